This design comes from an exercise in tuning for a short achievable clock period and few clock cycles on the open sky130 flow, not from production work.
RTL that was checked went through simulation tests only; none was proved equivalent to the original.
Order is by start time. A run may have started before the one above it ended, and the first run may already hold edits.
Some runs may be left out. An edit can pass the tests and still lose a function that they never use.
Function not checked in run 1: the RTL went through the layout flow alone.
Power is estimated from default activity; no workload was simulated.

==> design/flow/design.v <==
`default_nettype none
module alu32(
    input [31:0] srcA, srcB,
    input [2:0] alu_control,
    output reg [31:0] alu_out,
    output reg alu_zero,
    output reg alu_less
);
  always @(*) begin  
    case (alu_control)
      3'b000: alu_out = srcA + srcB;  
      3'b001: alu_out = srcA - srcB;  
      3'b010: alu_out = srcA & srcB;  
      3'b011: alu_out = srcA >> srcB[4:0];  
      3'b100: begin  
        alu_out = {(srcA[31:24] + srcB[31:24]),
             (srcA[23:16] + srcB[23:16]),
             (srcA[15:8]  + srcB[15:8]),
             (srcA[7:0]   + srcB[7:0])};
      end
      3'b101: begin  
        alu_out = {((srcA[31:24] + srcB[31:24]) >> 1),
             ((srcA[23:16] + srcB[23:16]) >> 1),
             ((srcA[15:8]  + srcB[15:8])  >> 1),
             ((srcA[7:0]   + srcB[7:0])   >> 1)};
      end
      3'b110: alu_out = 32'b0;  
      default: alu_out = 32'b0;
    endcase
    alu_zero = (alu_out == 32'b0);
    alu_less = ($signed(srcA) < $signed(srcB));
  end
endmodule
module control_unit(
    input  [6:0] opcode,
    input  [2:0] funct3,
    input  [6:0] funct7,
    output reg       BranchBeq,
    output reg       BranchJal,
    output reg       BranchJalr,
    output reg       RegWrite,
    output reg       MemToReg,
    output reg       MemWrite,
    output reg [2:0] ALUControl,
    output reg       ALUSrc,
    output reg [2:0] immControl,
    output reg      BranchBLT
    );
localparam R_TYPE   = 7'b0110011;
localparam addi_instr   = 7'b0010011;
localparam lw_instr   = 7'b0000011;
localparam sw_instr   = 7'b0100011;
localparam beq_blt_instr   = 7'b1100011;  
localparam JAL      = 7'b1101111;
localparam JALR     = 7'b1100111;
localparam ADD_V    = 7'b0001011;
  always @(*) begin
    BranchBeq   = 0;
    BranchJal   = 0;
    BranchJalr  = 0;
    RegWrite    = 0;
    MemToReg    = 0;
    MemWrite    = 0;
    ALUControl  = 3'b000;
    ALUSrc      = 0;
    immControl  = 3'b000;
    BranchBLT   = 0;
    case (opcode)
      R_TYPE: begin
        RegWrite = 1;
        ALUSrc   = 0;
        if (funct3 == 3'b000) begin
          if (funct7 == 7'b0100000)
            ALUControl = 3'b001;  
          else
            ALUControl = 3'b000;  
        end
        else if (funct3 == 3'b111) begin
          ALUControl = 3'b010;  
        end
        else if (funct3 == 3'b101) begin
          ALUControl = 3'b011;  
        end
      end
      addi_instr: begin
        RegWrite = 1;
        ALUSrc   = 1;
        ALUControl = 3'b000;
        immControl = 3'b001;
      end
      lw_instr: begin
        RegWrite = 1;
        ALUSrc   = 1;
        MemToReg = 1;
        ALUControl = 3'b000;
        immControl = 3'b001;
      end
      sw_instr: begin
        MemWrite = 1;
        ALUSrc   = 1;
        ALUControl = 3'b000;
        immControl = 3'b010; 
      end
      beq_blt_instr: begin
        if (funct3 == 3'b000) begin  
          BranchBeq = 1;
          ALUControl = 3'b001; 
        end
        else if (funct3 == 3'b100) begin  
          BranchBLT = 1;
          ALUControl = 3'b110;  
        end
        immControl = 3'b011;
      end
      JAL: begin
        RegWrite  = 1;
        BranchJal = 1;
        ALUSrc = 1;
        immControl = 3'b101;
      end
      JALR: begin
        RegWrite  = 1;
        BranchJalr = 1;
        ALUSrc = 1;
        immControl = 3'b001;
      end
      ADD_V: begin
        RegWrite = 1;
        ALUSrc   = 0;
        if (funct3 == 3'b000) begin
          ALUControl = 3'b100;
        end
        else if (funct3 == 3'b001) begin
          ALUControl = 3'b101;
        end
      end
      default: begin
        RegWrite   = 0;
        MemToReg   = 0;
        MemWrite   = 0;
        BranchBeq  = 0;
        BranchJal  = 0;
        BranchJalr = 0;
        ALUSrc     = 0;
        ALUControl = 3'b000;
        immControl = 3'b000;
        BranchBLT  = 0;
      end
    endcase
  end
endmodule
module imm_decode(
    input  [31:0] instr,
    input  [2:0]  immControl,
    output reg [31:0] imm_out);
  always @(*) begin
    case (immControl)
      3'b000: imm_out = 0;  
      3'b001: imm_out =  {{20{instr[31]}}, instr[31:20]};  
      3'b010: imm_out = {{20{instr[31]}}, instr[31:25], instr[11:7]};  
      3'b011: imm_out = {{19{instr[31]}}, instr[31], instr[7], instr[30:25], instr[11:8], 1'b0};  
      3'b100: imm_out = {instr[31:12], 12'b0};  
      3'b101: imm_out = {{11{instr[31]}}, instr[31], instr[19:12], instr[20], instr[30:21], 1'b0};  
      default: imm_out = 32'b0;
    endcase
  end
endmodule
module reg_file(
  input clk,
  input regWrite,
  input [4:0] rs1, rs2, addressWrite,
  input [31:0] wd,
  output reg [31:0] rd1, rd2);
  reg [31:0] regs [31:0];
  always @(posedge clk) begin
    if (regWrite && (addressWrite != 0))
      regs[addressWrite] <= wd;
  end
  always @(*) begin
    rd1 = (rs1 == 0) ? 32'b0 : regs[rs1];
    rd2 = (rs2 == 0) ? 32'b0 : regs[rs2];
  end
endmodule
module mux2_1(
  input  [31:0] a, 
  input  [31:0] b, 
  input  select,
  output [31:0] y
);
  assign y = (select == 0) ? a : b;
endmodule
module pc_reg(
    input        clk,
    input        reset,
    input [31:0] out,
    output reg [31:0] pc
);
  always @(posedge clk) begin
    if (reset)
      pc <= 32'b0;
    else
      pc <= out;
  end
endmodule
module add_operation(
    input  [31:0] a,
    input  [31:0] b,
    output [31:0] y
);
    assign y = a + b;
endmodule
module and2(input a, b, output y);
    assign y = a & b;
endmodule
module or2(input a, b, output y);
    assign y = a | b;
endmodule
module or3(input a, b, c, output y);
    assign y = a | b | c;
endmodule
module processor( input         clk, reset,
                  output [31:0] PC,
                  input  [31:0] instruction,
                  output        WE,
                  output [31:0] address_to_mem,
                  output [31:0] data_to_mem,
                  input  [31:0] data_from_mem
);
wire [6:0]  opcode = instruction[6:0];
wire [2:0]  funct3 = instruction[14:12];
wire [6:0]  funct7 = instruction[31:25];
wire [4:0]  a1    = instruction[19:15];
wire [4:0]  a2    = instruction[24:20];
wire [4:0]  a3     = instruction[11:7];
wire RegWrite, MemToReg, MemWrite, ALUSrc, BranchJal, BranchJalr, BranchBeq, BranchJalrx, branchBLT;
wire [2:0] ALUControl, immControl;
wire alu_zero, alu_less;
wire [31:0] ALUOut;
control_unit cu_res (opcode, funct3, funct7, BranchBeq, BranchJal, BranchJalr, RegWrite, MemToReg, MemWrite, ALUControl, ALUSrc, immControl, branchBLT);
wire [31:0] imm_out;
imm_decode dec_res (instruction, immControl, imm_out);
wire [31:0] rd1, rd2, writeData;
reg_file reg_res (clk, RegWrite, a1, a2, a3, writeData, rd1, rd2);
wire [31:0] SrcA = rd1;
wire [31:0] SrcB;
mux2_1 alu_operand_mux (rd2, imm_out, ALUSrc, SrcB);
alu32 alu_res (SrcA, SrcB, ALUControl, ALUOut, alu_zero, alu_less);
assign WE             = MemWrite;
assign address_to_mem = ALUOut; 
assign data_to_mem    = rd2;
wire [31:0] PCplus4;
wire [31:0] jalr_target;
wire [31:0] regWriteData;
mux2_1 regWriteMux1 (ALUOut, PCplus4, BranchJalrx, jalr_target);
mux2_1 regWriteMux2 (jalr_target, data_from_mem, MemToReg, writeData);
wire [31:0] branchAdderOutput;
wire[31:0] branchTargetOutput;
add_operation branchAdder (imm_out, PC, branchAdderOutput);
mux2_1 branchTarget_mux (branchAdderOutput, ALUOut, BranchJalr, branchTargetOutput);
add_operation pcPlus4Adder (PC, 32'd4, PCplus4);
wire BranchOutcome;
wire[31:0] Pc_n;
mux2_1 leftestMux (PCplus4, branchTargetOutput, BranchOutcome, Pc_n);
pc_reg pc_register (clk, reset, Pc_n, PC);
or2 branchOrJalr (BranchJal, BranchJalr, BranchJalrx);
wire branchBeqAndZeroResult;
wire branchBLTandLessResult;
and2 branchAndZero (BranchBeq, alu_zero, branchBeqAndZeroResult);
and2 branchBltAndLess (branchBLT, alu_less, branchBLTandLessResult);
or3 branchOutcomeOrJal (branchBeqAndZeroResult, BranchJalrx, branchBLTandLessResult, BranchOutcome);
endmodule
`default_nettype wire
==> design/flow/run.sh <==
#!/bin/bash
# synth_recipe.tcl (not shown) runs the flow's synth.tcl, then flattens the netlist and writes it again
# the make line also repeats each setting of config.mk as NAME=value (left out here)
make -C /OpenROAD-flow-scripts/flow DESIGN_CONFIG=/design/flow/config.mk WORK_HOME=/design/flow/orfs CLKGATE_MAP_FILE= SYNTH_SCRIPT=/design/flow/synth_recipe.tcl finish
==> design/flow/config.mk <==
export PLATFORM = sky130hd
export DESIGN_NAME = processor
export DESIGN_NICKNAME = processor
export VERILOG_FILES = /design/flow/design.v
export SDC_FILE = /design/flow/constraint.sdc
export NUM_CORES = 4
export LEC_CHECK = 0
export CAP_MARGIN = 20
export CORE_MARGIN = 2
export CORE_UTILIZATION = 40
export SLEW_MARGIN = 20
==> design/flow/constraint.sdc <==
create_clock -name core_clock -period 11.0 [get_ports {clk}]
set_input_delay 2.2000 -clock core_clock [delete_from_list [all_inputs] [get_ports {clk}]]
set_output_delay 2.2000 -clock core_clock [all_outputs]
set_load 0.01 [all_outputs]
==> summary.txt, run 1 <==
Clock Path Buffers=3; Post-Syn Area=roughly 0.059 mm²; WL final=225000 µm; Arrival @ worst endpoint=8.51 ns; beginning of the critical path=instruction[20]; Worst-Skew Late Latency=0.75 ns; P&R area growth vs syn=15.9%; TNS Setup=0 ns; max_cap viols=0; Max VDD drop=~0.13 mV; Initial Utilization=0.403; io pins=163; FILL cells=12600; setup violators final=0; vias per std cell=~6.7; CP max FO=24; vias in the first global route=41500; number of flip-flops in the largest register=1024; nets=4607; Finished Cell Area=around 0.068 mm²; Vias=43200; Worst Hold Slack=0.598 ns; Pins Over Slew Limit=0; RSZ-0062 raised after global routing=false; worst hold start=pc_register.pc[1]; area leader, netlist=edfxtp_1; n_diodes=0; reg2reg path depth=29; share of cells above drive strength 1=0.253; antenna-violating nets left=0; CP Class=in2out; largest net degree at the start of global routing=61; Fmax=0.0934 GHz; core footprint=0.146 mm²; period utilization=0.974; Min Clock Period, post-route=10.71 ns; total track usage=0.295; leak pwr=23.1 nW; worst r2r src=reg_res.regs[11][8]; Die H=slightly below 400 µm; Cells after Synth=between 4000 and 5000; Worst-Margin Slew=1.14 ns; Seq/Total Area, Yosys=0.534; Clock Skew=0.0474 ns; CTS buffer count=105; Hold Path Class=reg2reg; Avg WL per Cell=35.0 µm; Inst Count DP=around 6200; asr flop ratio synth=0; initial antenna violation count=3; total power=11.6 mW; Mapped Avg Cell Area=14.3 µm²; Hold Path Depth=2; Die X=slightly below 400 µm; GRT overflow=0; clk slew on worst S/H paths=0.06 ns; gpl congestion=between 1 and 1.5; CP endpoint kind=primary output; worst path required time=8.80 ns; DR DRC count=0; CTS tree=built; CP Launch Type=primary input; Most used DFF post-synth=edfxtp_1; die area=0.150 mm²; count of cell types in the netlist=97; Cell Rows=140; Slew headroom=0.238; ranking of synthesized cells by area=edfxtp_1, mux4_2, mux2i_1; Hold Fails Final Rpt=0; 1st-pass router iterations=6; drt initial violations=6064; H-tree depth=3; Placed Area=0.0648 mm²; Ys Warns=5; PortBufs=around 160; first-pass GRT wire length=315000 µm; post-synthesis register bit count=around 1100; outcome=no timing/DRC/antenna violations; Non-Filler Instances=6443; hpwl dp=149000 µm; EDFF count, synth=1024; Clk Tree Root Cell=clkbuf_16; Yosys top cell area share=0.523; CTS sink cnt=1056; pwr/cell area=170 mW/mm²
metrics by stage:
step | worst slack (ns) | utilization
6_report | 0.289 | 0.467
5_1_grt | 0.0351 | 0.467
4_1_cts | 0.267 | 0.467
3_5_place_dp | 0.304 | 0.444
3_3_place_gp | 0.269 | 0.444
2_1_floorplan | 0.0215 | -
cell families (layout without fill, tap and decap cells):
logic type	after synthesis	after routing	share of synthesized area
mux	728	728	0.232
buf+inv	413	803	0.0302
simple gates	944	944	0.0780
flops	1056	1056	0.534
other cells	1	32	0.0000637
xor+xnor	80	80	0.0119
fa+ha+maj	102	102	0.0225
compound gates	781	781	0.0920
cell type report:
type                       instances  area [µm²]  share of cell area
multi-input combinational       2667       26300               0.385
timing repair buffer             481        4280              0.0627
inverter                         128         482             0.00706
sequential                      1056       31400               0.460
clock buffer                     126        2770              0.0406
clock inverter                    68         634             0.00930
tap                             1917        2400              0.0352
worst paths after layout:
check | endpoint | slack, ns
max | address_to_mem[31] | 0.29
min | pc_register.pc[1] | 0.60
max reg2reg | pc_register.pc[17] | 3.82
min reg2reg | pc_register.pc[1] | 0.60
critical path, stage by stage:
cell	delay, ns
buf_8	0.24
buf_12	0.24
buf_12	0.25
buf_4	0.21
mux4_2	0.51
and2_1	0.18
a2111oi_2	0.59
o31a_1	0.27
ha_1	0.28
buf_4	0.17
o21a_1	0.18
o31a_1	0.14
o211ai_1	0.28
a21o_1	0.23
a211oi_1	0.11
buf_4	0.19
o311ai_0	0.58
nand3_1	0.25
nand2_1	0.19
o211ai_1	0.13
mux2i_1	0.14
o221ai_1	0.31
clkdlybuf4s50_1	0.61
cell usage after synthesis, drive strengths merged, types with 21 or more instances:
master and count:
edfxtp 1024, dfxtp 32, and2 37, nor2b 32, o221ai 28, a31oi 21
nand2b 25, nand3 83, o22ai 46, mux2i 197, ha 96, xnor2 47
nand2 248, a22o 22, a21oi 160, a21o 29, inv 125, o21ai 151
xor2 33, mux4 504, and3 32, a211oi 40, a22oi 65, a221oi 33
nor3 86, mux2 27, nor2 266, clkbuf 143, buf 142
cell usage in the layout (no fill, tap or decap), types with 20 or more instances in the layout:
cell,n
dfxtp_1,32
clkinv_2,21
a211oi_1,25
clkinv_1,26
o21ai_0,118
clkdlybuf4s50_1,153
nand2_1,247
conb_1,32
o22ai_1,45
a31oi_1,21
and2_1,35
nand2b_1,25
xor2_1,33
o21ai_2,24
mux4_2,504
mux2_2,20
inv_1,118
nor2b_1,32
edfxtp_1,1024
or3_1,20
nand3_1,83
a221oi_1,33
mux2i_1,196
xnor2_1,47
a21o_1,29
buf_4,301
ha_1,96
a22oi_1,65
o221ai_1,28
nor2_1,226
nor3_1,83
a21oi_1,159
buf_12,20
nor2_4,35
clkbuf_16,108
a22o_1,22
and3_1,32
power breakdown:
group          switching (mW)  total (mW)  leakage, nW  internal, mW
logic                    1.99        3.00         12.0          1.01
clock network            1.59        3.60         1.65          2.01
registers              0.0234        5.00         9.45          4.97
timing repair:
item                                   4_1_cts  5_1_grt
hold buffers                                 0        0
gates resized for setup                      0        4
buffers inserted                             0        1
setup endpoints to repair                    0        2
endpoints found under the hold margin        0        0
layer usage:
| metal | up-vias | part of all wire | track usage |
|---|---|---|---|
| met4 | 0 | 0.052 | 0.141 |
| met5 | - | 0 | 0 |
| met3 | 545 | 0.11 | 0.0594 |
| met1 | 22300 | 0.38 | 0.399 |
| li1 | 17300 | - | - |
| met2 | 3028 | 0.45 | 0.457 |
==> run 2: changes to the inputs <==
==> design/flow/design.v (replaced) <==
`default_nettype none
module processor( input         clk, reset,
                  output [31:0] PC,
                  input  [31:0] instruction,
                  output        WE,
                  output [31:0] address_to_mem,
                  output [31:0] data_to_mem,
                  input  [31:0] data_from_mem
);
  function [32:0] ks_add(input [31:0] x, input [31:0] y, input cin);
    reg [32:0] g, p, gn, pn;
    integer k, d;
    begin
      g = {x & y, cin};
      p = {x ^ y, 1'b0};
      for (d = 1; d < 33; d = d * 2) begin
        gn = g;
        pn = p;
        for (k = d; k < 33; k = k + 1) begin
          gn[k] = g[k] | (p[k] & g[k-d]);
          pn[k] = p[k] & p[k-d];
        end
        g = gn;
        p = pn;
      end
      ks_add = {g[32], (x ^ y) ^ g[31:0]};
    end
  endfunction
  localparam JT_BITS = 2;
  localparam JT_N    = 1 << JT_BITS;
  reg  [31:0] pc_f;
  reg         x_valid;
  reg  [31:0] x_pc, x_pc4, x_imm, x_tgt, x_a, x_b, x_s, x_pnpc;
  reg         x_ptaken;               
  reg         x_am, x_aw, x_ar, x_bm, x_bw, x_br, x_sm, x_sw, x_sr;
  reg  [4:0]  x_rs1, x_rs2, x_rd;     
  reg         x_use1, x_use2;
  reg         x_op_add, x_op_sub, x_op_and, x_op_srl, x_op_addv, x_op_avgv;
  reg         x_use_imm, x_link, x_load, x_store, x_beq, x_blt, x_jal, x_jalr;
  reg         m_valid, m_we, m_load;
  reg  [4:0]  m_rd;
  reg  [31:0] m_res, m_sdata;
  reg  [4:0]  w_rd;
  reg  [31:0] w_val;
  reg  [31:0] rf [1:31];
  reg         jt_v   [0:JT_N-1];      
  reg  [31:0] jt_tgt [0:JT_N-1];
  reg               u_valid;           
  reg [JT_BITS-1:0] u_idx;
  reg  [31:0]       u_tgt;
  wire [31:0] ins    = instruction;
  wire [6:0]  opcode = ins[6:0];
  wire [2:0]  f3     = ins[14:12];
  wire [4:0]  rs1    = ins[19:15];
  wire [4:0]  rs2    = ins[24:20];
  wire [4:0]  rd     = ins[11:7];
  wire d_r    = opcode == 7'b0110011;
  wire d_v    = opcode == 7'b0001011;
  wire d_addi = opcode == 7'b0010011;
  wire d_lw   = opcode == 7'b0000011;
  wire d_sw   = opcode == 7'b0100011;
  wire d_br   = opcode == 7'b1100011;
  wire d_jal  = opcode == 7'b1101111;
  wire d_jalr = opcode == 7'b1100111;
  wire d_wr      = d_r | d_v | d_addi | d_lw | d_jal | d_jalr;
  wire d_use_imm = d_addi | d_lw | d_sw | d_jalr;
  wire d_use1    = !d_jal;
  wire d_use2    = d_r | d_v | d_sw | d_br;
  wire [31:0] imm_i = {{20{ins[31]}}, ins[31:20]};
  wire [31:0] imm_s = {{20{ins[31]}}, ins[31:25], ins[11:7]};
  wire [31:0] imm_b = {{20{ins[31]}}, ins[7], ins[30:25], ins[11:8], 1'b0};
  wire [31:0] imm_j = {{12{ins[31]}}, ins[19:12], ins[20], ins[30:21], 1'b0};
  wire [31:0] d_imm = d_sw ? imm_s : d_br ? imm_b : d_jal ? imm_j : imm_i;
  reg  [31:0] rf_a, rf_b;
  integer r;
  always @(*) begin
    rf_a = 32'd0;
    rf_b = 32'd0;
    for (r = 1; r < 32; r = r + 1) begin
      rf_a = rf_a | ({32{rs1 == r}} & rf[r]);
      rf_b = rf_b | ({32{rs2 == r}} & rf[r]);
    end
  end
  wire fx_1 = x_valid && (x_rd != 5'd0) && (x_rd == rs1);
  wire fm_1 = m_valid && (m_rd != 5'd0) && (m_rd == rs1);
  wire fx_2 = x_valid && (x_rd != 5'd0) && (x_rd == rs2);
  wire fm_2 = m_valid && (m_rd != 5'd0) && (m_rd == rs2);
  wire [31:0] f_pc4 = pc_f + 32'd4;
  wire [32:0] f_tj  = ks_add(pc_f, imm_j, 1'b0);
  wire [32:0] f_tb  = ks_add(pc_f, imm_b, 1'b0);
  wire [JT_BITS-1:0] f_idx = pc_f[JT_BITS+1:2];
  wire        f_jr  = d_jalr && jt_v[f_idx];
  wire        f_bt  = d_br && ins[31];           
  wire        f_ptaken = d_jal || f_bt || f_jr;
  wire [31:0] f_pnpc = d_jal ? f_tj[31:0] :
                       f_bt  ? f_tb[31:0] :
                       f_jr  ? jt_tgt[f_idx] : f_pc4;
  wire [31:0] a  = ({32{x_am}} & m_res) | ({32{x_aw}} & w_val) | ({32{x_ar}} & x_a);
  wire [31:0] b  = ({32{x_bm}} & m_res) | ({32{x_bw}} & w_val) | ({32{x_br}} & x_b);
  wire [31:0] sd = ({32{x_sm}} & m_res) | ({32{x_sw}} & w_val) | ({32{x_sr}} & x_s);
  wire stall = x_valid && m_load && ((x_am && x_use1) || (x_sm && x_use2));
  wire sm_1 = m_valid && (m_rd != 5'd0) && (m_rd == x_rs1);
  wire sm_2 = m_valid && (m_rd != 5'd0) && (m_rd == x_rs2);
  wire [32:0] sum_c  = ks_add(a, b, 1'b0);
  wire [32:0] diff_c = ks_add(a, ~b, 1'b1);
  wire [31:0] sum  = sum_c[31:0];
  wire [31:0] diff = diff_c[31:0];
  wire [31:0] andv = a & b;
  wire [31:0] srlv = a >> b[4:0];
  wire [7:0]  v0 = a[7:0]   + b[7:0];
  wire [7:0]  v1 = a[15:8]  + b[15:8];
  wire [7:0]  v2 = a[23:16] + b[23:16];
  wire [7:0]  v3 = a[31:24] + b[31:24];
  wire [31:0] addv = {v3, v2, v1, v0};
  wire [31:0] avgv = {1'b0, v3[7:1], 1'b0, v2[7:1], 1'b0, v1[7:1], 1'b0, v0[7:1]};
  wire [31:0] alu = ({32{x_op_add}}  & sum)
                  | ({32{x_op_sub}}  & diff)
                  | ({32{x_op_and}}  & andv)
                  | ({32{x_op_srl}}  & srlv)
                  | ({32{x_op_addv}} & addv)
                  | ({32{x_op_avgv}} & avgv)
                  | ({32{x_link}}    & x_pc4);
  wire eq = (a == b);
  wire lt = (a[31] != b[31]) ? a[31] : diff[31];
  wire taken = x_jal || (x_beq && eq) || (x_blt && lt);    
  wire [31:0] cr = a ^ x_imm ^ x_pnpc;
  wire [31:0] cg = (a & x_imm) | ((a | x_imm) & ~x_pnpc);
  wire jalr_ok = !cr[0] && (cr[31:1] == cg[30:0]);
  wire mis = x_valid && !stall && (x_jalr ? !jalr_ok : (taken != x_ptaken));
  wire [31:0] redirect = x_jalr ? sum : taken ? x_tgt : x_pc4;
  wire x_go = x_valid && !stall;      
  assign PC             = pc_f;
  assign WE             = m_we;
  assign address_to_mem = m_res;
  assign data_to_mem    = m_sdata;
  wire [31:0] wb = m_load ? data_from_mem : m_res;
  integer i;
  always @(posedge clk) begin
    if (m_valid && m_rd != 5'd0)
      rf[m_rd] <= wb;
  end
  always @(posedge clk) begin
    if (!stall) begin
      x_pc       <= pc_f;
      x_pc4      <= f_pc4;
      x_pnpc     <= f_pnpc;
      x_ptaken   <= f_ptaken;
      x_imm      <= d_imm;
      x_tgt      <= d_jal ? f_tj[31:0] : f_tb[31:0];
      x_a        <= rf_a;
      x_b        <= d_use_imm ? d_imm : rf_b;
      x_s        <= rf_b;
      x_am       <= fx_1;
      x_aw       <= !fx_1 && fm_1;
      x_ar       <= !fx_1 && !fm_1;
      x_bm       <= !d_use_imm && fx_2;
      x_bw       <= !d_use_imm && !fx_2 && fm_2;
      x_br       <= d_use_imm || (!fx_2 && !fm_2);
      x_sm       <= fx_2;
      x_sw       <= !fx_2 && fm_2;
      x_sr       <= !fx_2 && !fm_2;
      x_rs1      <= rs1;
      x_rs2      <= rs2;
      x_rd       <= d_wr ? rd : 5'd0;
      x_use1     <= d_use1;
      x_use2     <= d_use2;
      x_op_add   <= (d_r && f3 == 3'b000 && !ins[30]) || d_addi || d_lw || d_sw;
      x_op_sub   <= d_r && f3 == 3'b000 && ins[30];
      x_op_and   <= d_r && f3 == 3'b111;
      x_op_srl   <= d_r && f3 == 3'b101;
      x_op_addv  <= d_v && !f3[0];
      x_op_avgv  <= d_v && f3[0];
      x_use_imm  <= d_use_imm;
      x_link     <= d_jal | d_jalr;
      x_load     <= d_lw;
      x_store    <= d_sw;
      x_beq      <= d_br && f3 == 3'b000;
      x_blt      <= d_br && f3 == 3'b100;
      x_jal      <= d_jal;
      x_jalr     <= d_jalr;
    end else begin
      x_a  <= a;
      x_b  <= b;
      x_s  <= sd;
      x_am <= 1'b0;
      x_aw <= sm_1;
      x_ar <= !sm_1;
      x_bm <= 1'b0;
      x_bw <= !x_use_imm && sm_2;
      x_br <= x_use_imm || !sm_2;
      x_sm <= 1'b0;
      x_sw <= sm_2;
      x_sr <= !sm_2;
    end
    m_res   <= alu;
    m_sdata <= sd;
    w_val   <= wb;
    u_idx   <= x_pc[JT_BITS+1:2];
    u_tgt   <= sum;
    if (u_valid)
      jt_tgt[u_idx] <= u_tgt;
  end
  always @(posedge clk) begin
    if (reset) begin
      pc_f    <= 32'd0;
      x_valid <= 1'b0;
      m_valid <= 1'b0;
      m_we    <= 1'b0;
      m_load  <= 1'b0;
      m_rd    <= 5'd0;
      w_rd    <= 5'd0;
      u_valid <= 1'b0;
      for (i = 0; i < JT_N; i = i + 1)
        jt_v[i] <= 1'b0;
    end else begin
      if (mis)
        pc_f <= redirect;
      else if (!stall)
        pc_f <= f_pnpc;
      if (mis)
        x_valid <= 1'b0;
      else if (!stall)
        x_valid <= 1'b1;
      m_valid <= x_go;
      m_we    <= x_go && x_store;
      m_load  <= x_go && x_load;
      m_rd    <= x_go ? x_rd : 5'd0;
      w_rd    <= m_valid ? m_rd : 5'd0;
      u_valid <= x_go && x_jalr;
      if (u_valid)
        jt_v[u_idx] <= 1'b1;
    end
  end
endmodule
`default_nettype wire
==> design/flow/flow/run.sh (new file) <==
#!/bin/bash
set -euo pipefail
bash standard.sh SETUP_SLACK_MARGIN=7.4 MATCH_CELL_FOOTPRINT=0 \
  "BUFFER_PORTS_ARGS=-buffer_cell sky130_fd_sc_hd__buf_4" finish > standard.log 2>&1
==> design/flow/standard.sh (new file) <==
#!/bin/bash
# synth_recipe.tcl (not shown) runs the flow's synth.tcl, then flattens the netlist and writes it again
# the make line also repeats each setting of config.mk as NAME=value (left out here)
make -C /OpenROAD-flow-scripts/flow DESIGN_CONFIG=/design/flow/config.mk WORK_HOME=/design/flow/orfs CLKGATE_MAP_FILE= SYNTH_SCRIPT=/design/flow/synth_recipe.tcl "${@:-finish}"
--- a/design/flow/config.mk
+++ b/design/flow/config.mk
@@ -5,7 +5,9 @@
 export SDC_FILE = /design/flow/constraint.sdc
 export NUM_CORES = 4
 export LEC_CHECK = 0
+export ABC_CLOCK_PERIOD_IN_PS = 3000
 export CAP_MARGIN = 20
 export CORE_MARGIN = 2
 export CORE_UTILIZATION = 40
 export SLEW_MARGIN = 20
+export TNS_END_PERCENT = 20
removed: design/flow/run.sh
==> run 2 against run 1 <==
Compared with the run above:
- clock-buffer cell count is 77 higher
- sequential share of layout area is 3.6 points higher
- highest routed layer is now met5
- synthesized area is 24% higher
- via count is 47% higher
- global-route usage is 7.3 points higher
- cell count is 35% higher
- sequential power is about 40% higher
- total power is 36% higher
- wire length is 59% higher
- critical path depth is 3 lower
- setup slack better by 5.8 ns
- maximum frequency is 120% higher
==> summary.txt, run 2 <==
Worst Hold Slack=0.339 ns; Fmax=0.204 GHz; Worst-Skew Late Latency=0.87 ns; leak pwr=31.3 nW; Max VDD drop=0.140 mV; GRT overflow=0; period utilization=0.446; post-synthesis register bit count=1553; antenna-violating nets left=0; met3 Track Usage GR=0.136; Die X=431 µm; CP max FO=10; Seq/Total Area, Yosys=0.602; GRT busiest layer=met2; P&R area growth vs syn=21.5%; Cells after Synth=5827; area leader, netlist=edfxtp_1; Ys Warns=1; Mapped Avg Cell Area=12.5 µm²; CTS sink cnt=1553; met1 global-route usage=0.435; RSZ-0062 raised after global routing=true; Cell Rows=~160; Initial Utilization=0.403; share of cells above drive strength 1=0.213; Clk Tree Root Cell=clkbuf_16; io pins=163; clk slew on worst S/H paths=about 0.060 ns; Clock Path Buffers=3; Non-Filler Instances=8727; first-pass GRT wire length=476000 µm; most frequent cells in the layout=edfxtp_1, a22oi_1, buf_4, nand2_1, dfxtp_1; CTS tree=built; core footprint=0.181 mm²; CTS buffer count=164; gpl congestion=0.988; hpwl dp=205000 µm; met2 Usage GRT=0.547; vias per std cell=between 7 and 8; die area=0.185 mm²; most common cell after layout, fill and taps aside=edfxtp_1; pwr/cell area=roughly 180 mW/mm²; count of cell types in the netlist=100; Min Clock Period, post-route=4.91 ns; ranking of synthesized cells by area=edfxtp_1, dfxtp_1, a22oi_1; CP endpoint kind=flop; PortBufs=162; initial antenna violation count=24; Hold Fails Final Rpt=0; most common cell in the netlist=edfxtp_1; Avg WL per Cell=41.2 µm; vias in the first global route=58600; EDFF count, synth=1274; worst path required time=11.75 ns; Worst-Margin Slew=1.19 ns; Post-Syn Area=0.0728 mm²; asr flop ratio synth=0; Pins Over Slew Limit=0; outcome=no timing/DRC/antenna violations; nets=6418; Reg with most FFs=rf; Hold Path Class=reg2reg; DR DRC count=0; Clock Skew=0.0408 ns; Most used DFF post-synth=edfxtp_1; largest net degree at the start of global routing=83; WL final=359000 µm; CP Class=reg2reg; Die H=431 µm; setup violators final=0; total track usage=0.368; max_cap viols=0; Arrival @ worst endpoint=5.66 ns; H-tree depth=4; Vias=63400; number of flip-flops in the largest register=approximately 1000; TNS Setup=0 ns; Inst Count DP=8114; drt initial violations=13100; Yosys top cell area share=0.526; Slew headroom=0.205; CP Launch Type=flop; 1st-pass router iterations=14; Synth top cells by count=edfxtp_1, a22oi_1, nand2_1
[run 2: cell types whose count changed after synthesis, sizes merged, moves of 84 or more]
cell,previous run,this run
a22oi,65,554
mux4,504,33
edfxtp,1024,1274
dfxtp,32,279
a221oi,33,255
a22o,22,235
clkbuf,143,337
nand4,19,139
nand2,248,354
mux2i,197,92
nand3,83,175
a222oi,11,95
[run 2: cell type report]
cell class                      instances  area (µm²)
Fill cell                           15700       92300
Sequential cell                      1553       43900
Multi-Input combinational cell       3721       29400
Timing Repair Buffer                  620        5920
Clock buffer                          203        4530
Tap cell                             2370        2970
Clock inverter                         98        1200
Inverter                              145         568
Antenna cell                           16        40.0
Timing Repair inverter                  1        5.00
[run 2: per-layer routing]
layer  up-vias  part of all wire
met5         -           0.00088
met4        27             0.099
met3      1946              0.15
met2      6352              0.42
met1     30800              0.33
li1      24300                 -
[run 2: critical path: stages (launching register included)]
cell and delay (ns):
dfxtp_4 0.35, buf_12 0.14, a222oi_1 0.50, bufbuf_16 0.34, inv_2 0.05, ha_1 0.23
o21ba_4 0.23, nor2b_4 0.15, o311ai_4 0.15, a21oi_4 0.26, o22ai_4 0.12, o311ai_4 0.30
a211oi_2 0.14, fa_2 0.37, a21o_1 0.19, o211ai_1 0.32, nand4b_4 0.23, buf_8 0.22
buf_4 0.15, mux2i_1 0.13, a211oi_2 0.22
[run 2: report_power, final]
part           total (mW)  leakage [nW]  switching (mW)  internal (mW)
sequential           7.02          14.0           0.242           6.78
clock                5.92          2.77            2.54           3.38
combinational        2.88          14.6            1.87           1.00
total                15.8          31.3            4.66           11.2
[run 2: worst paths after layout]
| kind | cells after the start | from | end | slack [ns] |
|---|---|---|---|---|
| setup / recovery | 20 | x_bw | flop | 6.09 |
| hold / removal | 0 | x_pc[2] | u_idx[0] | 0.34 |
| setup reg to reg | 20 | x_bw | flop | 6.09 |
| hold reg to reg | 0 | x_pc[2] | u_idx[0] | 0.34 |
[run 2: logic make-up after synthesis]
| group | Yosys count | share of synthesized area |
|---|---|---|
| flip-flops | 1553 | 0.602 |
| multiplexers | 176 | 0.0307 |
| AND/OR/NAND/NOR | 1272 | 0.0852 |
| adder cells (fa/ha/maj) | 146 | 0.0290 |
| buffers and inverters | 558 | 0.0303 |
| XOR/XNOR | 182 | 0.0219 |
| AO/OA/AOI/OAI | 1940 | 0.201 |
[run 2: repair_timing]
item                       in CTS  in global routing
cloned                         12                 13
hold buffers                    0                  0
gates resized for setup       274                296
setup buffers                 141                130
pin swaps                      87                112
setup endpoints to repair     311                306
[run 2: metrics by stage]
stage | worst slack (ns) | utilization | cell area [µm²] | power [mW]
floorplan | 5.98 | - | 72800 | 8.37
global placement | 4.14 | 0.428 | 77300 | 9.47
detailed placement | 4.01 | 0.428 | 77300 | 9.47
CTS | 6.21 | 0.474 | 85700 | 15.6
global route | 5.97 | 0.489 | 88400 | 16.1
finish | 6.09 | 0.489 | 88400 | 15.8
Testbench counts for the RTL of run 2, summed over its fixed seeds: cycles 52,909.
==> run 3: changes to the inputs <==
==> design/flow/design.v (replaced) <==
`default_nettype none
module processor( input         clk, reset,
                  output [31:0] PC,
                  input  [31:0] instruction,
                  output        WE,
                  output [31:0] address_to_mem,
                  output [31:0] data_to_mem,
                  input  [31:0] data_from_mem
);
  localparam BTB_BITS = 5;
  localparam BTB_N    = 1 << BTB_BITS;
  localparam TAG_W    = 8;                
  reg  [31:0] pc_f;
  reg         x_valid;
  reg  [31:0] x_pc, x_pc4, x_imm, x_a, x_b, x_s, x_pnpc;
  reg         x_am, x_aw, x_ar, x_bm, x_bw, x_br, x_sm, x_sw, x_sr;
  reg         x_pred_seq;             
  reg  [4:0]  x_rs1, x_rs2, x_rd;     
  reg         x_use1, x_use2;
  reg         x_op_add, x_op_sub, x_op_and, x_op_srl, x_op_addv, x_op_avgv;
  reg         x_use_imm, x_link, x_load, x_store, x_beq, x_blt, x_jal, x_jalr;
  reg         m_valid, m_we, m_load;
  reg  [4:0]  m_rd;
  reg  [31:0] m_res, m_sdata;
  reg  [4:0]  w_rd;
  reg  [31:0] w_val;
  reg  [31:0] rf [1:31];
  reg                 u_valid, u_set;    
  reg  [29:0]         u_pc, u_tgt;
  reg              btb_v   [0:BTB_N-1];
  reg  [TAG_W-1:0] btb_tag [0:BTB_N-1];
  reg  [29:0]      btb_tgt [0:BTB_N-1];
  wire [31:0] ins    = instruction;
  wire [6:0]  opcode = ins[6:0];
  wire [2:0]  f3     = ins[14:12];
  wire [4:0]  rs1    = ins[19:15];
  wire [4:0]  rs2    = ins[24:20];
  wire [4:0]  rd     = ins[11:7];
  wire d_r    = opcode == 7'b0110011;
  wire d_v    = opcode == 7'b0001011;
  wire d_addi = opcode == 7'b0010011;
  wire d_lw   = opcode == 7'b0000011;
  wire d_sw   = opcode == 7'b0100011;
  wire d_br   = opcode == 7'b1100011;
  wire d_jal  = opcode == 7'b1101111;
  wire d_jalr = opcode == 7'b1100111;
  wire d_wr   = d_r | d_v | d_addi | d_lw | d_jal | d_jalr;
  wire [31:0] imm_i = {{20{ins[31]}}, ins[31:20]};
  wire [31:0] imm_s = {{20{ins[31]}}, ins[31:25], ins[11:7]};
  wire [31:0] imm_b = {{20{ins[31]}}, ins[7], ins[30:25], ins[11:8], 1'b0};
  wire [31:0] imm_j = {{12{ins[31]}}, ins[19:12], ins[20], ins[30:21], 1'b0};
  wire [31:0] d_imm = d_sw ? imm_s : d_br ? imm_b : d_jal ? imm_j : imm_i;
  wire [31:0] rf_a = (rs1 == 5'd0) ? 32'd0 : rf[rs1];
  wire [31:0] rf_b = (rs2 == 5'd0) ? 32'd0 : rf[rs2];
  wire d_use_imm = d_addi | d_lw | d_sw | d_jalr;
  wire d_use1     = !d_jal;
  wire d_use2     = d_r | d_v | d_sw | d_br;
  wire fx_1 = x_valid && (x_rd != 5'd0) && (x_rd == rs1);
  wire fm_1 = m_valid && (m_rd != 5'd0) && (m_rd == rs1);
  wire fx_2 = x_valid && (x_rd != 5'd0) && (x_rd == rs2);
  wire fm_2 = m_valid && (m_rd != 5'd0) && (m_rd == rs2);
  wire [BTB_BITS-1:0] f_idx = pc_f[BTB_BITS+1:2];
  wire        f_hit  = btb_v[f_idx] && (btb_tag[f_idx] == pc_f[TAG_W+BTB_BITS+1:BTB_BITS+2]);
  wire [31:0] f_pc4  = pc_f + 32'd4;
  wire [31:0] f_tgt  = {btb_tgt[f_idx], 2'b00};
  wire [31:0] f_pnpc = f_hit ? f_tgt : f_pc4;
  wire        f_seq  = !f_hit || (f_tgt == f_pc4);
  wire [31:0] a  = ({32{x_am}} & m_res) | ({32{x_aw}} & w_val) | ({32{x_ar}} & x_a);
  wire [31:0] b  = ({32{x_bm}} & m_res) | ({32{x_bw}} & w_val) | ({32{x_br}} & x_b);
  wire [31:0] sd = ({32{x_sm}} & m_res) | ({32{x_sw}} & w_val) | ({32{x_sr}} & x_s);
  wire stall = x_valid && m_load && ((x_am && x_use1) || (x_sm && x_use2));
  wire sm_1 = m_valid && (m_rd != 5'd0) && (m_rd == x_rs1);
  wire sm_2 = m_valid && (m_rd != 5'd0) && (m_rd == x_rs2);
  wire [31:0] sum  = a + b;
  wire [31:0] diff = a - b;
  wire [31:0] andv = a & b;
  wire [31:0] srlv = a >> b[4:0];
  wire [7:0]  v0 = a[7:0]   + b[7:0];
  wire [7:0]  v1 = a[15:8]  + b[15:8];
  wire [7:0]  v2 = a[23:16] + b[23:16];
  wire [7:0]  v3 = a[31:24] + b[31:24];
  wire [31:0] addv = {v3, v2, v1, v0};
  wire [31:0] avgv = {1'b0, v3[7:1], 1'b0, v2[7:1], 1'b0, v1[7:1], 1'b0, v0[7:1]};
  wire [31:0] alu = ({32{x_op_add}}  & sum)
                  | ({32{x_op_sub}}  & diff)
                  | ({32{x_op_and}}  & andv)
                  | ({32{x_op_srl}}  & srlv)
                  | ({32{x_op_addv}} & addv)
                  | ({32{x_op_avgv}} & avgv)
                  | ({32{x_link}}    & x_pc4);
  wire eq = (a == b);
  wire lt = ($signed(a) < $signed(b));
  wire taken = x_jal || x_jalr || (x_beq && eq) || (x_blt && lt);
  wire [31:0] pc_imm = x_pc + x_imm;
  wire [31:0] target = x_jalr ? sum : pc_imm;
  wire [31:0] cp  = x_jalr ? a : x_pc;
  wire [31:0] cr  = cp ^ x_imm ^ x_pnpc;
  wire [31:0] cg  = (cp & x_imm) | ((cp | x_imm) & ~x_pnpc);
  wire tgt_ok = !cr[0] && (cr[31:1] == cg[30:0]);
  wire mis = x_valid && !stall && (taken ? !tgt_ok : !x_pred_seq);
  wire [31:0] redirect = taken ? target : x_pc4;
  wire x_go = x_valid && !stall;      
  assign PC             = pc_f;
  assign WE             = m_we;
  assign address_to_mem = m_res;
  assign data_to_mem    = m_sdata;
  wire [31:0] wb = m_load ? data_from_mem : m_res;
  integer i;
  always @(posedge clk) begin
    if (m_valid && m_rd != 5'd0)
      rf[m_rd] <= wb;
  end
  always @(posedge clk) begin
      if (!stall) begin
        x_pc       <= pc_f;
        x_pc4      <= f_pc4;
        x_pnpc     <= f_pnpc;
        x_pred_seq <= f_seq;
        x_imm      <= d_imm;
        x_a        <= rf_a;
        x_b        <= d_use_imm ? d_imm : rf_b;
        x_s        <= rf_b;
        x_am       <= fx_1;
        x_aw       <= !fx_1 && fm_1;
        x_ar       <= !fx_1 && !fm_1;
        x_bm       <= !d_use_imm && fx_2;
        x_bw       <= !d_use_imm && !fx_2 && fm_2;
        x_br       <= d_use_imm || (!fx_2 && !fm_2);
        x_sm       <= fx_2;
        x_sw       <= !fx_2 && fm_2;
        x_sr       <= !fx_2 && !fm_2;
        x_rs1      <= rs1;
        x_rs2      <= rs2;
        x_rd       <= d_wr ? rd : 5'd0;
        x_use1     <= d_use1;
        x_use2     <= d_use2;
        x_op_add   <= (d_r && f3 == 3'b000 && !ins[30]) || d_addi || d_lw || d_sw;
        x_op_sub   <= d_r && f3 == 3'b000 && ins[30];
        x_op_and   <= d_r && f3 == 3'b111;
        x_op_srl   <= d_r && f3 == 3'b101;
        x_op_addv  <= d_v && !f3[0];
        x_op_avgv  <= d_v && f3[0];
        x_use_imm  <= d_use_imm;
        x_link     <= d_jal | d_jalr;
        x_load     <= d_lw;
        x_store    <= d_sw;
        x_beq      <= d_br && f3 == 3'b000;
        x_blt      <= d_br && f3 == 3'b100;
        x_jal      <= d_jal;
        x_jalr     <= d_jalr;
      end else begin
        x_a  <= a;
        x_b  <= b;
        x_s  <= sd;
        x_am <= 1'b0;
        x_aw <= sm_1;
        x_ar <= !sm_1;
        x_bm <= 1'b0;
        x_bw <= !x_use_imm && sm_2;
        x_br <= x_use_imm || !sm_2;
        x_sm <= 1'b0;
        x_sw <= sm_2;
        x_sr <= !sm_2;
      end
      m_res   <= alu;
      m_sdata <= sd;
      w_val <= wb;
      u_set   <= taken;
      u_pc    <= x_pc[31:2];
      u_tgt   <= target[31:2];
      if (u_valid) begin
        btb_tag[u_pc[BTB_BITS-1:0]] <= u_pc[TAG_W+BTB_BITS-1:BTB_BITS];
        btb_tgt[u_pc[BTB_BITS-1:0]] <= u_tgt;
      end
  end
  always @(posedge clk) begin
    if (reset) begin
      pc_f    <= 32'd0;
      x_valid <= 1'b0;
      m_valid <= 1'b0;
      m_we    <= 1'b0;
      m_load  <= 1'b0;
      m_rd    <= 5'd0;
      w_rd    <= 5'd0;
      u_valid <= 1'b0;
      for (i = 0; i < BTB_N; i = i + 1)
        btb_v[i] <= 1'b0;
    end else begin
      if (mis)
        pc_f <= redirect;
      else if (!stall)
        pc_f <= f_pnpc;
      if (mis)
        x_valid <= 1'b0;
      else if (!stall)
        x_valid <= 1'b1;
      m_valid <= x_go;
      m_we    <= x_go && x_store;
      m_load  <= x_go && x_load;
      m_rd    <= x_go ? x_rd : 5'd0;
      w_rd  <= m_valid ? m_rd : 5'd0;
      u_valid <= x_go && (taken || !x_pred_seq);
      if (u_valid)
        btb_v[u_pc[BTB_BITS-1:0]] <= u_set;
    end
  end
endmodule
`default_nettype wire
--- a/design/flow/config.mk
+++ b/design/flow/config.mk
@@ -5,7 +5,7 @@
 export SDC_FILE = /design/flow/constraint.sdc
 export NUM_CORES = 4
 export LEC_CHECK = 0
-export ABC_CLOCK_PERIOD_IN_PS = 3000
+export ABC_CLOCK_PERIOD_IN_PS = 3500
 export CAP_MARGIN = 20
 export CORE_MARGIN = 2
 export CORE_UTILIZATION = 40
==> run 3 against run 2 <==
Compared with the run above:
- register-to-register slack better by 0.68 ns
- die area is 65% higher
- sequential power is 65% higher
- worst hold slack better by 0.11 ns
- non-clock buffer count is 102 higher
- cell area is 62% higher
- synthesized area is 65% higher
- highest routed layer unchanged
==> summary.txt, run 3 <==
Clock Skew=0.110 ns; clk slew on worst S/H paths=0.06 ns; antenna-violating nets left=0; Final Core Density=0.480; CP Class=reg2reg; initial antenna violation count=40; Clk Tree Root Cell=clkbuf_16; Clock Path Buffers=4; number of flip-flops in the largest register=992; PortBufs=162; Pins Over Slew Limit=0; area leader, netlist=edfxtp_1; TNS Setup=0 ns; Die H=553 µm; largest net degree at the start of global routing=108; Arrival @ worst endpoint=4.96 ns; outcome=no timing/DRC/antenna violations; nets=~8000; Avg WL per Cell=36.5 µm; CTS sink cnt=around 2700; Inst Count DP=11300; 1st-pass router iterations=17; RSZ-0062 raised after global routing=true; CTS tree=built; Non-Filler Instances=12100; Worst-Margin Slew=1.28 ns; post-synthesis register bit count=about 2700; Cells after Synth=7430; CTS buffer count=about 280; Hold Fails Final Rpt=0; Mapped Avg Cell Area=16.2 µm²; io pins=between 150 and 200; first-pass GRT wire length=603000 µm; CP max FO=16; die area=0.305 mm²; vias in the first global route=75400; worst path required time=11.73 ns; Die X=553 µm; Slew headroom=0.148; EDFF count, synth=2387; Reg with most FFs=rf; sw frac=0.260; CP Launch Type=flop; Ys Warns=1; Most used DFF post-synth=edfxtp_1; Worst-Skew Late Latency=0.91 ns; Yosys top cell area share=0.596; H-tree depth=5; power share of the combinational group=0.143; Clock power frac=0.388; GRT overflow=0; CP endpoint kind=flop; most common cell after layout, fill and taps aside=edfxtp_1; Hold Path Depth=1; NetSw=around 6.4 mW; pwr/cell area=about 170 mW/mm²; period utilization=0.385; setup violators final=0; drt initial violations=13300; count of cell types in the netlist=88; Min Clock Period, post-route=4.23 ns; Reg power frac=0.468; Fmax=0.236 GHz; Post-Syn Area=0.120 mm²; total track usage=0.279; asr flop ratio synth=0; Max VDD drop=approximately 0.14 mV; Seq/Total Area, Yosys=0.644; core footprint=0.300 mm²; DR DRC count=0; most frequent cells in the layout=edfxtp_1, mux4_2, buf_4, nand2_1, clkbuf_16; vias per std cell=6.49; share of cells above drive strength 1=0.300; Cell Rows=201; Vias=approximately 79000; ranking of synthesized cells by area=edfxtp_1, mux4_2, dfxtp_1; max_cap viols=0; Int Power=approximately 18 mW; hpwl dp=roughly 250000 µm; gpl congestion=between 0.9 and 1; WL final=443000 µm; leak pwr=48.9 nW; Synth top cells by count=edfxtp_1, mux4_2, nor2_1; Hold Path Class=reg2reg; reg2reg path depth=18; P&R area growth vs syn=19.4%; Initial Utilization=0.402; most common cell in the netlist=edfxtp_1
-- run 3: layout make-up --
type | instances | area [µm²]
Multi-Input combinational cell | 4022 | 42900
Timing Repair Buffer | 722 | 8100
Sequential cell | 2679 | 77600
Tap cell | 3958 | 4950
Clock buffer | 371 | 7760
Timing Repair inverter | 2 | 22.5
Fill cell | 24800 | 156000
Antenna cell | 24 | 60.1
Clock inverter | 137 | 1370
Inverter | 224 | 927
-- run 3: power groups by stage --
stage	clock [mW]	combinational [mW]	sequential (mW)
floorplan	0	1.70	11.7
global placement	0	2.70	11.8
detailed placement	0	2.70	11.8
CTS	9.65	3.22	11.6
global route	10.0	3.66	11.6
finish	9.59	3.54	11.6
-- run 3: repair_timing --
| item | CTS | global route |
|---|---|---|
| hold buffers | 0 | 0 |
| resized for setup | 557 | 204 |
| pin swaps | 132 | 107 |
| setup buffers | 190 | 74 |
| gates cloned | 67 | 21 |
| endpoints found under the setup margin | 366 | 390 |
-- run 3: kinds of logic (layout without fill, tap and decap cells) --
group | Yosys count | count (layout) | share of synthesized area
flops | 2679 | 2679 | 0.644
simple gates | 1265 | 1266 | 0.0476
mux | 1227 | 1227 | 0.185
compound gates | 1192 | 1192 | 0.0682
buf+inv | 730 | 1456 | 0.0245
xor+xnor | 204 | 204 | 0.0148
fa+ha+maj | 133 | 133 | 0.0161
other cells | 0 | 24 | 0
-- run 3: final timing paths --
| path | from | to | slack, ns |
|---|---|---|---|
| max | x_bm | pc_f[10] | 6.77 |
| min | x_load | m_load | 0.45 |
| max reg2reg | x_bm | pc_f[10] | 6.77 |
| min reg2reg | x_load | m_load | 0.45 |
-- run 3: per-layer routing --
| layer | share of wire | wire (µm) | vias up | global-route usage |
|---|---|---|---|---|
| met1 | 0.39 | 171000 | 41200 | 0.387 |
| met5 | 0.00035 | 153 | - | 0 |
| li1 | - | - | 31100 | - |
| met2 | 0.44 | 195000 | 5532 | 0.416 |
| met4 | 0.055 | 24200 | 24 | 0.130 |
| met3 | 0.12 | 52600 | 1011 | 0.0656 |
-- run 3: stage by stage --
step	worst slack [ns]	power (mW)	instance area, µm²	hold slack, ns
CTS	6.88	24.4	141000	0.448
global placement	4.70	14.5	127000	0.426
finish	6.77	24.7	144000	0.445
detailed placement	4.69	14.5	127000	0.435
global route	6.66	25.3	144000	0.490
floorplan	6.91	13.4	121000	0.377
-- run 3: critical path, cell delays in order, from the launching register on --
cell       delay (ns)
dfxtp_4          0.39
clkbuf_16        0.21
a222oi_1         0.41
buf_4            0.20
buf_4            0.20
inv_1            0.10
ha_4             0.34
nor2_4           0.07
and3_4           0.20
and3_1           0.19
a311oi_2         0.30
nand2_4          0.15
nor2_4           0.21
clkinv_8         0.10
mux2_4           0.38
buf_6            0.14
nor2_4           0.18
o211ai_1         0.12
a21oi_1          0.17
Testbench counts for the RTL of run 3, summed over its fixed seeds: cycles 54,609.
==> run 4: changes to the inputs <==
==> design/flow/design.v (replaced) <==
`default_nettype none
module processor( input         clk, reset,
                  output [31:0] PC,
                  input  [31:0] instruction,
                  output        WE,
                  output [31:0] address_to_mem,
                  output [31:0] data_to_mem,
                  input  [31:0] data_from_mem
);
  function [32:0] ks_add(input [31:0] x, input [31:0] y, input cin);
    reg [32:0] g, p, gn, pn;
    integer k, d;
    begin
      g = {x & y, cin};
      p = {x ^ y, 1'b0};
      for (d = 1; d < 33; d = d * 2) begin
        gn = g;
        pn = p;
        for (k = d; k < 33; k = k + 1) begin
          gn[k] = g[k] | (p[k] & g[k-d]);
          pn[k] = p[k] & p[k-d];
        end
        g = gn;
        p = pn;
      end
      ks_add = {g[32], (x ^ y) ^ g[31:0]};
    end
  endfunction
  localparam JT_BITS = 2;
  localparam JT_N    = 1 << JT_BITS;
  reg  [31:0] pc_f;
  reg         x_valid;
  reg  [31:0] x_pc, x_pc4, x_imm, x_tgt, x_pnpc;
  reg         x_ptaken;               
  reg  [31:0] x_ca0, x_ca1, x_ca2, x_ca3, x_cb0, x_cb1, x_cb2, x_cb3;
  reg  [31:0] x_afv, x_bfv, x_sfv;
  reg  [5:0]  x_asel, x_bsel, x_ssel;
  reg  [4:0]  x_rs1, x_rs2, x_rd;     
  reg         x_use1, x_use2;
  reg         x_op_add, x_op_sub, x_op_and, x_op_srl, x_op_addv, x_op_avgv;
  reg         x_use_imm, x_link, x_load, x_store, x_beq, x_blt, x_jal, x_jalr;
  reg         m_valid, m_we, m_load;
  reg  [4:0]  m_rd;
  reg  [31:0] m_res, m_sdata;
  reg  [31:0] rf [1:31];
  reg         jt_v   [0:JT_N-1];      
  reg  [31:0] jt_tgt [0:JT_N-1];
  reg               u_valid;           
  reg [JT_BITS-1:0] u_idx;
  reg  [31:0]       u_tgt;
  wire [31:0] ins    = instruction;
  wire [6:0]  opcode = ins[6:0];
  wire [2:0]  f3     = ins[14:12];
  wire [4:0]  rs1    = ins[19:15];
  wire [4:0]  rs2    = ins[24:20];
  wire [4:0]  rd     = ins[11:7];
  wire d_r    = opcode == 7'b0110011;
  wire d_v    = opcode == 7'b0001011;
  wire d_addi = opcode == 7'b0010011;
  wire d_lw   = opcode == 7'b0000011;
  wire d_sw   = opcode == 7'b0100011;
  wire d_br   = opcode == 7'b1100011;
  wire d_jal  = opcode == 7'b1101111;
  wire d_jalr = opcode == 7'b1100111;
  wire d_wr      = d_r | d_v | d_addi | d_lw | d_jal | d_jalr;
  wire d_use_imm = d_addi | d_lw | d_sw | d_jalr;
  wire d_use1    = !d_jal;
  wire d_use2    = d_r | d_v | d_sw | d_br;
  wire [31:0] imm_i = {{20{ins[31]}}, ins[31:20]};
  wire [31:0] imm_s = {{20{ins[31]}}, ins[31:25], ins[11:7]};
  wire [31:0] imm_b = {{20{ins[31]}}, ins[7], ins[30:25], ins[11:8], 1'b0};
  wire [31:0] imm_j = {{12{ins[31]}}, ins[19:12], ins[20], ins[30:21], 1'b0};
  wire [31:0] d_imm = d_sw ? imm_s : d_br ? imm_b : d_jal ? imm_j : imm_i;
  function [31:0] rf_pick(input [2:0] grp, input [1:0] k);
    integer q;
    begin
      rf_pick = 32'd0;
      for (q = 0; q < 8; q = q + 1)
        if ({q[2:0], k} != 5'd0)
          rf_pick = rf_pick | ({32{grp == q[2:0]}} & rf[{q[2:0], k}]);
    end
  endfunction
  wire fx_1 = x_valid && (x_rd != 5'd0) && (x_rd == rs1);
  wire fm_1 = m_valid && (m_rd != 5'd0) && (m_rd == rs1);
  wire fx_2 = x_valid && (x_rd != 5'd0) && (x_rd == rs2);
  wire fm_2 = m_valid && (m_rd != 5'd0) && (m_rd == rs2);
  wire       f_af = fm_1;
  wire       f_bf = d_use_imm || fm_2;
  wire       f_sf = fm_2;
  wire [3:0] oh1  = 4'b0001 << rs1[1:0];
  wire [3:0] oh2  = 4'b0001 << rs2[1:0];
  wire [31:0] f_pc4 = pc_f + 32'd4;
  wire [31:0] f_tj  = pc_f + imm_j;
  wire [31:0] f_tb  = pc_f + imm_b;
  wire [JT_BITS-1:0] f_idx = pc_f[JT_BITS+1:2];
  wire        f_jr  = d_jalr && jt_v[f_idx];
  wire        f_bt  = d_br && ins[31];           
  wire        f_ptaken = d_jal || f_bt || f_jr;
  wire [31:0] f_pnpc = d_jal ? f_tj :
                       f_bt  ? f_tb :
                       f_jr  ? jt_tgt[f_idx] : f_pc4;
  function [31:0] pick6(input [5:0] sel, input [31:0] c0, input [31:0] c1,
                        input [31:0] c2, input [31:0] c3, input [31:0] v,
                        input [31:0] m);
    pick6 = ({32{sel[0]}} & c0) | ({32{sel[1]}} & c1) | ({32{sel[2]}} & c2) |
            ({32{sel[3]}} & c3) | ({32{sel[4]}} & v)  | ({32{sel[5]}} & m);
  endfunction
  wire [31:0] a  = pick6(x_asel, x_ca0, x_ca1, x_ca2, x_ca3, x_afv, m_res);
  wire [31:0] b  = pick6(x_bsel, x_cb0, x_cb1, x_cb2, x_cb3, x_bfv, m_res);
  wire [31:0] sd = pick6(x_ssel, x_cb0, x_cb1, x_cb2, x_cb3, x_sfv, m_res);
  wire sm_1 = m_valid && (m_rd != 5'd0) && (m_rd == x_rs1);
  wire sm_2 = m_valid && (m_rd != 5'd0) && (m_rd == x_rs2);
  wire stall = x_valid && m_load && ((sm_1 && x_use1) || (sm_2 && x_use2));
  wire [32:0] sum_c  = ks_add(a, b, 1'b0);
  wire [32:0] diff_c = ks_add(a, ~b, 1'b1);
  wire [31:0] sum  = sum_c[31:0];
  wire [31:0] diff = diff_c[31:0];
  wire [31:0] andv = a & b;
  wire [31:0] srlv = a >> b[4:0];
  wire [7:0]  v0 = a[7:0]   + b[7:0];
  wire [7:0]  v1 = a[15:8]  + b[15:8];
  wire [7:0]  v2 = a[23:16] + b[23:16];
  wire [7:0]  v3 = a[31:24] + b[31:24];
  wire [31:0] addv = {v3, v2, v1, v0};
  wire [31:0] avgv = {1'b0, v3[7:1], 1'b0, v2[7:1], 1'b0, v1[7:1], 1'b0, v0[7:1]};
  wire [31:0] alu = ({32{x_op_add}}  & sum)
                  | ({32{x_op_sub}}  & diff)
                  | ({32{x_op_and}}  & andv)
                  | ({32{x_op_srl}}  & srlv)
                  | ({32{x_op_addv}} & addv)
                  | ({32{x_op_avgv}} & avgv)
                  | ({32{x_link}}    & x_pc4);
  wire eq = (a == b);
  wire lt = $signed(a) < $signed(b);
  wire taken = x_jal || (x_beq && eq) || (x_blt && lt);    
  wire [31:0] cr = a ^ x_imm ^ x_pnpc;
  wire [31:0] cg = (a & x_imm) | ((a | x_imm) & ~x_pnpc);
  wire jalr_ok = !cr[0] && (cr[31:1] == cg[30:0]);
  wire mis = x_valid && !stall && (x_jalr ? !jalr_ok : (taken != x_ptaken));
  wire [31:0] redirect = x_jalr ? sum : x_ptaken ? x_pc4 : x_tgt;
  wire x_go = x_valid && !stall;      
  assign PC             = pc_f;
  assign WE             = m_we;
  assign address_to_mem = m_res;
  assign data_to_mem    = m_sdata;
  wire [31:0] wb = m_load ? data_from_mem : m_res;
  integer i;
  always @(posedge clk) begin
    if (m_valid && m_rd != 5'd0)
      rf[m_rd] <= wb;
  end
  always @(posedge clk) begin
    if (!stall) begin
      x_pc       <= pc_f;
      x_pc4      <= f_pc4;
      x_pnpc     <= f_pnpc;
      x_ptaken   <= f_ptaken;
      x_imm      <= d_imm;
      x_tgt      <= d_jal ? f_tj : f_tb;
      x_ca0      <= rf_pick(rs1[4:2], 2'd0);
      x_ca1      <= rf_pick(rs1[4:2], 2'd1);
      x_ca2      <= rf_pick(rs1[4:2], 2'd2);
      x_ca3      <= rf_pick(rs1[4:2], 2'd3);
      x_cb0      <= rf_pick(rs2[4:2], 2'd0);
      x_cb1      <= rf_pick(rs2[4:2], 2'd1);
      x_cb2      <= rf_pick(rs2[4:2], 2'd2);
      x_cb3      <= rf_pick(rs2[4:2], 2'd3);
      x_asel     <= fx_1 ? 6'b100000 : f_af ? 6'b010000 : {2'b00, oh1};
      x_afv      <= wb;
      x_bsel     <= d_use_imm ? 6'b010000 : fx_2 ? 6'b100000 : f_bf ? 6'b010000 : {2'b00, oh2};
      x_bfv      <= d_use_imm ? d_imm : wb;
      x_ssel     <= fx_2 ? 6'b100000 : f_sf ? 6'b010000 : {2'b00, oh2};
      x_sfv      <= wb;
      x_rs1      <= rs1;
      x_rs2      <= rs2;
      x_rd       <= d_wr ? rd : 5'd0;
      x_use1     <= d_use1;
      x_use2     <= d_use2;
      x_op_add   <= (d_r && f3 == 3'b000 && !ins[30]) || d_addi || d_lw || d_sw;
      x_op_sub   <= d_r && f3 == 3'b000 && ins[30];
      x_op_and   <= d_r && f3 == 3'b111;
      x_op_srl   <= d_r && f3 == 3'b101;
      x_op_addv  <= d_v && !f3[0];
      x_op_avgv  <= d_v && f3[0];
      x_use_imm  <= d_use_imm;
      x_link     <= d_jal | d_jalr;
      x_load     <= d_lw;
      x_store    <= d_sw;
      x_beq      <= d_br && f3 == 3'b000;
      x_blt      <= d_br && f3 == 3'b100;
      x_jal      <= d_jal;
      x_jalr     <= d_jalr;
    end else begin
      if (sm_1) begin
        x_asel <= 6'b010000;
        x_afv  <= wb;
      end
      if (sm_2 && !x_use_imm) begin
        x_bsel <= 6'b010000;
        x_bfv  <= wb;
      end
      if (sm_2) begin
        x_ssel <= 6'b010000;
        x_sfv  <= wb;
      end
    end
    m_res   <= alu;
    m_sdata <= sd;
    u_idx   <= x_pc[JT_BITS+1:2];
    u_tgt   <= sum;
    if (u_valid)
      jt_tgt[u_idx] <= u_tgt;
  end
  always @(posedge clk) begin
    if (reset) begin
      pc_f    <= 32'd0;
      x_valid <= 1'b0;
      m_valid <= 1'b0;
      m_we    <= 1'b0;
      m_load  <= 1'b0;
      m_rd    <= 5'd0;
      u_valid <= 1'b0;
      for (i = 0; i < JT_N; i = i + 1)
        jt_v[i] <= 1'b0;
    end else begin
      if (mis)
        pc_f <= redirect;
      else if (!stall)
        pc_f <= f_pnpc;
      if (mis)
        x_valid <= 1'b0;
      else if (!stall)
        x_valid <= 1'b1;
      m_valid <= x_go;
      m_we    <= x_go && x_store;
      m_load  <= x_go && x_load;
      m_rd    <= x_go ? x_rd : 5'd0;
      u_valid <= x_go && x_jalr;
      if (u_valid)
        jt_v[u_idx] <= 1'b1;
    end
  end
endmodule
`default_nettype wire
==> design/flow/flow/run.sh (replaced) <==
#!/bin/bash
set -euo pipefail
bash standard.sh SETUP_SLACK_MARGIN=7.6 MATCH_CELL_FOOTPRINT=0 \
  "BUFFER_PORTS_ARGS=-buffer_cell sky130_fd_sc_hd__buf_4" finish > standard.log 2>&1
--- a/design/flow/config.mk
+++ b/design/flow/config.mk
@@ -5,7 +5,7 @@
 export SDC_FILE = /design/flow/constraint.sdc
 export NUM_CORES = 4
 export LEC_CHECK = 0
-export ABC_CLOCK_PERIOD_IN_PS = 3500
+export ABC_CLOCK_PERIOD_IN_PS = 3000
 export CAP_MARGIN = 20
 export CORE_MARGIN = 2
 export CORE_UTILIZATION = 40
==> run 4 against run 3 <==
Compared with the run above:
- still clean on timing, DRC and antenna
- global-route usage is 4.9 points higher
- critical path depth is 1 lower
- combinational power is 13% lower
- first-iteration DRC count is 13% lower
- sequential power is 29% lower
- setup slack worse by 0.017 ns
- clock skew is 0.030 ns lower
- wire length is 19% lower
- maximum frequency is 0.40% lower
- synthesized cell count is 16% lower
- sequential cell count is 893 lower
- critical path type unchanged
==> summary.txt, run 4 <==
core footprint=0.205 mm²; asr flop ratio synth=0; pre-CTS setup slack=5.32 ns; P&R area growth vs syn=22.8%; Fmax=approximately 0.24 GHz; nets=about 6900; drt initial violations=between 10000 and 15000; TNS Setup=0 ns; total power=approximately 18 mW; setup violators final=0; Post-Syn Area=slightly above 0.08 mm²; pwr/cell area=~180 mW/mm²; CTS tree=built; first-pass GRT wire length=487000 µm; Die H=between 400 and 500 µm; H-tree depth=4; DR DRC count=0; Yosys top cell area share=0.598; count of cell types in the netlist=86; Die X=458 µm; most common cell in the netlist=edfxtp_1; NetSw=roughly 5 mW; Inst Count DP=8808; Worst-Skew Late Latency=0.89 ns; PortBufs=around 160; Slew headroom=0.203; die area=about 0.21 mm²; gpl congestion=~1; initial antenna violation count=14; ranking of synthesized cells by area=edfxtp_1, a22oi_1, dfxtp_1; Most used DFF post-synth=edfxtp_1; Finished Cell Area=approximately 0.10 mm²; CP Class=reg2reg; outcome=no timing/DRC/antenna violations; RSZ-0062 raised after global routing=true; Avg WL per Cell=37.9 µm; Cell Rows=around 170; cts hold-fix bufs=0; CP Launch Type=flop; share of cells above drive strength 1=0.250; most frequent cells in the layout=edfxtp_1, a22oi_1, buf_4, nand2_1, nand4_1; Max VDD drop=0.137 mV; Worst-Margin Slew=between 1 and 1.5 ns; GRT overflow=0; Initial Utilization=0.403; io pins=163; Ys Warns=1; Synth top cells by count=edfxtp_1, a22oi_1, clkbuf_1; clk slew on worst S/H paths=0.06 ns; post-synthesis register bit count=1786; Vias=66000; Int Power=12.8 mW; CTS buffer count=183; Non-Filler Instances=between 9000 and 10000; Hold Path Class=reg2reg; CP endpoint kind=flop; WL final=360000 µm; Clk Tree Root Cell=clkbuf_16; largest net degree at the start of global routing=125; area leader, netlist=edfxtp_1; max_cap viols=0; sw frac=0.283; antenna-violating nets left=0; Min Clock Period, post-route=approximately 4.2 ns; Arrival @ worst endpoint=4.94 ns; Worst Hold Slack=~0.34 ns; Mapped Avg Cell Area=between 10 and 15 µm²; most common cell after layout, fill and taps aside=edfxtp_1; CTS sink cnt=1786; total track usage=0.328; Cells after Synth=6263; Placed Area=0.0872 mm²; worst path required time=roughly 12 ns; Clock power frac=0.369; Reg with most FFs=rf; 1st-pass router iterations=9; Hold Fails Final Rpt=0; Seq/Total Area, Yosys=0.633; power share of the combinational group=0.172; Clock Path Buffers=3; vias per std cell=slightly below 7; number of flip-flops in the largest register=just under 1000; hpwl dp=209000 µm; period utilization=0.386; leak pwr=35.2 nW; smallest setup slack after layout=about 6.8 ns; Reg power frac=0.459; EDFF count, synth=1644; Clock Skew=between 0.07 and 0.08 ns; Final Core Density=0.495; vias in the first global route=61600; CP max FO=32; Pins Over Slew Limit=0
-- run 4: kinds of logic (layout without fill, tap and decap cells) --
logic type | count (synthesis) | after routing | synth area share
flip-flops | 1786 | 1786 | 0.633
AO/OA/AOI/OAI | 1978 | 1978 | 0.175
buffers and inverters | 614 | 1147 | 0.0288
XOR/XNOR | 186 | 186 | 0.0197
AND/OR/NAND/NOR | 1252 | 1259 | 0.0747
adder cells (fa/ha/maj) | 147 | 147 | 0.0257
other | 0 | 7 | 0
multiplexers | 300 | 300 | 0.0434
-- run 4: per-layer routing --
layer | routed length (µm) | vias up | GRT usage
met2 | 155000 | 5802 | 0.484
met5 | 235 | - | 0.00115
met1 | 127000 | 32900 | 0.422
li1 | - | 26100 | -
met3 | 49000 | 1290 | 0.0910
met4 | 28800 | 22 | 0.218
-- run 4: layout make-up --
cell class | instances | area, µm²
repair buffers | 639 | 6570
inverters | 162 | 708
multi-input cells | 3870 | 32000
repair inverters | 3 | 22.5
fillers | 17300 | 103000
flip-flops and latches | 1786 | 52300
clock inverters | 107 | 1420
well taps | 2688 | 3360
clock buffers | 236 | 4960
diodes | 7 | 17.5
-- run 4: final timing paths --
path                            slack [ns]  cells past startpoint  endpoint       from
worst max-delay path                  6.75                     17   pc_f[5]  x_asel[2]
worst max register to register        6.75                     17   pc_f[5]  x_asel[2]
worst min register to register        0.34                      0  u_idx[1]    x_pc[3]
worst min-delay path                  0.34                      0  u_idx[1]    x_pc[3]
-- run 4: timing repair --
action | in CTS | in global routing
pin swaps | 143 | 142
buffers inserted | 178 | 120
cloned | 36 | 6
resized for setup | 740 | 269
setup endpoints to repair | 1102 | 595
-- run 4: worst max-delay path, cell delays in order, from the launching register on --
cell and delay [ns]:
edfxtp_1 0.42, buf_12 0.22, a22oi_2 0.33, and3_4 0.28, inv_2 0.07, ha_4 0.27, or3_4 0.34, or3_4 0.38
nor3_4 0.26, nand3_2 0.10, o2111a_1 0.16, a221oi_2 0.33, and2_4 0.26, buf_4 0.13, clkbuf_16 0.16, buf_6 0.10
mux2i_1 0.17, a211oi_1 0.09
-- run 4: power by group through the flow --
stage	registers (mW)	clock network, mW	logic (mW)
after detailed placement	8.32	0	2.28
after global placement	8.31	0	2.27
final	8.21	6.61	3.07
after floorplan	8.14	0	1.39
after global routing	8.21	6.88	3.17
after CTS	8.18	6.63	2.78
Testbench counts for the RTL of run 4, summed over its fixed seeds: cycles 52,909.
==> run 5: changes to the inputs <==
--- a/design/flow/design.v
+++ b/design/flow/design.v
@@ -29,6 +29,7 @@
   localparam JT_BITS = 2;
   localparam JT_N    = 1 << JT_BITS;
   reg  [31:0] pc_f;
+  reg  [31:0] pc_o;                   
   reg         x_valid;
   reg  [31:0] x_pc, x_pc4, x_imm, x_tgt, x_pnpc;
   reg         x_ptaken;               
@@ -42,9 +43,12 @@
   reg         m_valid, m_we, m_load;
   reg  [4:0]  m_rd;
   reg  [31:0] m_res, m_sdata;
+  reg  [31:0] m_addr;                 
   reg  [31:0] rf [1:31];
   reg         jt_v   [0:JT_N-1];      
   reg  [31:0] jt_tgt [0:JT_N-1];
+  reg         lr_v;                   
+  reg  [31:0] lr;
   reg               u_valid;           
   reg [JT_BITS-1:0] u_idx;
   reg  [31:0]       u_tgt;
@@ -93,12 +97,17 @@
   wire [31:0] f_tj  = pc_f + imm_j;
   wire [31:0] f_tb  = pc_f + imm_b;
   wire [JT_BITS-1:0] f_idx = pc_f[JT_BITS+1:2];
-  wire        f_jr  = d_jalr && jt_v[f_idx];
+  wire        f_ret = (rd == 5'd0) && lr_v;
+  wire        f_jr  = d_jalr && (f_ret || jt_v[f_idx]);
+  wire [31:0] f_jrt = f_ret ? lr : jt_tgt[f_idx];
   wire        f_bt  = d_br && ins[31];           
   wire        f_ptaken = d_jal || f_bt || f_jr;
   wire [31:0] f_pnpc = d_jal ? f_tj :
                        f_bt  ? f_tb :
-                       f_jr  ? jt_tgt[f_idx] : f_pc4;
+                       f_jr  ? f_jrt : f_pc4;
+  wire [31:0] f_pnpc_o = f_jr  ? f_jrt :
+                         f_bt  ? f_tb :
+                         d_jal ? f_tj : f_pc4;
   function [31:0] pick6(input [5:0] sel, input [31:0] c0, input [31:0] c1,
                         input [31:0] c2, input [31:0] c3, input [31:0] v,
                         input [31:0] m);
@@ -139,9 +148,9 @@
   wire mis = x_valid && !stall && (x_jalr ? !jalr_ok : (taken != x_ptaken));
   wire [31:0] redirect = x_jalr ? sum : x_ptaken ? x_pc4 : x_tgt;
   wire x_go = x_valid && !stall;      
-  assign PC             = pc_f;
+  assign PC             = pc_o;
   assign WE             = m_we;
-  assign address_to_mem = m_res;
+  assign address_to_mem = m_addr;
   assign data_to_mem    = m_sdata;
   wire [31:0] wb = m_load ? data_from_mem : m_res;
   integer i;
@@ -205,7 +214,10 @@
       end
     end
     m_res   <= alu;
+    m_addr  <= sum;
     m_sdata <= sd;
+    if (x_go && x_link && x_rd != 5'd0)
+      lr <= x_pc4;
     u_idx   <= x_pc[JT_BITS+1:2];
     u_tgt   <= sum;
     if (u_valid)
@@ -214,12 +226,14 @@
   always @(posedge clk) begin
     if (reset) begin
       pc_f    <= 32'd0;
+      pc_o    <= 32'd0;
       x_valid <= 1'b0;
       m_valid <= 1'b0;
       m_we    <= 1'b0;
       m_load  <= 1'b0;
       m_rd    <= 5'd0;
       u_valid <= 1'b0;
+      lr_v    <= 1'b0;
       for (i = 0; i < JT_N; i = i + 1)
         jt_v[i] <= 1'b0;
     end else begin
@@ -228,6 +242,10 @@
       else if (!stall)
         pc_f <= f_pnpc;
       if (mis)
+        pc_o <= redirect;
+      else if (!stall)
+        pc_o <= f_pnpc_o;
+      if (mis)
         x_valid <= 1'b0;
       else if (!stall)
         x_valid <= 1'b1;
@@ -235,6 +253,8 @@
       m_we    <= x_go && x_store;
       m_load  <= x_go && x_load;
       m_rd    <= x_go ? x_rd : 5'd0;
+      if (x_go && x_link && x_rd != 5'd0)
+        lr_v <= 1'b1;
       u_valid <= x_go && x_jalr;
       if (u_valid)
         jt_v[u_idx] <= 1'b1;
==> run 5 against run 4 <==
Compared with the run above:
- synthesized area up 3.3%
- sequential share of layout area up 0.053 points
- clock-buffer cell count up 14
- first-iteration DRC count up 19%
- setup slack worse by 0.035 ns
- critical path depth down 2
- clock power down 2%
- clock skew down 0.013 ns
- via count up 4.7%
- core utilization down 0.34 points
- sequential cell count up 65
==> summary.txt, run 5 <==
outcome=no timing/DRC/antenna violations; Hold Path Depth=0; EDFF count, synth=1676; die area=0.217 mm²; drt initial violations=13800; CP endpoint kind=flop; core footprint=approximately 0.21 mm²; Clk Tree Root Cell=clkbuf_16; most common cell after layout, fill and taps aside=edfxtp_1; P&R area growth vs syn=22.3%; 1st-pass router iterations=26; Largest stage delay, worst path=0.50 ns; ranking of synthesized cells by area=edfxtp_1, a22oi_1, dfxtp_1; max_cap viols=0; Vias=69100; Worst Hold Slack=0.353 ns; leak pwr=~36 nW; DR DRC count=0; first-pass GRT wire length=around 530000 µm; Arrival @ worst endpoint=5.04 ns; area leader, netlist=edfxtp_1; setup violators final=0; Hold Path Class=reg2reg; Post-Syn Area=0.0853 mm²; Worst-Margin Slew=1.36 ns; Initial Utilization=0.402; CP Class=reg2reg; clk slew on worst S/H paths=around 0.070 ns; vias in the first global route=roughly 64000; total track usage=0.352; Worst-Skew Late Latency=around 0.90 ns; number of flip-flops in the largest register=992; Reg with most FFs=rf; CP max FO=16; Min Clock Period, post-route=4.28 ns; Seq/Total Area, Yosys=0.631; pwr/cell area=172 mW/mm²; Clock Skew=0.0663 ns; Die H=466 µm; Avg WL per Cell=39.8 µm; Cell Rows=169; worst r2r src=x_bsel[1]; Slowest-stage cell, CP=fa_2; worst path required time=around 12 ns; PortBufs=162; worst reg2reg endpoint=m_res[27]; Pins Over Slew Limit=0; cts hold-fix bufs=0; initial antenna violation count=42; WL final=393000 µm; RSZ-0062 raised after global routing=true; vias per std cell=between 6 and 7; Yosys top cell area share=0.590; Ys Warns=1; GRT overflow=0; count of cell types in the netlist=roughly 100; most frequent cells in the layout=edfxtp_1, a22oi_1, buf_4, nand2_1, nor2_1; nets=between 7000 and 8000; crit-path cells=buf_4, clkbuf_16, a22oi_1, nand3_4, ha_4, fa_2, a21o_1, a21oi_1, xnor2_1, a222oi_1, inv_1, a221o_1, a211o_1, a31oi_1, o21ba_4; io pins=163; Hold Fails Final Rpt=0; Max VDD drop=0.185 mV; gpl congestion=roughly 1.1; Slew headroom=0.0868; Fmax=0.233 GHz; Cells after Synth=6517; reg2reg path depth=15; Mapped Avg Cell Area=13.1 µm²; post-synthesis register bit count=1851; beginning of the critical path=x_bsel[1]; H-tree depth=4; CTS buffer count=188; Clock Path Buffers=3; Synth top cells by count=edfxtp_1, a22oi_1, clkbuf_1; most common cell in the netlist=edfxtp_1; TNS Setup=0 ns; largest net degree at the start of global routing=80; CTS tree=built; r2r setup slk=6.72 ns; CP Capture Point=m_res[27]; share of cells above drive strength 1=0.243; asr flop ratio synth=0; CTS sink cnt=approximately 1900; Most used DFF post-synth=edfxtp_1; period utilization=0.390; Die X=466 µm; antenna-violating nets left=0; CP Launch Type=flop; hpwl dp=235000 µm
## run 5: worst min path at each step
stage | start | to | slack [ns]
after floorplan | x_pc[2] | u_idx[0] | 0.32
after global placement | x_pc[2] | u_idx[0] | 0.33
after detailed placement | x_pc[2] | u_idx[0] | 0.34
after CTS | x_pc[2] | u_idx[0] | 0.35
after global routing | x_pc[2] | u_idx[0] | 0.37
final | x_pc[2] | u_idx[0] | 0.35
## run 5: per-layer routing
layer  global-route usage  vias up  wire (µm)
met5                    0        -        355
met4                0.270       26      37500
met3                0.119     1606      57400
met2                0.507     6425     166000
met1                0.435    34100     133000
li1                     -    27000          -
## run 5: kinds of logic after synthesis
family	Yosys count	share of synthesized area
compound gates	2031	0.172
flops	1851	0.631
simple gates	1368	0.0796
buf+inv	621	0.0284
mux	308	0.0436
xor+xnor	191	0.0196
fa+ha+maj	147	0.0249
## run 5: stage by stage
step	utilization	area, µm²	cells	power, mW	setup slack, ns
2_1_floorplan	-	85700	6517	9.68	6.44
3_3_place_gp	0.425	90100	9183	10.9	4.96
3_5_place_dp	0.425	90200	9185	10.9	4.98
4_1_cts	0.485	103000	9813	17.7	6.81
5_1_grt	0.491	104000	9868	18.3	6.68
6_report	0.492	104000	9888	18.0	6.72
## run 5: cell type report
class / count / area (µm²)
Timing Repair inverter: 2 / 16.3
Fill cell: 18100 / 108000
Multi-Input combinational cell: 4056 / 33600
Clock buffer: 250 / 5200
Clock inverter: 101 / 962
Inverter: 149 / 639
Sequential cell: 1851 / 53800
Timing Repair Buffer: 628 / 6390
Tap cell: 2821 / 3530
Antenna cell: 30 / 75.1
## run 5: what timing repair did
| item | CTS | global route |
|---|---|---|
| hold endpoints to repair | 0 | 0 |
| setup buffers | 242 | 41 |
| gates resized for setup | 839 | 176 |
| setup endpoints to repair | 933 | 908 |
| gates cloned | 35 | 3 |
| pin swaps | 168 | 107 |
## run 5: power breakdown
group | switching (mW) | total (mW) | internal, mW
Sequential | 0.369 | 8.44 | 8.07
Combinational | 1.95 | 3.07 | 1.11
Clock | 2.89 | 6.47 | 3.58
## run 5: worst max-delay path, delay by kind of cell (launching register included)
kind	cells	cell delay (ns)
flip-flops	1	0.39
buffers and inverters	3	0.51
AO/OA/AOI/OAI	8	2.05
AND/OR/NAND/NOR	1	0.25
adder cells (fa/ha/maj)	2	0.78
XOR/XNOR	1	0.14
Testbench counts for the RTL of run 5, summed over its fixed seeds: cycles 52,347.
==> run 6: changes to the inputs <==
--- a/design/flow/design.v
+++ b/design/flow/design.v
@@ -33,9 +33,9 @@
   reg         x_valid;
   reg  [31:0] x_pc, x_pc4, x_imm, x_tgt, x_pnpc;
   reg         x_ptaken;               
-  reg  [31:0] x_ca0, x_ca1, x_ca2, x_ca3, x_cb0, x_cb1, x_cb2, x_cb3;
-  reg  [31:0] x_afv, x_bfv, x_sfv;
-  reg  [5:0]  x_asel, x_bsel, x_ssel;
+  reg  [31:0] x_cra, x_crb;           
+  reg  [31:0] x_bop;                  
+  reg         x_am, x_bm, x_sm;       
   reg  [4:0]  x_rs1, x_rs2, x_rd;     
   reg         x_use1, x_use2;
   reg         x_op_add, x_op_sub, x_op_and, x_op_srl, x_op_addv, x_op_avgv;
@@ -84,15 +84,18 @@
           rf_pick = rf_pick | ({32{grp == q[2:0]}} & rf[{q[2:0], k}]);
     end
   endfunction
+  function [31:0] rf_full(input [4:0] n);
+    case (n[1:0])
+      2'd0: rf_full = rf_pick(n[4:2], 2'd0);
+      2'd1: rf_full = rf_pick(n[4:2], 2'd1);
+      2'd2: rf_full = rf_pick(n[4:2], 2'd2);
+      default: rf_full = rf_pick(n[4:2], 2'd3);
+    endcase
+  endfunction
   wire fx_1 = x_valid && (x_rd != 5'd0) && (x_rd == rs1);
   wire fm_1 = m_valid && (m_rd != 5'd0) && (m_rd == rs1);
   wire fx_2 = x_valid && (x_rd != 5'd0) && (x_rd == rs2);
   wire fm_2 = m_valid && (m_rd != 5'd0) && (m_rd == rs2);
-  wire       f_af = fm_1;
-  wire       f_bf = d_use_imm || fm_2;
-  wire       f_sf = fm_2;
-  wire [3:0] oh1  = 4'b0001 << rs1[1:0];
-  wire [3:0] oh2  = 4'b0001 << rs2[1:0];
   wire [31:0] f_pc4 = pc_f + 32'd4;
   wire [31:0] f_tj  = pc_f + imm_j;
   wire [31:0] f_tb  = pc_f + imm_b;
@@ -108,15 +111,9 @@
   wire [31:0] f_pnpc_o = f_jr  ? f_jrt :
                          f_bt  ? f_tb :
                          d_jal ? f_tj : f_pc4;
-  function [31:0] pick6(input [5:0] sel, input [31:0] c0, input [31:0] c1,
-                        input [31:0] c2, input [31:0] c3, input [31:0] v,
-                        input [31:0] m);
-    pick6 = ({32{sel[0]}} & c0) | ({32{sel[1]}} & c1) | ({32{sel[2]}} & c2) |
-            ({32{sel[3]}} & c3) | ({32{sel[4]}} & v)  | ({32{sel[5]}} & m);
-  endfunction
-  wire [31:0] a  = pick6(x_asel, x_ca0, x_ca1, x_ca2, x_ca3, x_afv, m_res);
-  wire [31:0] b  = pick6(x_bsel, x_cb0, x_cb1, x_cb2, x_cb3, x_bfv, m_res);
-  wire [31:0] sd = pick6(x_ssel, x_cb0, x_cb1, x_cb2, x_cb3, x_sfv, m_res);
+  wire [31:0] a  = x_am ? m_res : x_cra;
+  wire [31:0] b  = x_bm ? m_res : x_bop;
+  wire [31:0] sd = x_sm ? m_res : x_crb;
   wire sm_1 = m_valid && (m_rd != 5'd0) && (m_rd == x_rs1);
   wire sm_2 = m_valid && (m_rd != 5'd0) && (m_rd == x_rs2);
   wire stall = x_valid && m_load && ((sm_1 && x_use1) || (sm_2 && x_use2));
@@ -139,12 +136,29 @@
                   | ({32{x_op_addv}} & addv)
                   | ({32{x_op_avgv}} & avgv)
                   | ({32{x_link}}    & x_pc4);
-  wire eq = (a == b);
-  wire lt = $signed(a) < $signed(b);
-  wire taken = x_jal || (x_beq && eq) || (x_blt && lt);    
-  wire [31:0] cr = a ^ x_imm ^ x_pnpc;
-  wire [31:0] cg = (a & x_imm) | ((a | x_imm) & ~x_pnpc);
-  wire jalr_ok = !cr[0] && (cr[31:1] == cg[30:0]);
+  wire [31:0] csrca [0:1];
+  wire [31:0] csrcb [0:1];
+  wire [1:0]  csa = {x_am, !x_am};
+  wire [1:0]  csb = {x_sm, !x_sm};
+  assign csrca[0] = x_cra;  assign csrca[1] = m_res;
+  assign csrcb[0] = x_crb;  assign csrcb[1] = m_res;
+  reg  taken_bc, jalr_ok;
+  reg  [31:0] cr, cg;
+  integer ia, ib;
+  always @(*) begin
+    taken_bc = 1'b0;
+    jalr_ok  = 1'b0;
+    for (ia = 0; ia < 2; ia = ia + 1) begin
+      for (ib = 0; ib < 2; ib = ib + 1)
+        taken_bc = taken_bc | (csa[ia] & csb[ib] &
+                     ((x_beq & (csrca[ia] == csrcb[ib])) |
+                      (x_blt & ($signed(csrca[ia]) < $signed(csrcb[ib])))));
+      cr = csrca[ia] ^ x_imm ^ x_pnpc;
+      cg = (csrca[ia] & x_imm) | ((csrca[ia] | x_imm) & ~x_pnpc);
+      jalr_ok = jalr_ok | (csa[ia] & !cr[0] & (cr[31:1] == cg[30:0]));
+    end
+  end
+  wire taken = x_jal || taken_bc;    
   wire mis = x_valid && !stall && (x_jalr ? !jalr_ok : (taken != x_ptaken));
   wire [31:0] redirect = x_jalr ? sum : x_ptaken ? x_pc4 : x_tgt;
   wire x_go = x_valid && !stall;      
@@ -166,20 +180,12 @@
       x_ptaken   <= f_ptaken;
       x_imm      <= d_imm;
       x_tgt      <= d_jal ? f_tj : f_tb;
-      x_ca0      <= rf_pick(rs1[4:2], 2'd0);
-      x_ca1      <= rf_pick(rs1[4:2], 2'd1);
-      x_ca2      <= rf_pick(rs1[4:2], 2'd2);
-      x_ca3      <= rf_pick(rs1[4:2], 2'd3);
-      x_cb0      <= rf_pick(rs2[4:2], 2'd0);
-      x_cb1      <= rf_pick(rs2[4:2], 2'd1);
-      x_cb2      <= rf_pick(rs2[4:2], 2'd2);
-      x_cb3      <= rf_pick(rs2[4:2], 2'd3);
-      x_asel     <= fx_1 ? 6'b100000 : f_af ? 6'b010000 : {2'b00, oh1};
-      x_afv      <= wb;
-      x_bsel     <= d_use_imm ? 6'b010000 : fx_2 ? 6'b100000 : f_bf ? 6'b010000 : {2'b00, oh2};
-      x_bfv      <= d_use_imm ? d_imm : wb;
-      x_ssel     <= fx_2 ? 6'b100000 : f_sf ? 6'b010000 : {2'b00, oh2};
-      x_sfv      <= wb;
+      x_cra      <= fm_1 ? wb : rf_full(rs1);
+      x_crb      <= fm_2 ? wb : rf_full(rs2);
+      x_bop      <= d_use_imm ? d_imm : fm_2 ? wb : rf_full(rs2);
+      x_am       <= fx_1;
+      x_bm       <= fx_2 && !d_use_imm;
+      x_sm       <= fx_2;
       x_rs1      <= rs1;
       x_rs2      <= rs2;
       x_rd       <= d_wr ? rd : 5'd0;
@@ -201,16 +207,16 @@
       x_jalr     <= d_jalr;
     end else begin
       if (sm_1) begin
-        x_asel <= 6'b010000;
-        x_afv  <= wb;
+        x_am  <= 1'b0;
+        x_cra <= wb;
       end
       if (sm_2 && !x_use_imm) begin
-        x_bsel <= 6'b010000;
-        x_bfv  <= wb;
+        x_bm  <= 1'b0;
+        x_bop <= wb;
       end
       if (sm_2) begin
-        x_ssel <= 6'b010000;
-        x_sfv  <= wb;
+        x_sm  <= 1'b0;
+        x_crb <= wb;
       end
     end
     m_res   <= alu;
==> run 6 against run 5 <==
Compared with the run above:
- non-clock buffer count increased by 435
- sequential cell count decreased by 271
- first-iteration DRC count increased by 17%
- cell area increased by 3.5%
- largest cell class unchanged
- die area decreased by 3.1%
==> summary.txt, run 6 <==
outcome=no timing/DRC/antenna violations; Cells after Synth=roughly 7000; share of cells above drive strength 1=0.316; CP max FO=4; FF/Latch Area=0.0457 mm²; TNS Setup=0 ns; worst path required time=11.76 ns; smallest setup slack after layout=6.62 ns; area leader, netlist=edfxtp_1; largest net degree at the start of global routing=93; FILL cells=16900; antenna-violating nets left=0; die area=0.210 mm²; CP Class=in2reg; Fmax=0.228 GHz; Post-Syn Area=between 0.08 and 0.09 mm²; Vias=~76000; pre-CTS setup slack=slightly above 4 ns; post-synthesis register bit count=1580; Min Clock Period, post-route=4.38 ns; pwr/cell area=162 mW/mm²; ranking of synthesized cells by area=edfxtp_1, dfxtp_1, ha_1; first-pass GRT wire length=560000 µm; Die H=approximately 460 µm; Hold Path Class=reg2reg; Worst-Margin Slew=1.31 ns; reg2reg path depth=17; gpl congestion=0.988; Inst Count DP=9583; Pins Over Slew Limit=0; CP Launch Type=primary input; Slew headroom=0.116; Worst Hold Slack=0.344 ns; Avg WL per Cell=39.9 µm; period utilization=0.398; vias in the first global route=68800; Mapped Avg Cell Area=11.8 µm²; setup violators final=0; cts hold-fix bufs=0; P&R area growth vs syn=30.7%; total track usage=0.382; Ys Warns=1; CTS tree=built; EDFF count, synth=about 1400; Clock Path Buffers=3; Worst-Skew Late Latency=0.88 ns; Hold Fails Final Rpt=0; clk slew on worst S/H paths=around 0.06 ns; CP endpoint kind=flop; Placed Area=0.0875 mm²; Clock Skew=0.0807 ns; WL final=approximately 420000 µm; DR DRC count=0; hpwl dp=236000 µm; Reg with most FFs=rf; CTS sink cnt=1580; max_cap viols=0; most common cell after layout, fill and taps aside=edfxtp_1; PortBufs=162; GRT overflow=0; Cell Rows=166; Initial Utilization=0.403; Arrival @ worst endpoint=between 5 and 6 ns; Max VDD drop=roughly 0.13 mV; drt initial violations=16100; H-tree depth=4; area taken by multi-input logic gates=0.0400 mm²; count of cell types in the netlist=100; Seq/Total Area, Yosys=0.553; RSZ-0062 raised after global routing=true; vias per std cell=7.14; Non-Filler Instances=10600; asr flop ratio synth=0; Synth top cells by count=edfxtp_1, nand2_1, a21oi_1; total power=17.4 mW; Hold Path Depth=0; initial antenna violation count=36; leak pwr=39.2 nW; core footprint=0.205 mm²; Final Core Density=0.527; io pins=163; number of flip-flops in the largest register=992; Most used DFF post-synth=edfxtp_1; most common cell in the netlist=edfxtp_1; nets=8105; Yosys top cell area share=0.511; most frequent cells in the layout=edfxtp_1, buf_4, nand2_1, a21oi_1, nor2_1; Clk Tree Root Cell=clkbuf_16; CTS buffer count=about 160; Finished Cell Area=between 0.1 and 0.15 mm²; Die X=458 µm; 1st-pass router iterations=10
[run 6: cell types whose count changed in the layout (fill, tap and decap cells not counted), moves of 145 or more]
| cell | before | now |
|---|---|---|
| a22o_1 | 25 | 173 |
| nor2_1 | 232 | 377 |
| a21oi_1 | 139 | 413 |
| a22oi_1 | 1122 | 196 |
| edfxtp_1 | 1676 | 1405 |
| buf_4 | 462 | 662 |
| nand4_1 | 225 | 53 |
| nand2_1 | 304 | 538 |
[run 6: critical path, stage by stage]
cell and delay, ns:
buf_12 0.13, ha_4 0.27, o21ai_2 0.05, o211ai_1 0.52, a2111oi_4 0.20, o211ai_1 0.21, buf_4 0.17, a41oi_4 0.16
buf_4 0.21, buf_6 0.11, nand2_1 0.07, a21oi_2 0.05, a221o_1 0.30, or3_4 0.38, nand3_1 0.09
[run 6: where the power goes]
| group | switching (mW) | total (mW) | leakage (nW) | internal, mW |
|---|---|---|---|---|
| Clock | 2.57 | 5.91 | 2.73 | 3.35 |
| Combinational | 2.72 | 4.37 | 21.5 | 1.65 |
| Sequential | 0.266 | 7.17 | 15.0 | 6.90 |
[run 6: area by class of cell]
class                      instances  area share
timing repair inverter             2    0.000151
antenna                           21    0.000487
timing repair buffer            1063       0.113
sequential                      1580       0.423
tap                             2688      0.0312
clock buffer                     210      0.0410
clock inverter                    98      0.0111
multi-input combinational       4723       0.371
inverter                         233     0.00891
[run 6: kinds of logic (layout without fill, tap and decap cells)]
group / Yosys count / after routing / share of synthesized area
muxes: 524 / 524 / 0.0777
xor gates and xnor gates: 214 / 214 / 0.0227
AOI/OAI and AO/OA: 2190 / 2191 / 0.182
other: 0 / 21 / 0
buffers and inverters: 714 / 1606 / 0.0340
DFF: 1580 / 1580 / 0.553
adders and majority gates: 272 / 272 / 0.0474
and+or+nand+nor: 1511 / 1522 / 0.0829
[run 6: repair_timing]
action / 4_1_cts / 5_1_grt
setup buffers: 404 / 211
pin swaps: 303 / 306
resized for setup: 1215 / 521
cloned: 80 / 11
endpoints found under the setup margin: 689 / 719
[run 6: routing by layer]
layer | up-vias | GRT usage | share of wire
met1 | 36800 | 0.489 | 0.35
met5 | - | 0.0142 | 0.0021
met3 | 2151 | 0.170 | 0.17
met2 | 7965 | 0.508 | 0.38
met4 | 37 | 0.272 | 0.092
li1 | 28800 | - | -
[run 6: worst paths after layout]
check,from,to,slack [ns]
worst max register to register,x_bop[0],pc_f[18],6.84
worst max-delay path,instruction[10],pc_f[22],6.62
worst min-delay path,x_pc[2],u_idx[0],0.34
worst min register to register,x_pc[2],u_idx[0],0.34
Testbench counts for the RTL of run 6, summed over its fixed seeds: cycles 52,347.
==> run 7: changes to the inputs <==
--- a/design/flow/design.v
+++ b/design/flow/design.v
@@ -103,14 +103,8 @@
   wire        f_ret = (rd == 5'd0) && lr_v;
   wire        f_jr  = d_jalr && (f_ret || jt_v[f_idx]);
   wire [31:0] f_jrt = f_ret ? lr : jt_tgt[f_idx];
-  wire        f_bt  = d_br && ins[31];           
+  wire        f_bt  = d_br && (ins[31] || (f3 == 3'b000 && rs1 == rs2));
   wire        f_ptaken = d_jal || f_bt || f_jr;
-  wire [31:0] f_pnpc = d_jal ? f_tj :
-                       f_bt  ? f_tb :
-                       f_jr  ? f_jrt : f_pc4;
-  wire [31:0] f_pnpc_o = f_jr  ? f_jrt :
-                         f_bt  ? f_tb :
-                         d_jal ? f_tj : f_pc4;
   wire [31:0] a  = x_am ? m_res : x_cra;
   wire [31:0] b  = x_bm ? m_res : x_bop;
   wire [31:0] sd = x_sm ? m_res : x_crb;
@@ -167,7 +161,28 @@
   assign address_to_mem = m_addr;
   assign data_to_mem    = m_sdata;
   wire [31:0] wb = m_load ? data_from_mem : m_res;
+  wire go_f   = !mis && !stall;
+  wire sel_tj = go_f && d_jal;
+  wire sel_tb = go_f && f_bt;
+  wire sel_jr = go_f && !d_jal && !f_bt && f_jr;
+  wire sel_p4 = go_f && !d_jal && !f_bt && !f_jr;
+  wire hold   = stall && !mis;
+  wire [31:0] pc_next   = ({32{sel_tj}} & f_tj)  | ({32{sel_tb}} & f_tb)
+                        | ({32{sel_jr}} & f_jrt) | ({32{sel_p4}} & f_pc4)
+                        | ({32{mis}} & redirect) | ({32{hold}} & pc_f);
+  wire [31:0] pc_next_o = ({32{hold}} & pc_o)    | ({32{mis}} & redirect)
+                        | ({32{sel_p4}} & f_pc4) | ({32{sel_jr}} & f_jrt)
+                        | ({32{sel_tb}} & f_tb)  | ({32{sel_tj}} & f_tj);
   integer i;
+  always @(posedge clk) begin
+    if (reset) begin
+      pc_f <= 32'd0;
+      pc_o <= 32'd0;
+    end else begin
+      pc_f <= pc_next;
+      pc_o <= pc_next_o;
+    end
+  end
   always @(posedge clk) begin
     if (m_valid && m_rd != 5'd0)
       rf[m_rd] <= wb;
@@ -176,10 +191,10 @@
     if (!stall) begin
       x_pc       <= pc_f;
       x_pc4      <= f_pc4;
-      x_pnpc     <= f_pnpc;
+      x_pnpc     <= f_jr ? f_jrt : f_pc4;      
       x_ptaken   <= f_ptaken;
       x_imm      <= d_imm;
-      x_tgt      <= d_jal ? f_tj : f_tb;
+      x_tgt      <= f_tb;                      
       x_cra      <= fm_1 ? wb : rf_full(rs1);
       x_crb      <= fm_2 ? wb : rf_full(rs2);
       x_bop      <= d_use_imm ? d_imm : fm_2 ? wb : rf_full(rs2);
@@ -231,8 +246,6 @@
   end
   always @(posedge clk) begin
     if (reset) begin
-      pc_f    <= 32'd0;
-      pc_o    <= 32'd0;
       x_valid <= 1'b0;
       m_valid <= 1'b0;
       m_we    <= 1'b0;
@@ -243,14 +256,6 @@
       for (i = 0; i < JT_N; i = i + 1)
         jt_v[i] <= 1'b0;
     end else begin
-      if (mis)
-        pc_f <= redirect;
-      else if (!stall)
-        pc_f <= f_pnpc;
-      if (mis)
-        pc_o <= redirect;
-      else if (!stall)
-        pc_o <= f_pnpc_o;
       if (mis)
         x_valid <= 1'b0;
       else if (!stall)
==> run 7 against run 6 <==
Compared with the run above:
- die area shrank 1.6%
- sequential share of layout area increased by 1.1 points
- cell area fell by 2.4%
- synthesized area down 1.6%
- register-to-register slack lost 0.15 ns
- combinational power down 2%
- global-route usage grew 0.85 points
- core utilization down 0.55 points
- clock skew fell by 0.013 ns
==> summary.txt, run 7 <==
worst path required time=11.73 ns; setup violators final=0; drt initial violations=16800; Synth top cells by count=edfxtp_1, nand2_1, a21oi_1; io pins=around 160; Die H=455 µm; FF/Latch Area=approximately 0.046 mm²; 1st-pass router iterations=14; Arrival @ worst endpoint=5.13 ns; gpl congestion=0.996; initial antenna violation count=42; top layer in use=met5; Slew headroom=0.210; Cell Rows=approximately 170; share of cells above drive strength 1=0.285; FILL cells=16800; Clock Skew=0.0676 ns; worst hold start=x_pc[2]; ranking of synthesized cells by area=edfxtp_1, dfxtp_1, ha_1; total track usage=0.391; Worst-Skew Late Latency=just under 0.9 ns; TNS Setup=0 ns; WL final=about 430000 µm; hpwl dp=230000 µm; H-tree depth=4; CP Class=in2reg; vias per std cell=7.25; Yosys top cell area share=0.519; most frequent cells in the layout=edfxtp_1, buf_4, nand2_1, a21oi_1, nor2_1; reg2reg path depth=16; CP Launch Type=primary input; die area=0.207 mm²; Inst Count DP=9450; first-pass GRT wire length=approximately 560000 µm; count of cell types in the netlist=94; Mapped Avg Cell Area=11.7 µm²; asr flop ratio synth=0; Hold Path Class=reg2reg; Vias=around 76000; r2r setup slk=6.69 ns; Worst Hold Slack=between 0.3 and 0.4 ns; nets=7985; number of flip-flops in the largest register=992; Post-Syn Area=0.0812 mm²; pwr/cell area=165 mW/mm²; Hold Fails Final Rpt=0; Non-Filler Instances=10500; clk slew on worst S/H paths=around 0.060 ns; Min Clock Period, post-route=4.40 ns; total power=17.4 mW; largest net degree at the start of global routing=103; DR WL met3=79900 µm; max_cap viols=0; CP max FO=6; Ys Warns=1; area leader, netlist=edfxtp_1; EDFF count, synth=1405; leak pwr=~38 nW; outcome=no timing/DRC/antenna violations; Initial Utilization=0.402; core footprint=0.202 mm²; CTS sink cnt=1578; GRT overflow=0; Max VDD drop=0.123 mV; area taken by multi-input logic gates=roughly 0.037 mm²; Most used DFF post-synth=edfxtp_1; Reg with most FFs=rf; vias in the first global route=66900; Avg WL per Cell=41.0 µm; worst reg2reg endpoint=pc_o[4]; Clock Path Buffers=3; CTS buffer count=165; worst r2r src=x_crb[3]; Pins Over Slew Limit=0; Cells after Synth=6916; CTS tree=built; most common cell after layout, fill and taps aside=edfxtp_1; DR DRC count=0; Fmax=0.227 GHz; cts hold-fix bufs=0; Die X=approximately 450 µm; post-synthesis register bit count=1578; hold endpoint=u_idx[0]; DR WL met2=165000 µm; Hold Path Depth=0; most common cell in the netlist=edfxtp_1; Seq/Total Area, Yosys=0.562; period utilization=0.400; P&R area growth vs syn=29.6%; PortBufs=162; Worst-Margin Slew=1.19 ns; routed length on met1=145000 µm; Clk Tree Root Cell=clkbuf_16; antenna-violating nets left=0; RSZ-0062 raised after global routing=true; CP endpoint kind=flop
[run 7: cell families (layout without fill, tap and decap cells)]
kind of cell               Yosys count  in the layout  share of synthesized area
other                                0             38                          0
AOI/OAI and AO/OA                 2176           2177                      0.184
muxes                              437            437                     0.0640
xor gates and xnor gates           233            233                     0.0251
buffers and inverters              708           1552                     0.0337
and+or+nand+nor                   1512           1535                     0.0829
DFF                               1578           1578                      0.562
adders and majority gates          272            272                     0.0482
[run 7: worst max path at each step]
stage	start	cells past startpoint	endpoint
2_1_floorplan	instruction[8]	14	pc_f[25]
3_3_place_gp	instruction[24]	12	x_bop[5]
3_5_place_dp	instruction[24]	12	x_bop[5]
4_1_cts	instruction[8]	16	pc_o[23]
5_1_grt	instruction[8]	17	pc_f[25]
6_report	instruction[28]	14	pc_o[23]
[run 7: where the power goes]
part / switching [mW] / internal [mW]
registers: 0.341 / 6.91
logic: 2.68 / 1.60
clock network: 2.61 / 3.26
total: 5.63 / 11.8
[run 7: routing by layer]
layer / GRT usage / vias up
li1: - / 28400
met1: 0.489 / 36700
met2: 0.524 / 8514
met3: 0.191 / 2406
met4: 0.266 / 46
met5: 0.00956 / -
[run 7: area by class of cell]
class | instances | area share
timing repair buffer | 1025 | 0.116
tap | 2672 | 0.0317
multi-input combinational | 4654 | 0.356
antenna | 38 | 0.000903
clock inverter | 99 | 0.0108
clock buffer | 205 | 0.0419
inverter | 223 | 0.00861
sequential | 1578 | 0.434
[run 7: timing repair]
action,CTS,global route
gates cloned,91,32
pin swaps,274,212
setup endpoints to repair,518,505
buffers inserted,350,229
gates resized for setup,980,396
[run 7: critical path, cell delays in order]
cell and delay (ns):
buf_12 0.14, ha_4 0.25, a2111o_1 0.49, o2111ai_2 0.28, a21boi_2 0.09, buf_6 0.14, a311oi_4 0.20, buf_6 0.17
o21ai_4 0.09, a221o_1 0.33, a222oi_1 0.32, o31a_1 0.20, buf_6 0.14, nand2_1 0.05
[run 7: metrics by stage]
stage	setup slack [ns]	utilization	instance area, µm²
after floorplan	6.18	-	81400
after global placement	4.62	0.426	86100
after detailed placement	4.55	0.426	86100
after CTS	6.65	0.499	101000
after global routing	6.56	0.521	105000
final	6.60	0.521	105000
Testbench counts for the RTL of run 7, summed over its fixed seeds: cycles 52,139.

-- what the ideal ports hide --
The results above use ideal ports. As a check the final layouts listed here were re-extracted and re-timed, cells and wires unchanged.
Step 1 assumes that a clkbuf_16 drives the clock port and a buf_2 every other input.
Step 2 moves the port delays by t, midway between the first and last clock arrival at a register: inputs arrive t later, outputs are due t later. That takes back most of the time a late clock gives input paths.
a / b / c = ideal / step 1 / step 2; a / b = the first two.
run	t, ns	slack for setup (ns)	hold WS [ns]	worst slew at a driven data input, ns
run 1	0.815	0.289 / 0.236 / 0.236	0.598 / 0.598 / 0.598	0.09
run 2	0.949	6.090 / 6.090 / 5.606	0.339 / 0.339 / 0.339	0.17
run 3	0.951	6.768 / 6.768 / 5.960	0.445 / 0.445 / 0.445	0.36
run 4	0.938	6.751 / 6.608 / 5.670	0.344 / 0.344 / 0.344	0.55
run 5	0.947	6.715 / 6.669 / 5.723	0.353 / 0.353 / 0.353	0.51
run 6	0.938	6.622 / 6.494 / 5.556	0.344 / 0.344 / 0.344	0.44
run 7	0.952	6.599 / 6.143 / 5.191	0.339 / 0.339 / 0.339	0.73
After both steps every run listed still meets setup and hold. The setup slack of run 7, which loses most, moves by -0.456 ns with the drivers and by -1.408 ns with both steps.
